What follows belongs to an exercise in optimizing a design on an open flow for small area; a production flow would make more cautious choices.
The RTL was checked by simulation tests, not by an equivalence proof against the original design.
The runs stand in the order in which they began. Some may have run side by side, so a run need not build on the results above it, and the first need not be the original design.
The series may have gaps, and a smaller design here may also do less where the tests do not look.
Power figures rest on the tool's default switching activity, not on a simulated workload.

**flow/config.mk**
```make
export PLATFORM = sky130hd
export DESIGN_NAME = Array_44
export DESIGN_NICKNAME = Array_44
export VERILOG_FILES = /design/flow/design.v
export SDC_FILE = /design/flow/constraint.sdc
export NUM_CORES = 8
export LEC_CHECK = 0
export CAP_MARGIN = 30
export CORE_MARGIN = 2
export CORE_UTILIZATION = 40
export SLEW_MARGIN = 20
```
**flow/constraint.sdc**
```tcl
create_clock -name core_clock -period 9.5 [get_ports {Clk}]
set_input_delay 1.9000 -clock core_clock [delete_from_list [all_inputs] [get_ports {Clk}]]
set_output_delay 1.9000 -clock core_clock [all_outputs]
set_load 0.01 [all_outputs]
```
**flow/design.v**
```verilog
`timescale 1ns/1ps
module ACT_PRE_PROCESS_UNIT(Input_act_data,mask,Output_act_data);
	parameter DATA_WIDTH = 8;
	parameter BLOCK_NUMBER = 16;
	input [BLOCK_NUMBER*DATA_WIDTH-1:0]Input_act_data;
	input [3:0]mask;
	output reg [DATA_WIDTH-1:0]Output_act_data;
	always @(Input_act_data,mask)
	begin
		case(mask)
		4'b0000:Output_act_data = Input_act_data[DATA_WIDTH*1-1:DATA_WIDTH*0];
		4'b0001:Output_act_data = Input_act_data[DATA_WIDTH*2-1:DATA_WIDTH*1];
		4'b0010:Output_act_data = Input_act_data[DATA_WIDTH*3-1:DATA_WIDTH*2];
		4'b0011:Output_act_data = Input_act_data[DATA_WIDTH*4-1:DATA_WIDTH*3];
		4'b0100:Output_act_data = Input_act_data[DATA_WIDTH*5-1:DATA_WIDTH*4];
		4'b0101:Output_act_data = Input_act_data[DATA_WIDTH*6-1:DATA_WIDTH*5];
		4'b0110:Output_act_data = Input_act_data[DATA_WIDTH*7-1:DATA_WIDTH*6];
		4'b0111:Output_act_data = Input_act_data[DATA_WIDTH*8-1:DATA_WIDTH*7];
		4'b1000:Output_act_data = Input_act_data[DATA_WIDTH*9-1:DATA_WIDTH*8];
		4'b1001:Output_act_data = Input_act_data[DATA_WIDTH*10-1:DATA_WIDTH*9];
		4'b1010:Output_act_data = Input_act_data[DATA_WIDTH*11-1:DATA_WIDTH*10];
		4'b1011:Output_act_data = Input_act_data[DATA_WIDTH*12-1:DATA_WIDTH*11];
		4'b1100:Output_act_data = Input_act_data[DATA_WIDTH*13-1:DATA_WIDTH*12];
		4'b1101:Output_act_data = Input_act_data[DATA_WIDTH*14-1:DATA_WIDTH*13];
		4'b1110:Output_act_data = Input_act_data[DATA_WIDTH*15-1:DATA_WIDTH*14];
		4'b1111:Output_act_data = Input_act_data[DATA_WIDTH*16-1:DATA_WIDTH*15];	
		endcase
	end
endmodule 
`timescale 1ns/1ps
module CONTROL_UNIT(Mask,Direction,Select_signal);
	input [3:0]Mask;
	input Direction;
	output reg [1:0]Select_signal;
	always @(Direction,Mask)
	begin
		if(Direction == 0)
			Select_signal = Mask[3:2];
		else 
		begin
			Select_signal = Mask[1:0];
		end
	end
endmodule 
`timescale 1ns/100ps
module MAC_UNIT(Input_act,Input_weight,Block_control,Select,Clk,Output_0,Output_1,Output_2,Output_3,rst);
	parameter DATA_WIDTH = 8;
	parameter BLOCK_WIDTH = 4;
	parameter SELECT_WIDTH = 2;
	input [DATA_WIDTH-1:0]Input_act;
	input [DATA_WIDTH-1:0]Input_weight;
	input Block_control;
	input [SELECT_WIDTH-1:0] Select;
	input Clk;
	input rst;
	output reg [4*DATA_WIDTH-1:0] Output_0;
	output reg [4*DATA_WIDTH-1:0] Output_1;
	output reg [4*DATA_WIDTH-1:0] Output_2;
	output reg [4*DATA_WIDTH-1:0] Output_3;
	wire Block_control_out;
	wire [4*DATA_WIDTH-1:0]multi_result;
	wire [4*DATA_WIDTH-1:0]add_result;
	reg [4*DATA_WIDTH-1:0]output_mux;
    reg [4*DATA_WIDTH-1:0] Input_mux_0;
	reg [4*DATA_WIDTH-1:0] Input_mux_1;
	reg [4*DATA_WIDTH-1:0] Input_mux_2;
	reg [4*DATA_WIDTH-1:0] Input_mux_3;
	assign multi_result = Input_act*Input_weight;
	assign add_result = multi_result+output_mux;
	always@(posedge Clk)
	begin
		if(!rst)
		begin
			Input_mux_0 <= 0;
			Input_mux_1 <= 0;
			Input_mux_2 <= 0;
			Input_mux_3 <= 0;
		end
		else if(rst == 1)
	    begin
			if(Block_control == 1)
			begin
				if(Select == 0)
				begin
					Input_mux_0 <= add_result;
				end
				else if(Select == 1) 
				begin
					Input_mux_1 <= add_result;
				end
				else if(Select == 2)
				begin
					Input_mux_2 <= add_result;
				end
				else if(Select == 3)
				begin
					Input_mux_3 <= add_result;
				end
			end
			else if(Block_control == 0)
			begin
				Input_mux_0 <= 0;
				Input_mux_1 <= 0;
				Input_mux_2 <= 0;
				Input_mux_3 <= 0;
			end
		end
	end
	always @(*)
	begin
		case(Select)
			2'b00: begin
				   output_mux = Input_mux_0;
				   end
			2'b01: begin
				   output_mux = Input_mux_1;
				   end
			2'b10: begin
				   output_mux = Input_mux_2;
				   end
			2'b11: begin
				   output_mux = Input_mux_3;
				   end
		endcase
	end
	assign Block_control_out = ~Block_control;
	always @(*)
	begin
		if(Block_control_out == 1)
			Output_0 = Input_mux_0;
		else
			Output_0 = 0;
	end
	always @(*)
	begin
		if(Block_control_out == 1)
			Output_1 = Input_mux_1;
		else
			Output_1 = 0;
	end
	always @(*)
	begin
		if(Block_control_out == 1)
			Output_2 = Input_mux_2;
		else
			Output_2 = 0;
	end
	always @(*)
	begin
		if(Block_control_out == 1)
			Output_3= Input_mux_3;
		else
			Output_3 = 0;
	end
endmodule
`timescale 1ns/100ps
module RESULT_PROCESS(Input_data_0,Input_data_1,Input_data_2,Input_data_3,Control,Clk,rst,
				      Output_data_0,Output_data_1,Output_data_2,Output_data_3);
	parameter DATA_WIDTH = 8;
	input [4*DATA_WIDTH-1:0]Input_data_0;
	input [4*DATA_WIDTH-1:0]Input_data_1;
	input [4*DATA_WIDTH-1:0]Input_data_2;
	input [4*DATA_WIDTH-1:0]Input_data_3;
	input Control;
	input Clk;
	input rst;
	output [4*DATA_WIDTH-1:0]Output_data_0;
	output [4*DATA_WIDTH-1:0]Output_data_1;
	output [4*DATA_WIDTH-1:0]Output_data_2;
	output [4*DATA_WIDTH-1:0]Output_data_3;
	RESULT_ACC result_acc_0(.Input_data(Input_data_0),.Control(Control),.Clk(Clk),.rst(rst),.Output_data(Output_data_0));
	RESULT_ACC result_acc_1(.Input_data(Input_data_1),.Control(Control),.Clk(Clk),.rst(rst),.Output_data(Output_data_1));
	RESULT_ACC result_acc_2(.Input_data(Input_data_2),.Control(Control),.Clk(Clk),.rst(rst),.Output_data(Output_data_2));
	RESULT_ACC result_acc_3(.Input_data(Input_data_3),.Control(Control),.Clk(Clk),.rst(rst),.Output_data(Output_data_3));
endmodule
module RESULT_ACC(Input_data,Control,Clk,rst,Output_data);
	parameter DATA_WIDTH = 8;
	input [4*DATA_WIDTH-1:0] Input_data;
	input Control;
	input Clk;
	input rst;
	output reg [4*DATA_WIDTH-1:0]Output_data;
	reg [4*DATA_WIDTH-1:0]ACC_data;	
	wire [4*DATA_WIDTH-1:0]ACC_partial_data;
	reg [4*DATA_WIDTH-1:0]ACC_partial_OutputMUX_data;
	reg [4*DATA_WIDTH-1:0]ACC_partial_InputMUX_data;
	assign ACC_partial_data = ACC_data + Input_data;
	always@(posedge Clk)
	begin
		if(!rst)begin
			ACC_partial_InputMUX_data <= 0;
		end
		else begin
			ACC_partial_InputMUX_data <= ACC_partial_data;
		end
	end
	always @(*)
	begin
		Output_data = ACC_partial_InputMUX_data;
		ACC_partial_OutputMUX_data = ACC_partial_InputMUX_data;
	end
	always @(ACC_partial_OutputMUX_data,Control)
	begin
	   if(Control == 1)
	       ACC_data = ACC_partial_OutputMUX_data;
	   else
	       ACC_data = 0;
	end
endmodule
`timescale 1ns/1ps
module RESULT_SELECT(Result_local_0,Result_local_1,Result_local_2,Result_local_3,
					 ResultIn_0,ResultIn_1,ResultIn_2,ResultIn_3,Clk,ResultCapture,rst,
					 ResultOut_0,ResultOut_1,ResultOut_2,ResultOut_3);
	parameter DATA_WIDTH = 8;
	input [4*DATA_WIDTH-1:0] Result_local_0;
	input [4*DATA_WIDTH-1:0] Result_local_1;
	input [4*DATA_WIDTH-1:0] Result_local_2;
	input [4*DATA_WIDTH-1:0] Result_local_3;
	input [4*DATA_WIDTH-1:0] ResultIn_0;
	input [4*DATA_WIDTH-1:0] ResultIn_1;
	input [4*DATA_WIDTH-1:0] ResultIn_2;
	input [4*DATA_WIDTH-1:0] ResultIn_3;
	input Clk;
	input rst;
	input ResultCapture;
	output reg [4*DATA_WIDTH-1:0] ResultOut_0;
	output reg [4*DATA_WIDTH-1:0] ResultOut_1;
	output reg [4*DATA_WIDTH-1:0] ResultOut_2;
	output reg [4*DATA_WIDTH-1:0] ResultOut_3;
	reg [4*DATA_WIDTH-1:0]ResultOut_mux_0;
	reg [4*DATA_WIDTH-1:0]ResultOut_mux_1;
	reg [4*DATA_WIDTH-1:0]ResultOut_mux_2;
	reg [4*DATA_WIDTH-1:0]ResultOut_mux_3;
	always @(ResultCapture,Result_local_0,ResultIn_0)
	begin
		if(ResultCapture == 0)
			ResultOut_mux_0 = Result_local_0;
		else
			ResultOut_mux_0 = ResultIn_0;
	end
	always @(ResultCapture,Result_local_1,ResultIn_1)
	begin
		if(ResultCapture == 0)
			ResultOut_mux_1 = Result_local_1;
		else
			ResultOut_mux_1 = ResultIn_1;
	end
	always @(ResultCapture,Result_local_2,ResultIn_2)
	begin
		if(ResultCapture == 0)
			ResultOut_mux_2 = Result_local_2;
		else
			ResultOut_mux_2 = ResultIn_2;
	end
	always @(ResultCapture,Result_local_3,ResultIn_3)
	begin
		if(ResultCapture == 0)
			ResultOut_mux_3 = Result_local_3;
		else
			ResultOut_mux_3 = ResultIn_3;
	end
	always @(posedge Clk)
	begin
		if(!rst)begin
			ResultOut_0 <= 0;
			ResultOut_1 <= 0;
			ResultOut_2 <= 0;
			ResultOut_3 <= 0;
		end
		else begin
			ResultOut_0 <= ResultOut_mux_0;
			ResultOut_1 <= ResultOut_mux_1;
			ResultOut_2 <= ResultOut_mux_2;
			ResultOut_3 <= ResultOut_mux_3;	
		end
	end
endmodule
`timescale 1ns/100ps
module CELL_UNIT (Input_act_data,Input_weight,mask,Block_control,Direction,Control,ResultCapture,Clk,rst,
            Cell_Output_data_0,Cell_Output_data_1,Cell_Output_data_2,Cell_Output_data_3,
            ResultIn_0,ResultIn_1,ResultIn_2,ResultIn_3);
	parameter DATA_WIDTH = 8;
	parameter BLOCK_WIDTH = 4;
	parameter SELECT_WIDTH = 2;
    input [BLOCK_WIDTH*BLOCK_WIDTH*DATA_WIDTH-1:0]Input_act_data;
	input [DATA_WIDTH-1:0]Input_weight;
    input [4*DATA_WIDTH-1:0]ResultIn_0;
    input [4*DATA_WIDTH-1:0]ResultIn_1;
    input [4*DATA_WIDTH-1:0]ResultIn_2;
    input [4*DATA_WIDTH-1:0]ResultIn_3;
    input [BLOCK_WIDTH-1:0]mask;
    input Block_control;
    input Direction;
    input Control;
    input ResultCapture;
    input Clk;
	input rst;
    output wire [4*DATA_WIDTH-1:0]Cell_Output_data_0;
    output wire [4*DATA_WIDTH-1:0]Cell_Output_data_1;
    output wire [4*DATA_WIDTH-1:0]Cell_Output_data_2;
    output wire [4*DATA_WIDTH-1:0]Cell_Output_data_3;
    wire [DATA_WIDTH-1:0]Input_act;
    wire [1:0]Select;
    wire [4*DATA_WIDTH-1:0] MAC_Output_0;
    wire [4*DATA_WIDTH-1:0] MAC_Output_1;
    wire [4*DATA_WIDTH-1:0] MAC_Output_2;
    wire [4*DATA_WIDTH-1:0] MAC_Output_3;
    wire [4*DATA_WIDTH-1:0]Result_Process_Output_0;
    wire [4*DATA_WIDTH-1:0]Result_Process_Output_1;
    wire [4*DATA_WIDTH-1:0]Result_Process_Output_2;
    wire [4*DATA_WIDTH-1:0]Result_Process_Output_3;
    ACT_PRE_PROCESS_UNIT act_pre_process_unit(
        .Input_act_data(Input_act_data),
        .mask(mask),
        .Output_act_data(Input_act)
    );
    CONTROL_UNIT control_unit(
        .Mask(mask),
        .Direction(Direction),
        .Select_signal(Select)
    );
    MAC_UNIT mac_unit(
        .Input_act(Input_act),
        .Input_weight(Input_weight),
        .Block_control(Block_control),
        .Select(Select),
        .Clk(Clk),
		.rst(rst),
        .Output_0(MAC_Output_0),
        .Output_1(MAC_Output_1),
        .Output_2(MAC_Output_2),
        .Output_3(MAC_Output_3)
    );
    RESULT_PROCESS result_process(
        .Input_data_0(MAC_Output_0),
        .Input_data_1(MAC_Output_1),
        .Input_data_2(MAC_Output_2),
        .Input_data_3(MAC_Output_3),
        .Control(Control),
        .Clk(Clk),
		.rst(rst),
        .Output_data_0(Result_Process_Output_0),
        .Output_data_1(Result_Process_Output_1),
        .Output_data_2(Result_Process_Output_2),
        .Output_data_3(Result_Process_Output_3)
    );
    RESULT_SELECT result_select(
        .Result_local_0(Result_Process_Output_0),
        .Result_local_1(Result_Process_Output_1),
        .Result_local_2(Result_Process_Output_2),
        .Result_local_3(Result_Process_Output_3),
        .ResultIn_0(ResultIn_0),
        .ResultIn_1(ResultIn_1),
        .ResultIn_2(ResultIn_2),
        .ResultIn_3(ResultIn_3),
        .Clk(Clk),
		.rst(rst),
        .ResultCapture(ResultCapture),
        .ResultOut_0(Cell_Output_data_0),
        .ResultOut_1(Cell_Output_data_1),
        .ResultOut_2(Cell_Output_data_2),
        .ResultOut_3(Cell_Output_data_3)
    );
endmodule
`timescale 1ns/100ps
module Array_44 #(
	parameter DATA_WIDTH = 8,
	parameter BLOCK_SIZE = 4,
	parameter SELECT_WIDTH = 2,
	parameter ARRAY_SIZE = 4
	)(
	input [BLOCK_SIZE*BLOCK_SIZE*DATA_WIDTH-1:0]Input_act0,
	input [BLOCK_SIZE*BLOCK_SIZE*DATA_WIDTH-1:0]Input_act1,
	input [BLOCK_SIZE*BLOCK_SIZE*DATA_WIDTH-1:0]Input_act2,
	input [BLOCK_SIZE*BLOCK_SIZE*DATA_WIDTH-1:0]Input_act3,
	input [DATA_WIDTH-1:0]Input_weight0,
	input [DATA_WIDTH-1:0]Input_weight1,
	input [DATA_WIDTH-1:0]Input_weight2,
	input [DATA_WIDTH-1:0]Input_weight3,
	input [4*DATA_WIDTH-1:0]Resultln0,
	input [4*DATA_WIDTH-1:0]Resultln1,
	input [4*DATA_WIDTH-1:0]Resultln2,
	input [4*DATA_WIDTH-1:0]Resultln3,
	input [4*DATA_WIDTH-1:0]Resultln4,
	input [4*DATA_WIDTH-1:0]Resultln5,
	input [4*DATA_WIDTH-1:0]Resultln6,
	input [4*DATA_WIDTH-1:0]Resultln7,
	input [4*DATA_WIDTH-1:0]Resultln8,
	input [4*DATA_WIDTH-1:0]Resultln9,
	input [4*DATA_WIDTH-1:0]Resultln10,
	input [4*DATA_WIDTH-1:0]Resultln11,
	input [4*DATA_WIDTH-1:0]Resultln12,
	input [4*DATA_WIDTH-1:0]Resultln13,
	input [4*DATA_WIDTH-1:0]Resultln14,
	input [4*DATA_WIDTH-1:0]Resultln15,
	input [3:0]mask0,
	input [3:0]mask1,
	input [3:0]mask2,
	input [3:0]mask3,
	input [3:0]mask4,
	input [3:0]mask5,
	input [3:0]mask6,
	input [3:0]mask7,
	input [3:0]mask8,
	input [3:0]mask9,
	input [3:0]mask10,
	input [3:0]mask11,
	input [3:0]mask12,
	input [3:0]mask13,
	input [3:0]mask14,
	input [3:0]mask15,
	input Block_control,
	input Direction,
	input Control,
	input ResultCapture,
	input Clk,
	input rst,
	output [4*DATA_WIDTH-1:0]Array_Output0,
	output [4*DATA_WIDTH-1:0]Array_Output1,
	output [4*DATA_WIDTH-1:0]Array_Output2,
	output [4*DATA_WIDTH-1:0]Array_Output3,
	output [4*DATA_WIDTH-1:0]Array_Output4,
	output [4*DATA_WIDTH-1:0]Array_Output5,
	output [4*DATA_WIDTH-1:0]Array_Output6,
	output [4*DATA_WIDTH-1:0]Array_Output7,
	output [4*DATA_WIDTH-1:0]Array_Output8,
	output [4*DATA_WIDTH-1:0]Array_Output9,
	output [4*DATA_WIDTH-1:0]Array_Output10,
	output [4*DATA_WIDTH-1:0]Array_Output11,
	output [4*DATA_WIDTH-1:0]Array_Output12,
	output [4*DATA_WIDTH-1:0]Array_Output13,
	output [4*DATA_WIDTH-1:0]Array_Output14,
	output [4*DATA_WIDTH-1:0]Array_Output15	
	);
	wire [4*DATA_WIDTH-1:0]Array_process[4*(BLOCK_SIZE-1)*BLOCK_SIZE-1:0];
	CELL_UNIT
	#(
		.DATA_WIDTH(DATA_WIDTH),
		.BLOCK_WIDTH(BLOCK_SIZE),
		.SELECT_WIDTH(SELECT_WIDTH)
	)
	Cell_unit_00
	(
		.Input_act_data(Input_act0),
		.Input_weight(Input_weight0),
		.mask(mask0),
		.Block_control(Block_control),
		.Direction(Direction),
		.Control(Control),
		.ResultCapture(ResultCapture),
		.Clk(Clk),
		.rst(rst),
		.ResultIn_0(Resultln0),
		.ResultIn_1(Resultln1),
		.ResultIn_2(Resultln2),
		.ResultIn_3(Resultln3),
		.Cell_Output_data_0(Array_process[0]),
		.Cell_Output_data_1(Array_process[1]),
		.Cell_Output_data_2(Array_process[2]),
		.Cell_Output_data_3(Array_process[3])
	);
	CELL_UNIT
	#(
		.DATA_WIDTH(DATA_WIDTH),
		.BLOCK_WIDTH(BLOCK_SIZE),
		.SELECT_WIDTH(SELECT_WIDTH)
	)
	Cell_unit_10
	(
		.Input_act_data(Input_act1),
		.Input_weight(Input_weight0),
		.mask(mask4),
		.Block_control(Block_control),
		.Direction(Direction),
		.Control(Control),
		.ResultCapture(ResultCapture),
		.Clk(Clk),
		.rst(rst),
		.ResultIn_0(Array_process[0]),
		.ResultIn_1(Array_process[1]),
		.ResultIn_2(Array_process[2]),
		.ResultIn_3(Array_process[3]),
		.Cell_Output_data_0(Array_process[16]),
		.Cell_Output_data_1(Array_process[17]),
		.Cell_Output_data_2(Array_process[18]),
		.Cell_Output_data_3(Array_process[19])
	);
	CELL_UNIT
	#(
		.DATA_WIDTH(DATA_WIDTH),
		.BLOCK_WIDTH(BLOCK_SIZE),
		.SELECT_WIDTH(SELECT_WIDTH)
	)
	Cell_unit_20
	(
		.Input_act_data(Input_act2),
		.Input_weight(Input_weight0),
		.mask(mask8),
		.Block_control(Block_control),
		.Direction(Direction),
		.Control(Control),
		.ResultCapture(ResultCapture),
		.Clk(Clk),
		.rst(rst),
		.ResultIn_0(Array_process[16]),
		.ResultIn_1(Array_process[17]),
		.ResultIn_2(Array_process[18]),
		.ResultIn_3(Array_process[19]),
		.Cell_Output_data_0(Array_process[32]),
		.Cell_Output_data_1(Array_process[33]),
		.Cell_Output_data_2(Array_process[34]),
		.Cell_Output_data_3(Array_process[35])
	);
	CELL_UNIT
	#(
		.DATA_WIDTH(DATA_WIDTH),
		.BLOCK_WIDTH(BLOCK_SIZE),
		.SELECT_WIDTH(SELECT_WIDTH)
	)
	Cell_unit_30
	(
		.Input_act_data(Input_act3),
		.Input_weight(Input_weight0),
		.mask(mask12),
		.Block_control(Block_control),
		.Direction(Direction),
		.Control(Control),
		.ResultCapture(ResultCapture),
		.Clk(Clk),
		.rst(rst),
		.ResultIn_0(Array_process[32]),
		.ResultIn_1(Array_process[33]),
		.ResultIn_2(Array_process[34]),
		.ResultIn_3(Array_process[35]),
		.Cell_Output_data_0(Array_Output0),
		.Cell_Output_data_1(Array_Output1),
		.Cell_Output_data_2(Array_Output2),
		.Cell_Output_data_3(Array_Output3)
	);
	CELL_UNIT
	#(
		.DATA_WIDTH(DATA_WIDTH),
		.BLOCK_WIDTH(BLOCK_SIZE),
		.SELECT_WIDTH(SELECT_WIDTH)
	)
	Cell_unit_01
	(
		.Input_act_data(Input_act0),
		.Input_weight(Input_weight1),
		.mask(mask1),
		.Block_control(Block_control),
		.Direction(Direction),
		.Control(Control),
		.ResultCapture(ResultCapture),
		.Clk(Clk),
		.rst(rst),
		.ResultIn_0(Resultln4),
		.ResultIn_1(Resultln5),
		.ResultIn_2(Resultln6),
		.ResultIn_3(Resultln7),
		.Cell_Output_data_0(Array_process[4]),
		.Cell_Output_data_1(Array_process[5]),
		.Cell_Output_data_2(Array_process[6]),
		.Cell_Output_data_3(Array_process[7])
	);
	CELL_UNIT
	#(
		.DATA_WIDTH(DATA_WIDTH),
		.BLOCK_WIDTH(BLOCK_SIZE),
		.SELECT_WIDTH(SELECT_WIDTH)
	)
	Cell_unit_11
	(
		.Input_act_data(Input_act1),
		.Input_weight(Input_weight1),
		.mask(mask5),
		.Block_control(Block_control),
		.Direction(Direction),
		.Control(Control),
		.ResultCapture(ResultCapture),
		.Clk(Clk),
		.rst(rst),
		.ResultIn_0(Array_process[4]),
		.ResultIn_1(Array_process[5]),
		.ResultIn_2(Array_process[6]),
		.ResultIn_3(Array_process[7]),
		.Cell_Output_data_0(Array_process[20]),
		.Cell_Output_data_1(Array_process[21]),
		.Cell_Output_data_2(Array_process[22]),
		.Cell_Output_data_3(Array_process[23])
	);
	CELL_UNIT
	#(
		.DATA_WIDTH(DATA_WIDTH),
		.BLOCK_WIDTH(BLOCK_SIZE),
		.SELECT_WIDTH(SELECT_WIDTH)
	)
	Cell_unit_21
	(
		.Input_act_data(Input_act2),
		.Input_weight(Input_weight1),
		.mask(mask9),
		.Block_control(Block_control),
		.Direction(Direction),
		.Control(Control),
		.ResultCapture(ResultCapture),
		.Clk(Clk),
		.rst(rst),
		.ResultIn_0(Array_process[20]),
		.ResultIn_1(Array_process[21]),
		.ResultIn_2(Array_process[22]),
		.ResultIn_3(Array_process[23]),
		.Cell_Output_data_0(Array_process[36]),
		.Cell_Output_data_1(Array_process[37]),
		.Cell_Output_data_2(Array_process[38]),
		.Cell_Output_data_3(Array_process[39])
	);
	CELL_UNIT
	#(
		.DATA_WIDTH(DATA_WIDTH),
		.BLOCK_WIDTH(BLOCK_SIZE),
		.SELECT_WIDTH(SELECT_WIDTH)
	)
	Cell_unit_31
	(
		.Input_act_data(Input_act3),
		.Input_weight(Input_weight1),
		.mask(mask13),
		.Block_control(Block_control),
		.Direction(Direction),
		.Control(Control),
		.ResultCapture(ResultCapture),
		.Clk(Clk),
		.rst(rst),
		.ResultIn_0(Array_process[36]),
		.ResultIn_1(Array_process[37]),
		.ResultIn_2(Array_process[38]),
		.ResultIn_3(Array_process[39]),
		.Cell_Output_data_0(Array_Output4),
		.Cell_Output_data_1(Array_Output5),
		.Cell_Output_data_2(Array_Output6),
		.Cell_Output_data_3(Array_Output7)
	);
	CELL_UNIT
	#(
		.DATA_WIDTH(DATA_WIDTH),
		.BLOCK_WIDTH(BLOCK_SIZE),
		.SELECT_WIDTH(SELECT_WIDTH)
	)
	Cell_unit_02
	(
		.Input_act_data(Input_act0),
		.Input_weight(Input_weight2),
		.mask(mask2),
		.Block_control(Block_control),
		.Direction(Direction),
		.Control(Control),
		.ResultCapture(ResultCapture),
		.Clk(Clk),
		.rst(rst),
		.ResultIn_0(Resultln8),
		.ResultIn_1(Resultln9),
		.ResultIn_2(Resultln10),
		.ResultIn_3(Resultln11),
		.Cell_Output_data_0(Array_process[8]),
		.Cell_Output_data_1(Array_process[9]),
		.Cell_Output_data_2(Array_process[10]),
		.Cell_Output_data_3(Array_process[11])
	);
	CELL_UNIT
	#(
		.DATA_WIDTH(DATA_WIDTH),
		.BLOCK_WIDTH(BLOCK_SIZE),
		.SELECT_WIDTH(SELECT_WIDTH)
	)
	Cell_unit_12
	(
		.Input_act_data(Input_act1),
		.Input_weight(Input_weight2),
		.mask(mask6),
		.Block_control(Block_control),
		.Direction(Direction),
		.Control(Control),
		.ResultCapture(ResultCapture),
		.Clk(Clk),
		.rst(rst),
		.ResultIn_0(Array_process[8]),
		.ResultIn_1(Array_process[9]),
		.ResultIn_2(Array_process[10]),
		.ResultIn_3(Array_process[11]),
		.Cell_Output_data_0(Array_process[24]),
		.Cell_Output_data_1(Array_process[25]),
		.Cell_Output_data_2(Array_process[26]),
		.Cell_Output_data_3(Array_process[27])
	);
	CELL_UNIT
	#(
		.DATA_WIDTH(DATA_WIDTH),
		.BLOCK_WIDTH(BLOCK_SIZE),
		.SELECT_WIDTH(SELECT_WIDTH)
	)
	Cell_unit_22
	(
		.Input_act_data(Input_act2),
		.Input_weight(Input_weight2),
		.mask(mask10),
		.Block_control(Block_control),
		.Direction(Direction),
		.Control(Control),
		.ResultCapture(ResultCapture),
		.Clk(Clk),
		.rst(rst),
		.ResultIn_0(Array_process[24]),
		.ResultIn_1(Array_process[25]),
		.ResultIn_2(Array_process[26]),
		.ResultIn_3(Array_process[27]),
		.Cell_Output_data_0(Array_process[40]),
		.Cell_Output_data_1(Array_process[41]),
		.Cell_Output_data_2(Array_process[42]),
		.Cell_Output_data_3(Array_process[43])
	);
	CELL_UNIT
	#(
		.DATA_WIDTH(DATA_WIDTH),
		.BLOCK_WIDTH(BLOCK_SIZE),
		.SELECT_WIDTH(SELECT_WIDTH)
	)
	Cell_unit_32
	(
		.Input_act_data(Input_act3),
		.Input_weight(Input_weight2),
		.mask(mask14),
		.Block_control(Block_control),
		.Direction(Direction),
		.Control(Control),
		.ResultCapture(ResultCapture),
		.Clk(Clk),
		.rst(rst),
		.ResultIn_0(Array_process[40]),
		.ResultIn_1(Array_process[41]),
		.ResultIn_2(Array_process[42]),
		.ResultIn_3(Array_process[43]),
		.Cell_Output_data_0(Array_Output8),
		.Cell_Output_data_1(Array_Output9),
		.Cell_Output_data_2(Array_Output10),
		.Cell_Output_data_3(Array_Output11)
	);
	CELL_UNIT
	#(
		.DATA_WIDTH(DATA_WIDTH),
		.BLOCK_WIDTH(BLOCK_SIZE),
		.SELECT_WIDTH(SELECT_WIDTH)
	)
	Cell_unit_03
	(
		.Input_act_data(Input_act0),
		.Input_weight(Input_weight3),
		.mask(mask3),
		.Block_control(Block_control),
		.Direction(Direction),
		.Control(Control),
		.ResultCapture(ResultCapture),
		.Clk(Clk),
		.rst(rst),
		.ResultIn_0(Resultln12),
		.ResultIn_1(Resultln13),
		.ResultIn_2(Resultln14),
		.ResultIn_3(Resultln15),
		.Cell_Output_data_0(Array_process[12]),
		.Cell_Output_data_1(Array_process[13]),
		.Cell_Output_data_2(Array_process[14]),
		.Cell_Output_data_3(Array_process[15])
	);
	CELL_UNIT
	#(
		.DATA_WIDTH(DATA_WIDTH),
		.BLOCK_WIDTH(BLOCK_SIZE),
		.SELECT_WIDTH(SELECT_WIDTH)
	)
	Cell_unit_13
	(
		.Input_act_data(Input_act1),
		.Input_weight(Input_weight3),
		.mask(mask7),
		.Block_control(Block_control),
		.Direction(Direction),
		.Control(Control),
		.ResultCapture(ResultCapture),
		.Clk(Clk),
		.rst(rst),
		.ResultIn_0(Array_process[12]),
		.ResultIn_1(Array_process[13]),
		.ResultIn_2(Array_process[14]),
		.ResultIn_3(Array_process[15]),
		.Cell_Output_data_0(Array_process[28]),
		.Cell_Output_data_1(Array_process[29]),
		.Cell_Output_data_2(Array_process[30]),
		.Cell_Output_data_3(Array_process[31])
	);
	CELL_UNIT
	#(
		.DATA_WIDTH(DATA_WIDTH),
		.BLOCK_WIDTH(BLOCK_SIZE),
		.SELECT_WIDTH(SELECT_WIDTH)
	)
	Cell_unit_23
	(
		.Input_act_data(Input_act2),
		.Input_weight(Input_weight3),
		.mask(mask11),
		.Block_control(Block_control),
		.Direction(Direction),
		.Control(Control),
		.ResultCapture(ResultCapture),
		.Clk(Clk),
		.rst(rst),
		.ResultIn_0(Array_process[28]),
		.ResultIn_1(Array_process[29]),
		.ResultIn_2(Array_process[30]),
		.ResultIn_3(Array_process[31]),
		.Cell_Output_data_0(Array_process[44]),
		.Cell_Output_data_1(Array_process[45]),
		.Cell_Output_data_2(Array_process[46]),
		.Cell_Output_data_3(Array_process[47])
	);
	CELL_UNIT
	#(
		.DATA_WIDTH(DATA_WIDTH),
		.BLOCK_WIDTH(BLOCK_SIZE),
		.SELECT_WIDTH(SELECT_WIDTH)
	)
	Cell_unit_33
	(
		.Input_act_data(Input_act3),
		.Input_weight(Input_weight3),
		.mask(mask15),
		.Block_control(Block_control),
		.Direction(Direction),
		.Control(Control),
		.ResultCapture(ResultCapture),
		.Clk(Clk),
		.rst(rst),
		.ResultIn_0(Array_process[44]),
		.ResultIn_1(Array_process[45]),
		.ResultIn_2(Array_process[46]),
		.ResultIn_3(Array_process[47]),
		.Cell_Output_data_0(Array_Output12),
		.Cell_Output_data_1(Array_Output13),
		.Cell_Output_data_2(Array_Output14),
		.Cell_Output_data_3(Array_Output15)
	);
endmodule 
```
**flow/run.sh**
```bash
#!/bin/bash
# synth_recipe.tcl (not shown) runs the flow's synth.tcl, then flattens the netlist and writes it again
# the make line also repeats each setting of config.mk as NAME=value (left out here)
make -C /OpenROAD-flow-scripts/flow DESIGN_CONFIG=/design/flow/config.mk WORK_HOME=/design/flow/orfs CLKGATE_MAP_FILE= SYNTH_SCRIPT=/design/flow/synth_recipe.tcl finish
```
==> results of run 1 <==
cell usage after synthesis, types with 68 or more instances:
cell / number / area [sq um]
a221oi_1: 142 / 1244
ha_1: 2816 / 35230
dfxtp_1: 6144 / 123000
nand3_1: 719 / 3598
mux2_2: 156 / 1757
a22oi_1: 154 / 1156
buf_1: 336 / 1261
o211ai_1: 113 / 848.3
o21ai_0: 1783 / 8924
xor2_1: 1021 / 8942
nor2b_1: 2436 / 15240
a211oi_1: 496 / 3724
o21bai_1: 260 / 1952
fa_1: 656 / 13130
a2111oi_0: 75 / 656.9
clkbuf_1: 1965 / 7376
o21a_1: 325 / 2440
and3_1: 237 / 1483
a311oi_1: 68 / 595.6
nand2b_1: 463 / 2897
or3_1: 287 / 1795
nor3_1: 735 / 3679
a21oi_1: 3296 / 16500
inv_1: 1696 / 6366
a21o_1: 1099 / 8250
nand2_1: 3098 / 11630
and2_1: 2840 / 17770
mux4_2: 488 / 10990
nand4_1: 196 / 1226
o31ai_1: 170 / 1276
nor2_1: 6535 / 24530
a211o_1: 72 / 630.6
or2_2: 79 / 494.2
xnor2_1: 1270 / 11120
mux2i_1: 2311 / 23130
a22o_1: 85 / 744.5
o22ai_1: 82 / 513.0
nor3b_1: 118 / 885.9
a21boi_0: 102 / 765.7
a31oi_1: 328 / 2052
a32oi_1: 72 / 630.6
power breakdown:
part	leakage [nW]	total [mW]	internal, mW	switching [mW]
sequential	49.7	28.4	27.1	1.26
combinational	147	47.5	20.5	27.0
clock	12.2	29.6	17.4	12.2
worst paths after layout:
| check | start | to | slack (ps) | cells after the start |
|---|---|---|---|---|
| max | mask10[3] | Cell_unit_22.mac_unit.Input_mux_0[24] | 230 | 43 |
| min | Cell_unit_02.result_select.ResultOut_0[15] | Cell_unit_12.result_select.ResultOut_0[15] | 430 | 2 |
| max reg2reg | Cell_unit_10.mac_unit.Input_mux_2[0] | flop | 4350 | 15 |
| min reg2reg | Cell_unit_02.result_select.ResultOut_0[15] | Cell_unit_12.result_select.ResultOut_0[15] | 430 | 2 |
placed cells by master, fill, tap and decap left out, types with 310 or more instances in the layout:
cell,n
and2_1,2839
dfxtp_1,6144
fa_1,656
nor3_1,730
inv_1,1695
o21ai_0,1763
a21o_1,1099
xnor2_1,1239
ha_1,2812
clkbuf_16,730
buf_12,369
xor2_1,1007
nor2_1,6478
nand2_1,3093
a211oi_1,493
buf_4,3113
mux2i_1,2300
a21oi_1,3255
nor2b_1,2433
a31oi_1,310
mux4_2,488
nand2b_1,463
o21a_1,320
clkdlybuf4s50_1,1564
nand3_1,715
kinds of logic after synthesis:
| logic type | share of synthesized area |
|---|---|
| flip-flops | 0.3160 |
| AND/OR/NAND/NOR | 0.2250 |
| XOR/XNOR | 0.05156 |
| adder cells (fa/ha/maj) | 0.1243 |
| AO/OA/AOI/OAI | 0.1506 |
| buffers and inverters | 0.03978 |
| multiplexers | 0.09281 |
metrics by stage:
stage / hold slack, ps / area, sq um / std cells
floorplan: 437.1 / 389200 / 46330
global placement: 448.9 / 444000 / 61970
detailed placement: 454.2 / 444500 / 62010
CTS: 426.5 / 469500 / 63300
global route: 463.7 / 470800 / 63440
finish: 430.6 / 471100 / 63560
cell type report:
cell class | instances | area (sq um)
fill | 93090 | 499600
clock buffer | 998 | 20750
multi-input combinational | 36110 | 252400
timing repair buffer | 5165 | 47720
sequential | 6144 | 123000
tap | 12920 | 16170
antenna | 215 | 538.0
inverter | 1708 | 6422
clock inverter | 299 | 4090
metal layers:
metal,track usage,up-vias,share of wire
li1,-,166900,-
met1,0.4887,177600,0.42
met2,0.5509,16530,0.42
met3,0.07551,3354,0.085
met4,0.2408,112,0.079
met5,0,-,0.00040
worst reg2reg max path, delay by kind of cell (launching register included):
| family | cells | cell delay [ps] |
|---|---|---|
| DFF | 1 | 370 |
| adders and majority gates | 2 | 650 |
| and+or+nand+nor | 3 | 420 |
| buffers and inverters | 1 | 70 |
| xor gates and xnor gates | 1 | 140 |
| AOI/OAI and AO/OA | 8 | 3390 |
timing repair:
action	4_1_cts	5_1_grt
gates resized for setup	28	126
hold buffers	0	0
buffers inserted	1	17
pin swaps	11	34
setup endpoints to repair	78	458
==> out/qor.yml, run 1 <==
outcome:
  status: "complete, no violations"
power_and_ir_drop:
  ir_drop_uv: 417.0
  p_per_area_nw_per_um2: 224.0
  power_mw: 105.5
  p_leak_nw: 209.2
synthesis:
  yosysWarnings: 6
  synth_edf_count: 0
  seq_area_frac_synth: 0.3160
  ys_types: 113
  synth_seq_cells: 6144
  postSynthAreaPerCell_sq_um: 8.401
  async_reset_ff_frac: 0
  syn_inst: 46330
  netlist_area_sq_um: 389200
  synth_top_flop_cell: "dfxtp_1"
  syn_nets: 50930
sta:
  max_freq_mhz: 107.9
  tns_ps: 0
  min_period_over_period: 0.9758
  finalClockSkew_ps: 90.54
  finalHoldViolations: 0
  tightest_slew_ps: 1197
  setup_viol: 0
  slew_headroom: 0.2020
  min_period_ps: 9270
  slew_violations: 0
  setup_ws_ps: 229.7
global_routing:
  track_usage: 0.3707
  antenna_found_initial: 318
  grt_start_max_net_pins: 195
  grt_pass1_wl_microns: 2625000
  grt_overflow_total: 0
  first_global_vias: 348500
clock_tree:
  numClockSinks: 6144
  numCtsBuffers: 722
  clockBufferDepth: 5
  cts-root-buf: "clkbuf_16"
  cts_tree: "built"
  clk_pin_slew_ps: 60
  clock_latency_ps: 1130
  htreeDepth: 6
floorplan:
  io-pin-count: 1638
  dieHeight_microns: 990.4
  die_x_microns: 990.4
  rows: 362
  coreArea_sq_um: 970600
  die_area_sq_um: 980900
  start_util: 0.4010
detailed_routing:
  dr.pass1.iters: 10
  antenna_left: 0
  drc: 0
  wl_microns: 1898000
  vias: 364400
  routedWlPerCell_microns: 29.86
  drt_iter0_drc: 39680
  via_per_inst: 5.734
run:
  maxCapViolCount: 0
setup_path:
  cp.required_ps: 10450
  endpoint_kind: "flop"
  critical_path_class: "input pin to flop"
  startpoint_type: "input pin"
  critPathArrivalTime_ps: 10220
  critPathMaxFanout: 11
  slowest_stage: "fa_1"
  crit_family: "compound AO/OA/AOI/OAI gates"
  max_stage_delay_ps: 530
  crit_buf_inv: 12
place:
  gp_congestion: 1.090
  pre_cts_ws_ps: -2185
  post-dp-hpwl_microns: 1541000
  port-buffer-count: 1637
worst_hold_path:
  min_path_type: "flop to flop"
layout:
  area_delta_synth_final_pct: 21.03
  final_util: 0.4853
  nets: 54440
  layout-drive-gt1-share: 0.1163
==> run 2: changes to the inputs <==
==> flow/design.v (replaced) <==
`timescale 1ns/1ps
module ACT_PRE_PROCESS_UNIT(Input_act_data, mask, Output_act_data);
	input  [127:0] Input_act_data;
	input  [3:0]   mask;
	output [7:0]   Output_act_data;
	wire [15:0] dec = 16'b1 << mask;
	wire [7:0] term [0:15];
	genvar i;
	generate for (i = 0; i < 16; i = i + 1) begin : g_t
		assign term[i] = Input_act_data[8*i +: 8] & {8{dec[i]}};
	end endgenerate
	assign Output_act_data = ((term[0] | term[1]) | (term[2] | term[3])) |
	                         ((term[4] | term[5]) | (term[6] | term[7])) |
	                         ((term[8] | term[9]) | (term[10] | term[11])) |
	                         ((term[12] | term[13]) | (term[14] | term[15]));
endmodule
`timescale 1ns/1ps
module CONTROL_UNIT(Mask, Direction, Select_onehot);
	input  [3:0] Mask;
	input        Direction;
	output [3:0] Select_onehot;
	wire [1:0] s = Direction ? Mask[1:0] : Mask[3:2];
	assign Select_onehot = 4'b0001 << s;
endmodule
`timescale 1ns/100ps
module MAC_UNIT(Input_act, Input_weight, Input_weight3, Select, P, Sum);
	input  [7:0]   Input_act;
	input  [7:0]   Input_weight;
	input  [9:0]   Input_weight3;   
	input  [3:0]   Select;          
	input  [127:0] P;
	output [31:0]  Sum;
	wire [31:0] psel = ({32{Select[0]}} & P[31:0])  | ({32{Select[1]}} & P[63:32]) |
	                   ({32{Select[2]}} & P[95:64]) | ({32{Select[3]}} & P[127:96]);
	wire [15:0] p = psel[15:0];
	wire [9:0] w1 = {2'b00, Input_weight};
	wire [9:0] w2 = {1'b0, Input_weight, 1'b0};
	wire [9:0] w3 = Input_weight3;
	wire d0_1 = Input_act[0] & ~Input_act[1];
	wire d0_2 = ~Input_act[0] & Input_act[1];
	wire d0_3 = Input_act[0] & Input_act[1];
	wire [9:0] pp0 = ({10{d0_1}} & w1) | ({10{d0_2}} & w2) | ({10{d0_3}} & w3);
	wire d1_1 = Input_act[2] & ~Input_act[3];
	wire d1_2 = ~Input_act[2] & Input_act[3];
	wire d1_3 = Input_act[2] & Input_act[3];
	wire [9:0] pp1 = ({10{d1_1}} & w1) | ({10{d1_2}} & w2) | ({10{d1_3}} & w3);
	wire d2_1 = Input_act[4] & ~Input_act[5];
	wire d2_2 = ~Input_act[4] & Input_act[5];
	wire d2_3 = Input_act[4] & Input_act[5];
	wire [9:0] pp2 = ({10{d2_1}} & w1) | ({10{d2_2}} & w2) | ({10{d2_3}} & w3);
	wire d3_1 = Input_act[6] & ~Input_act[7];
	wire d3_2 = ~Input_act[6] & Input_act[7];
	wire d3_3 = Input_act[6] & Input_act[7];
	wire [9:0] pp3 = ({10{d3_1}} & w1) | ({10{d3_2}} & w2) | ({10{d3_3}} & w3);
	wire ts1 = p[6] ^ pp0[6];
	wire tc2 = p[6] & pp0[6];
	wire ts3 = p[7] ^ pp0[7] ^ pp1[5];
	wire tc4 = (p[7] & pp0[7]) | (p[7] & pp1[5]) | (pp0[7] & pp1[5]);
	wire ts5 = p[8] ^ pp0[8] ^ pp1[6];
	wire tc6 = (p[8] & pp0[8]) | (p[8] & pp1[6]) | (pp0[8] & pp1[6]);
	wire ts7 = p[9] ^ pp0[9] ^ pp1[7];
	wire tc8 = (p[9] & pp0[9]) | (p[9] & pp1[7]) | (pp0[9] & pp1[7]);
	wire ts9 = p[10] ^ pp1[8];
	wire tc10 = p[10] & pp1[8];
	wire ts11 = p[11] ^ pp1[9];
	wire tc12 = p[11] & pp1[9];
	wire ts13 = p[4] ^ pp0[4];
	wire tc14 = p[4] & pp0[4];
	wire ts15 = p[5] ^ pp0[5] ^ pp1[3];
	wire tc16 = (p[5] & pp0[5]) | (p[5] & pp1[3]) | (pp0[5] & pp1[3]);
	wire ts17 = pp1[4] ^ pp2[2] ^ pp3[0];
	wire tc18 = (pp1[4] & pp2[2]) | (pp1[4] & pp3[0]) | (pp2[2] & pp3[0]);
	wire ts19 = pp2[3] ^ pp3[1] ^ tc2;
	wire tc20 = (pp2[3] & pp3[1]) | (pp2[3] & tc2) | (pp3[1] & tc2);
	wire ts21 = pp2[4] ^ pp3[2] ^ tc4;
	wire tc22 = (pp2[4] & pp3[2]) | (pp2[4] & tc4) | (pp3[2] & tc4);
	wire ts23 = pp2[5] ^ pp3[3] ^ tc6;
	wire tc24 = (pp2[5] & pp3[3]) | (pp2[5] & tc6) | (pp3[3] & tc6);
	wire ts25 = pp2[6] ^ pp3[4] ^ ts9;
	wire tc26 = (pp2[6] & pp3[4]) | (pp2[6] & ts9) | (pp3[4] & ts9);
	wire ts27 = pp2[7] ^ pp3[5] ^ tc10;
	wire tc28 = (pp2[7] & pp3[5]) | (pp2[7] & tc10) | (pp3[5] & tc10);
	wire ts29 = p[12] ^ pp2[8] ^ pp3[6];
	wire tc30 = (p[12] & pp2[8]) | (p[12] & pp3[6]) | (pp2[8] & pp3[6]);
	wire ts31 = p[13] ^ pp2[9];
	wire tc32 = p[13] & pp2[9];
	wire ts33 = p[2] ^ pp0[2];
	wire tc34 = p[2] & pp0[2];
	wire ts35 = p[3] ^ pp0[3] ^ pp1[1];
	wire tc36 = (p[3] & pp0[3]) | (p[3] & pp1[1]) | (pp0[3] & pp1[1]);
	wire ts37 = pp1[2] ^ pp2[0] ^ ts13;
	wire tc38 = (pp1[2] & pp2[0]) | (pp1[2] & ts13) | (pp2[0] & ts13);
	wire ts39 = pp2[1] ^ tc14 ^ ts15;
	wire tc40 = (pp2[1] & tc14) | (pp2[1] & ts15) | (tc14 & ts15);
	wire ts41 = ts1 ^ tc16 ^ ts17;
	wire tc42 = (ts1 & tc16) | (ts1 & ts17) | (tc16 & ts17);
	wire ts43 = tc18 ^ ts3 ^ ts19;
	wire tc44 = (tc18 & ts3) | (tc18 & ts19) | (ts3 & ts19);
	wire ts45 = ts5 ^ tc20 ^ ts21;
	wire tc46 = (ts5 & tc20) | (ts5 & ts21) | (tc20 & ts21);
	wire ts47 = ts7 ^ tc22 ^ ts23;
	wire tc48 = (ts7 & tc22) | (ts7 & ts23) | (tc22 & ts23);
	wire ts49 = tc8 ^ ts25 ^ tc24;
	wire tc50 = (tc8 & ts25) | (tc8 & tc24) | (ts25 & tc24);
	wire ts51 = ts11 ^ ts27 ^ tc26;
	wire tc52 = (ts11 & ts27) | (ts11 & tc26) | (ts27 & tc26);
	wire ts53 = tc12 ^ ts29 ^ tc28;
	wire tc54 = (tc12 & ts29) | (tc12 & tc28) | (ts29 & tc28);
	wire ts55 = pp3[7] ^ ts31 ^ tc30;
	wire tc56 = (pp3[7] & ts31) | (pp3[7] & tc30) | (ts31 & tc30);
	wire ts57 = p[14] ^ pp3[8] ^ tc32;
	wire tc58 = (p[14] & pp3[8]) | (p[14] & tc32) | (pp3[8] & tc32);
	wire ts59 = p[15] ^ pp3[9];
	wire tc60 = p[15] & pp3[9];
	wire [15:0] ra = {ts59, ts57, ts55, ts53, ts51, ts49, ts47, ts45, ts43, ts41, ts39, ts37, ts35, pp1[0], p[1], p[0]};
	wire [15:0] rb = {tc58, tc56, tc54, tc52, tc50, tc48, tc46, tc44, tc42, tc40, tc38, tc36, tc34, ts33, pp0[1], pp0[0]};
	wire [15:0] g0 = ra & rb;
	wire [15:0] p0 = ra ^ rb;
	wire bg61 = g0[1] | (p0[1] & g0[0]);
	wire bp62 = p0[1] & p0[0];
	wire bg63 = g0[3] | (p0[3] & g0[2]);
	wire bp64 = p0[3] & p0[2];
	wire bg65 = g0[5] | (p0[5] & g0[4]);
	wire bp66 = p0[5] & p0[4];
	wire bg67 = g0[7] | (p0[7] & g0[6]);
	wire bp68 = p0[7] & p0[6];
	wire bg69 = g0[9] | (p0[9] & g0[8]);
	wire bp70 = p0[9] & p0[8];
	wire bg71 = g0[11] | (p0[11] & g0[10]);
	wire bp72 = p0[11] & p0[10];
	wire bg73 = g0[13] | (p0[13] & g0[12]);
	wire bp74 = p0[13] & p0[12];
	wire bg75 = g0[15] | (p0[15] & g0[14]);
	wire bp76 = p0[15] & p0[14];
	wire bg77 = bg63 | (bp64 & bg61);
	wire bp78 = bp64 & bp62;
	wire bg79 = bg67 | (bp68 & bg65);
	wire bp80 = bp68 & bp66;
	wire bg81 = bg71 | (bp72 & bg69);
	wire bp82 = bp72 & bp70;
	wire bg83 = bg75 | (bp76 & bg73);
	wire bp84 = bp76 & bp74;
	wire bg85 = bg79 | (bp80 & bg77);
	wire bp86 = bp80 & bp78;
	wire bg87 = bg83 | (bp84 & bg81);
	wire bp88 = bp84 & bp82;
	wire bg89 = bg87 | (bp88 & bg85);
	wire bp90 = bp88 & bp86;
	wire bg91 = bg81 | (bp82 & bg85);
	wire bp92 = bp82 & bp86;
	wire bg93 = bg65 | (bp66 & bg77);
	wire bp94 = bp66 & bp78;
	wire bg95 = bg69 | (bp70 & bg85);
	wire bp96 = bp70 & bp86;
	wire bg97 = bg73 | (bp74 & bg91);
	wire bp98 = bp74 & bp92;
	wire bg99 = g0[2] | (p0[2] & bg61);
	wire bp100 = p0[2] & bp62;
	wire bg101 = g0[4] | (p0[4] & bg77);
	wire bp102 = p0[4] & bp78;
	wire bg103 = g0[6] | (p0[6] & bg93);
	wire bp104 = p0[6] & bp94;
	wire bg105 = g0[8] | (p0[8] & bg85);
	wire bp106 = p0[8] & bp86;
	wire bg107 = g0[10] | (p0[10] & bg95);
	wire bp108 = p0[10] & bp96;
	wire bg109 = g0[12] | (p0[12] & bg91);
	wire bp110 = p0[12] & bp92;
	wire bg111 = g0[14] | (p0[14] & bg97);
	wire bp112 = p0[14] & bp98;
	wire [15:0] lo;
	assign lo[0] = p0[0];
	assign lo[1] = p0[1] ^ g0[0];
	assign lo[2] = p0[2] ^ bg61;
	assign lo[3] = p0[3] ^ bg99;
	assign lo[4] = p0[4] ^ bg77;
	assign lo[5] = p0[5] ^ bg101;
	assign lo[6] = p0[6] ^ bg93;
	assign lo[7] = p0[7] ^ bg103;
	assign lo[8] = p0[8] ^ bg85;
	assign lo[9] = p0[9] ^ bg105;
	assign lo[10] = p0[10] ^ bg95;
	assign lo[11] = p0[11] ^ bg107;
	assign lo[12] = p0[12] ^ bg91;
	assign lo[13] = p0[13] ^ bg109;
	assign lo[14] = p0[14] ^ bg97;
	assign lo[15] = p0[15] ^ bg111;
	wire c16 = bg89 | tc60;
	wire [16:0] ones;
	assign ones[0] = 1'b1;
	genvar gi;
	generate for (gi = 0; gi < 16; gi = gi + 1) begin : g_inc
		assign ones[gi+1] = ones[gi] & psel[16+gi];
	end endgenerate
	wire [15:0] hi = psel[31:16] ^ ({16{c16}} & ones[15:0]);
	assign Sum = {hi, lo};
endmodule
`timescale 1ns/100ps
module RESULT_PROCESS(Clk, mac, g_mac, g_keep, g_hold, g_add, g_load, P, A, ca);
	input         Clk;
	input  [31:0] mac;
	input         g_mac, g_keep;           
	input         g_hold, g_add, g_load;   
	output reg [31:0] P;
	output reg [31:0] A;
	output reg        ca;
	wire [32:0] cy;
	wire [31:0] sum;
	assign cy[0] = 1'b0;
	genvar i;
	generate
		for (i = 0; i < 32; i = i + 1) begin : fa
			wire ci = (i == 16) ? ca : cy[i];
			assign sum[i]  = A[i] ^ P[i] ^ ci;
			assign cy[i+1] = (A[i] & P[i]) | (A[i] & ci) | (P[i] & ci);
		end
	endgenerate
	always @(posedge Clk) begin
		P  <= ({32{g_mac}} & mac) | ({32{g_keep}} & P);
		A  <= ({32{g_hold}} & A) | ({32{g_add}} & sum) | ({32{g_load}} & P);
		ca <= (g_hold & ca) | (g_add & cy[16]);
	end
endmodule
`timescale 1ns/1ps
module RESULT_SELECT #(parameter ROW = 0) (Clk, g_in, g_loc, A, ca, S_in, cs_in, S, cs);
	input          Clk;
	input          g_in, g_loc;
	input  [127:0] A;
	input  [3:0]   ca;
	input  [127:0] S_in;
	input  [3:0]   cs_in;     
	output [127:0] S;
	output [3:0]   cs;
	wire [127:0] x  = ({128{g_in}} & S_in)  | ({128{g_loc}} & A);
	wire [3:0]   cx = ({4{g_in}} & ((ROW == 0) ? 4'b0 : cs_in)) | ({4{g_loc}} & ca);
	generate
		if (ROW == 3) begin : resolve
			wire [127:0] y;
			genvar k, i;
			for (k = 0; k < 4; k = k + 1) begin : lane
				wire [16:0] cy;
				assign cy[0] = cx[k];
				for (i = 0; i < 16; i = i + 1) begin : ha
					assign y[32*k+16+i] = x[32*k+16+i] ^ cy[i];
					assign cy[i+1]      = x[32*k+16+i] & cy[i];
				end
				assign y[32*k +: 16] = x[32*k +: 16];
			end
			reg [127:0] Sr;
			always @(posedge Clk) Sr <= y;
			assign S = Sr;
			assign cs = 4'b0;
		end else begin : pass
			reg [127:0] Sr;
			reg [3:0]   csr;
			always @(posedge Clk) begin
				Sr  <= x;
				csr <= cx;
			end
			assign S = Sr;
			assign cs = csr;
		end
	endgenerate
endmodule
`timescale 1ns/100ps
module CELL_UNIT #(parameter ROW = 0) (
	input          Clk,
	input  [127:0] Input_act_data,
	input  [7:0]   Input_weight,
	input  [9:0]   Input_weight3,
	input  [3:0]   mask,
	input          Direction,
	input          g_acc, g_hold, g_add, g_load, g_in, g_loc,
	input  [127:0] S_in,
	input  [3:0]   cs_in,
	output [127:0] S_out,
	output [3:0]   cs_out
);
	wire [7:0]  act;
	wire [3:0]  sel;
	wire [31:0] mac;
	wire [127:0] P, A;
	wire [3:0]  ca;
	ACT_PRE_PROCESS_UNIT act_pre_process_unit (.Input_act_data(Input_act_data), .mask(mask), .Output_act_data(act));
	CONTROL_UNIT control_unit (.Mask(mask), .Direction(Direction), .Select_onehot(sel));
	MAC_UNIT mac_unit (.Input_act(act), .Input_weight(Input_weight), .Input_weight3(Input_weight3), .Select(sel), .P(P), .Sum(mac));
	genvar k;
	generate
		for (k = 0; k < 4; k = k + 1) begin : lane
			RESULT_PROCESS result_process (
				.Clk(Clk), .mac(mac),
				.g_mac(g_acc & sel[k]), .g_keep(g_acc & ~sel[k]),
				.g_hold(g_hold), .g_add(g_add), .g_load(g_load),
				.P(P[32*k +: 32]), .A(A[32*k +: 32]), .ca(ca[k])
			);
		end
	endgenerate
	RESULT_SELECT #(.ROW(ROW)) result_select (
		.Clk(Clk), .g_in(g_in), .g_loc(g_loc),
		.A(A), .ca(ca), .S_in(S_in), .cs_in(cs_in),
		.S(S_out), .cs(cs_out)
	);
endmodule
`timescale 1ns/100ps
module Array_44 #(
	parameter DATA_WIDTH = 8,
	parameter BLOCK_SIZE = 4,
	parameter SELECT_WIDTH = 2,
	parameter ARRAY_SIZE = 4
	)(
	input [BLOCK_SIZE*BLOCK_SIZE*DATA_WIDTH-1:0]Input_act0,
	input [BLOCK_SIZE*BLOCK_SIZE*DATA_WIDTH-1:0]Input_act1,
	input [BLOCK_SIZE*BLOCK_SIZE*DATA_WIDTH-1:0]Input_act2,
	input [BLOCK_SIZE*BLOCK_SIZE*DATA_WIDTH-1:0]Input_act3,
	input [DATA_WIDTH-1:0]Input_weight0,
	input [DATA_WIDTH-1:0]Input_weight1,
	input [DATA_WIDTH-1:0]Input_weight2,
	input [DATA_WIDTH-1:0]Input_weight3,
	input [4*DATA_WIDTH-1:0]Resultln0,
	input [4*DATA_WIDTH-1:0]Resultln1,
	input [4*DATA_WIDTH-1:0]Resultln2,
	input [4*DATA_WIDTH-1:0]Resultln3,
	input [4*DATA_WIDTH-1:0]Resultln4,
	input [4*DATA_WIDTH-1:0]Resultln5,
	input [4*DATA_WIDTH-1:0]Resultln6,
	input [4*DATA_WIDTH-1:0]Resultln7,
	input [4*DATA_WIDTH-1:0]Resultln8,
	input [4*DATA_WIDTH-1:0]Resultln9,
	input [4*DATA_WIDTH-1:0]Resultln10,
	input [4*DATA_WIDTH-1:0]Resultln11,
	input [4*DATA_WIDTH-1:0]Resultln12,
	input [4*DATA_WIDTH-1:0]Resultln13,
	input [4*DATA_WIDTH-1:0]Resultln14,
	input [4*DATA_WIDTH-1:0]Resultln15,
	input [3:0]mask0,
	input [3:0]mask1,
	input [3:0]mask2,
	input [3:0]mask3,
	input [3:0]mask4,
	input [3:0]mask5,
	input [3:0]mask6,
	input [3:0]mask7,
	input [3:0]mask8,
	input [3:0]mask9,
	input [3:0]mask10,
	input [3:0]mask11,
	input [3:0]mask12,
	input [3:0]mask13,
	input [3:0]mask14,
	input [3:0]mask15,
	input Block_control,
	input Direction,
	input Control,
	input ResultCapture,
	input Clk,
	input rst,
	output [4*DATA_WIDTH-1:0]Array_Output0,
	output [4*DATA_WIDTH-1:0]Array_Output1,
	output [4*DATA_WIDTH-1:0]Array_Output2,
	output [4*DATA_WIDTH-1:0]Array_Output3,
	output [4*DATA_WIDTH-1:0]Array_Output4,
	output [4*DATA_WIDTH-1:0]Array_Output5,
	output [4*DATA_WIDTH-1:0]Array_Output6,
	output [4*DATA_WIDTH-1:0]Array_Output7,
	output [4*DATA_WIDTH-1:0]Array_Output8,
	output [4*DATA_WIDTH-1:0]Array_Output9,
	output [4*DATA_WIDTH-1:0]Array_Output10,
	output [4*DATA_WIDTH-1:0]Array_Output11,
	output [4*DATA_WIDTH-1:0]Array_Output12,
	output [4*DATA_WIDTH-1:0]Array_Output13,
	output [4*DATA_WIDTH-1:0]Array_Output14,
	output [4*DATA_WIDTH-1:0]Array_Output15
	);
	wire [127:0] act [0:3];
	assign act[0] = Input_act0;
	assign act[1] = Input_act1;
	assign act[2] = Input_act2;
	assign act[3] = Input_act3;
	wire [7:0] wt [0:3];
	wire [9:0] wt3 [0:3];    
	assign wt[0] = Input_weight0;
	assign wt[1] = Input_weight1;
	assign wt[2] = Input_weight2;
	assign wt[3] = Input_weight3;
	assign wt3[0] = Input_weight0 + {Input_weight0, 1'b0};
	assign wt3[1] = Input_weight1 + {Input_weight1, 1'b0};
	assign wt3[2] = Input_weight2 + {Input_weight2, 1'b0};
	assign wt3[3] = Input_weight3 + {Input_weight3, 1'b0};
	wire [3:0] msk [0:15];
	assign msk[0] = mask0;   assign msk[1] = mask1;   assign msk[2] = mask2;   assign msk[3] = mask3;
	assign msk[4] = mask4;   assign msk[5] = mask5;   assign msk[6] = mask6;   assign msk[7] = mask7;
	assign msk[8] = mask8;   assign msk[9] = mask9;   assign msk[10] = mask10; assign msk[11] = mask11;
	assign msk[12] = mask12; assign msk[13] = mask13; assign msk[14] = mask14; assign msk[15] = mask15;
	wire [127:0] rin [0:3];
	assign rin[0] = {Resultln3,  Resultln2,  Resultln1,  Resultln0};
	assign rin[1] = {Resultln7,  Resultln6,  Resultln5,  Resultln4};
	assign rin[2] = {Resultln11, Resultln10, Resultln9,  Resultln8};
	assign rin[3] = {Resultln15, Resultln14, Resultln13, Resultln12};
	wire g_acc  = rst &  Block_control;                  
	wire g_hold = rst &  Block_control &  Control;       
	wire g_add  = rst & ~Block_control &  Control;       
	wire g_load = rst & ~Block_control & ~Control;       
	wire g_in   = rst &  ResultCapture;                  
	wire g_loc  = rst & ~ResultCapture;                  
	wire [127:0] s_chain [0:4][0:3];
	wire [3:0]   c_chain [0:4][0:3];
	genvar r, c;
	generate
		for (c = 0; c < 4; c = c + 1) begin : col
			assign s_chain[0][c] = rin[c];
			assign c_chain[0][c] = 4'b0;
			for (r = 0; r < 4; r = r + 1) begin : row
				CELL_UNIT #(.ROW(r)) u_cell (
					.Clk(Clk),
					.Input_act_data(act[r]),
					.Input_weight(wt[c]),
					.Input_weight3(wt3[c]),
					.mask(msk[4*r+c]),
					.Direction(Direction),
					.g_acc(g_acc), .g_hold(g_hold), .g_add(g_add), .g_load(g_load),
					.g_in(g_in), .g_loc(g_loc),
					.S_in(s_chain[r][c]), .cs_in(c_chain[r][c]),
					.S_out(s_chain[r+1][c]), .cs_out(c_chain[r+1][c])
				);
			end
		end
	endgenerate
	assign {Array_Output3,  Array_Output2,  Array_Output1,  Array_Output0}  = s_chain[4][0];
	assign {Array_Output7,  Array_Output6,  Array_Output5,  Array_Output4}  = s_chain[4][1];
	assign {Array_Output11, Array_Output10, Array_Output9,  Array_Output8}  = s_chain[4][2];
	assign {Array_Output15, Array_Output14, Array_Output13, Array_Output12} = s_chain[4][3];
endmodule
--- a/flow/config.mk
+++ b/flow/config.mk
@@ -7,2 +7,3 @@
 export LEC_CHECK = 0
+export ABC_AREA = 1
 export CAP_MARGIN = 30
==> run 2 against run 1 <==
  * Worst hold slack worse by 11 ps
  * Core utilization is 1.2 points lower
  * Clock skew is 31 ps higher
  * Die area is 19% lower
  * Synthesized cell count is 20% lower
  * Design area is 21% lower
==> out/qor.yml, run 2 <==
outcome:
  status: "complete, no violations"
power_and_ir_drop:
  ir_drop_uv: 225.7
  seqPwrFrac: 0.364
  p_per_area_nw_per_um2: 204.0
  power_frac_comb: 0.260
  p_leak_nw: 127.2
  power_frac_clock: 0.376
  intPower_mw: 49.40
  switching_share: 0.3505
  p_sw_mw: 26.66
  power_mw: 76.06
setup_path:
  critical_path_class: "input pin to flop"
  r2r_start: "col[3].row[0].u_cell.lane[0].result_process.A[0]"
  critPathLaunch: "mask10[2]"
  critPathMaxFanout: 11
  max_stage_delay_ps: 690
  endpoint_kind: "flop"
  startpoint_type: "input pin"
  crit_top_cell: "nand2_1"
  critPathArrivalTime_ps: 9750
  cp.required_ps: 10530
  slowest_stage: "nor2_1"
worst_hold_path:
  min_path_type: "flop to flop"
  min_from: "col[0].row[2].u_cell.lane[0].result_process.P[22]"
synthesis:
  synth_top_flop_cell: "dfxtp_1"
  yosysWarnings: 7
  synth_commonest_cells: "6256 x dfxtp_1, 5833 x inv_1, 4982 x o21ai_0, 3599 x nand3_1, 3286 x nand2_1"
  async_reset_ff_frac: 0
  seq_area_frac_synth: 0.3955
  ys_types: 57
  postSynthAreaPerCell_sq_um: 8.573
  syn_inst: 36940
  syn_nets: 41190
  synth_seq_cells: 6256
  yosys.cell_count.top_type: "dfxtp_1"
  synth_area_leaders: "dfxtp_1 40%, fa_1 15%, o21ai_0 7.9%, inv_1 6.9%, nand3_1 5.7%"
  yosysTopAreaCell: "dfxtp_1"
  netlist_area_sq_um: 316700
  synth_edf_count: 0
  synthDominantCellAreaShare: 0.3955
floorplan:
  rows: 326
  start_util: 0.4017
  dieHeight_microns: 893.8
  die_area_sq_um: 798900
  die_x_microns: 893.8
  io-pin-count: 1638
  coreArea_sq_um: 788500
sta:
  rsz0062_at_grt: "false"
  setup_viol: 0
  max_freq_mhz: 114.7
  finalHoldViolations: 0
  slew_violations: 0
  min_period_ps: 8719
  tns_ps: 0
  min_period_over_period: 0.9178
  slew_headroom: 0.1477
  tightest_slew_ps: 1265
  finalClockSkew_ps: 121.6
place:
  post-dp-hpwl_microns: 1432000
  port-buffer-count: 1637
  dpl-instance-area_sq_um: 347800
  placed_cells: 48130
  gp_congestion: 1.103
clock_tree:
  cts_setup_buffers: 0
  clk_pin_slew_ps: 60
  cts_tree: "built"
  numClockSinks: 6256
  holdBufCountCts: 0
  numCtsBuffers: 687
  cts_resized: 0
  htreeDepth: 6
  clockBufferDepth: 4
  clock_latency_ps: 1240
  cts-root-buf: "clkbuf_16"
global_routing:
  grt_overflow_total: 0
  antenna_found_initial: 413
  track_usage: 0.4348
  grt_pass1_wl_microns: 2418000
  grt_start_max_net_pins: 214
  first_global_vias: 286900
detailed_routing:
  routedWlPerCell_microns: 36.25
  wl_microns: 1804000
  antenna_left: 0
  via_per_inst: 6.047
  drt_iter0_drc: 43630
  dr.pass1.iters: 9
  drc: 0
  vias: 301000
layout:
  area_delta_synth_final_pct: 17.76
  nets: 42590
  layout_commonest_cell: "dfxtp_1"
  reg_top3: "col.row.u_cell.lane.result_process.A: 2048 flops, col.row.u_cell.lane.result_process.P: 2048 flops, col.row.u_cell.result_select.pass.Sr: 1536 flops"
  fillers: 75980
  layout.cells.non_filler: 49780
  final_cell_mix: "6256 x dfxtp_1, 5828 x inv_1, 4940 x o21ai_0"
  layout-drive-gt1-share: 0.06553
  final_cell_area_sq_um: 372900
run:
  maxCapViolCount: 0
run 2: cell types whose count changed in the layout (fill, tap and decap cells not counted), sizes merged, moves of 2319 or more:
| cell | previous run | this run |
|---|---|---|
| inv | 1720 | 5876 |
| and2 | 2846 | 20 |
| o22ai | 82 | 2567 |
| nand3 | 723 | 3612 |
| o21ai | 1798 | 5078 |
| a21oi | 3298 | 418 |
| mux2i | 2319 | 0 |
| buf | 3585 | 1164 |
| nor2b | 2437 | 0 |
| nor2 | 6535 | 1316 |
run 2: path summary, 6_finish.rpt:
| kind | endpoint | slack, ps | cells past startpoint |
|---|---|---|---|
| hold / removal | col[0].row[2].u_cell.lane[0].result_process.A[22] | 420 | 2 |
| hold reg to reg | col[0].row[2].u_cell.lane[0].result_process.A[22] | 420 | 2 |
| setup / recovery | col[2].row[2].u_cell.lane[1].result_process.P[17] | 780 | 25 |
| setup reg to reg | col[3].row[0].u_cell.lane[0].result_process.A[15] | 2140 | 18 |
run 2: worst max-delay path, delay by kind of cell:
| kind | cells | cell delay (ps) |
|---|---|---|
| fa+ha+maj | 5 | 1750 |
| xor+xnor | 1 | 340 |
| compound gates | 3 | 830 |
| simple gates | 11 | 2950 |
| buf+inv | 5 | 1920 |
run 2: logic make-up after synthesis:
group,synth area share
XOR/XNOR,0.008269
AO/OA/AOI/OAI,0.1981
buffers and inverters,0.09636
flip-flops,0.3955
adder cells (fa/ha/maj),0.1808
AND/OR/NAND/NOR,0.1211
run 2: power by group through the flow:
stage / clock (mW) / sequential (mW) / combinational [mW]
floorplan: 0 / 28.1 / 10.0
global placement: 0 / 28.2 / 19.0
detailed placement: 0 / 28.3 / 19.1
CTS: 28.6 / 27.7 / 19.2
global route: 29.7 / 27.8 / 20.8
finish: 28.6 / 27.7 / 19.8
run 2: per-stage QoR:
stage | worst slack [ps] | util | hold slack [ps]
floorplan | 2337 | - | 420.8
global placement | -409.4 | 0.4405 | 436.6
detailed placement | -325.1 | 0.4412 | 433.9
CTS | 893.7 | 0.4714 | 411.1
global route | 374.6 | 0.4725 | 457.9
finish | 780.9 | 0.4730 | 419.2
run 2: cell type report:
class	count	area, sq um	share of cell area
inverters	5979	22470	0.06024
repair buffers	2788	25950	0.06959
well taps	10500	13130	0.03521
diodes	379	948.4	0.002543
multi-input cells	22630	161300	0.4326
clock inverters	292	4114	0.01103
flip-flops and latches	6256	125200	0.3358
clock buffers	958	19770	0.05300
run 2: routing by layer:
layer	GRT usage	part of all wire
met3	0.1227	0.11
met5	0.001431	0.00061
met1	0.5281	0.36
met4	0.3840	0.11
met2	0.6292	0.42
==> run 3: changes to the inputs <==
--- a/flow/config.mk
+++ b/flow/config.mk
@@ -11,2 +11,3 @@
 export CORE_UTILIZATION = 40
+export CTS_BUF_LIST = sky130_fd_sc_hd__clkbuf_4 sky130_fd_sc_hd__clkbuf_8
 export SLEW_MARGIN = 20
==> run 3 against run 2 <==
  * Worst setup slack gained 440 ps
  * Clock skew is 31 ps higher
  * Worst hold slack got worse by 34 ps
  * Combinational power about the same
  * Synthesized cell count is the same
  * Design area is essentially flat
  * Clock-buffer cell count increased by 835
==> out/qor.yml, run 3 <==
place:
  post-dp-hpwl_microns: 1432000
  placed_cells: 48130
  port-buffer-count: 1637
  gp_congestion: 1.103
  pre_cts_ws_ps: -325.1
  dpl-instance-area_sq_um: 347800
setup_path:
  cp.required_ps: 10860
  r2r_slack_ps: 2130
  critPathMaxFanout: 11
  startpoint_type: "input pin"
  critical_path_class: "input pin to flop"
  reg2reg_depth: 18
  r2r_start: "col[3].row[0].u_cell.lane[0].result_process.A[0]"
  r2r-end: "col[3].row[0].u_cell.lane[0].result_process.A[15]"
  endpoint_kind: "flop"
  critPathArrivalTime_ps: 9650
clock_tree:
  cts_resized: 0
  numCtsBuffers: 1177
  cts-root-buf: "clkbuf_8"
  holdBufCountCts: 0
  numClockSinks: 6256
  cts_tree: "built"
  clockBufferDepth: 5
  clock_latency_ps: 1560
  cts_setup_buffers: 0
  clk_pin_slew_ps: 60
  htreeDepth: 7
detailed_routing:
  drt_iter0_drc: 43270
  vias: 304600
  antenna_left: 0
  routedWlPerCell_microns: 35.93
  via_per_inst: 6.033
  drc: 0
  wl_microns: 1815000
  dr.pass1.iters: 9
layout:
  layout.cells.non_filler: 50500
  final_cell_mix: "6256 x dfxtp_1, 5828 x inv_1, 4940 x o21ai_0"
  nets: 43080
  fillers: 76400
  area_delta_synth_final_pct: 17.84
  reg_top3: "col.row.u_cell.lane.result_process.A: 2048 flops, col.row.u_cell.lane.result_process.P: 2048 flops, col.row.u_cell.result_select.pass.Sr: 1536 flops"
  final_cell_area_sq_um: 373200
  layout-drive-gt1-share: 0.08531
  layout_commonest_cell: "dfxtp_1"
global_routing:
  track_usage: 0.4392
  antenna_found_initial: 428
  grt_start_max_net_pins: 214
  grt_overflow_total: 0
  first_global_vias: 291300
  grt_pass1_wl_microns: 2432000
synthesis:
  synth_edf_count: 0
  async_reset_ff_frac: 0
  netlist_area_sq_um: 316700
  synth_top_flop_cell: "dfxtp_1"
  synth_commonest_cells: "6256 x dfxtp_1, 5833 x inv_1, 4982 x o21ai_0, 3599 x nand3_1, 3286 x nand2_1"
  synth_area_leaders: "dfxtp_1 40%, fa_1 15%, o21ai_0 7.9%, inv_1 6.9%, nand3_1 5.7%"
  yosysTopAreaCell: "dfxtp_1"
  yosys.cell_count.top_type: "dfxtp_1"
  yosysWarnings: 7
  synthDominantCellAreaShare: 0.3955
  synth_seq_cells: 6256
  seq_area_frac_synth: 0.3955
  ys_types: 57
  syn_inst: 36940
  postSynthAreaPerCell_sq_um: 8.573
  syn_nets: 41190
sta:
  setup_ws_ps: 1216
  slew_violations: 0
  min_period_over_period: 0.8720
  min_period_ps: 8284
  slew_headroom: 0.1356
  tightest_slew_ps: 1297
  max_freq_mhz: 120.7
  rsz0062_at_grt: "false"
  finalHoldViolations: 0
  setup_viol: 0
  finalClockSkew_ps: 153.0
power_and_ir_drop:
  ir_drop_uv: 194.9
  p_per_area_nw_per_um2: 202.1
  power_mw: 75.41
  p_leak_nw: 128.3
floorplan:
  coreArea_sq_um: 788500
  rows: 326
  start_util: 0.4017
  io-pin-count: 1638
  dieHeight_microns: 893.8
  die_area_sq_um: 798900
  die_x_microns: 893.8
run:
  maxCapViolCount: 0
worst_hold_path:
  min_from: "col[0].row[2].u_cell.lane[3].result_process.P[20]"
  whs_endpoint: "col[0].row[2].u_cell.lane[3].result_process.A[20]"
  min_path_type: "flop to flop"
  hold_depth: 2
outcome:
  status: "complete, no violations"
==> run 3: cell counts after synthesis <==
Identical to the previous run, type by type.
==> run 3: power by group <==
group          internal (mW)  switching [mW]
registers               27.2           0.549
clock network           15.7            12.2
logic                   5.91            13.9
==> run 3: layer usage <==
layer | up-vias | track usage | wire [microns]
li1 | 129200 | - | -
met1 | 149900 | 0.5251 | 659500
met2 | 20570 | 0.6304 | 758100
met3 | 4793 | 0.1410 | 203500
met4 | 140 | 0.3928 | 192500
met5 | - | 0.001014 | 959
==> run 3: logic make-up (layout without fill, tap and decap cells) <==
group | after synthesis | after routing | synth area share
compound gates | 10570 | 10570 | 0.1981
xor+xnor | 299 | 299 | 0.008269
fa+ha+maj | 3124 | 3124 | 0.1808
buf+inv | 8058 | 10730 | 0.09636
flops | 6256 | 6256 | 0.3955
other cells | 0 | 391 | 0
simple gates | 8631 | 8631 | 0.1211
==> run 3: how the worst max path moves through the flow <==
stage | start | to | slack, ps | cells after the start
6_report | mask10[2] | col[2].row[2].u_cell.lane[2].result_process.P[17] | 1220 | 25
5_1_grt | mask10[2] | col[2].row[2].u_cell.lane[2].result_process.P[17] | 710 | 25
4_1_cts | mask10[2] | col[2].row[2].u_cell.lane[2].result_process.P[17] | 1230 | 25
3_5_place_dp | mask10[2] | col[2].row[2].u_cell.lane[1].result_process.P[17] | -330 | 25
3_3_place_gp | mask10[2] | col[2].row[2].u_cell.lane[1].result_process.P[17] | -410 | 25
2_1_floorplan | Input_weight1[1] | col[1].row[1].u_cell.lane[1].result_process.P[13] | 2340 | 21
==> run 3: per-stage QoR <==
step,hold WS [ps],util,setup TNS [ps]
2_1_floorplan,420.8,-,0
3_3_place_gp,436.6,0.4405,-7218
3_5_place_dp,433.9,0.4412,-3595
4_1_cts,372.6,0.4718,0
5_1_grt,430.5,0.4728,0
6_report,385.6,0.4733,0
==> run 3: worst max-delay path, cell delays in order <==
cell and delay, ps:
clkdlybuf4s50_1 670, inv_1 460, nand3_1 550, o22ai_1 570
nor2_1 100, nand4_1 470, clkinv_1 470, nor2_1 480
nand2_1 90, o211ai_1 110, ha_1 210, fa_1 420
fa_1 510, ha_1 340, nand2_1 70, inv_1 50
nand3_1 70, nand3_1 210, nand2_1 120, nand2_1 50
nor2_1 680, inv_1 270, ha_1 280, xor2_1 350
o22ai_1 110
==> run 3: area by class of cell <==
class / count / area, sq um / area share
repair buffers: 2787 / 25940 / 0.06951
clock buffers: 1793 / 22680 / 0.06077
well taps: 10500 / 13130 / 0.03519
inverters: 5979 / 22470 / 0.06019
flip-flops and latches: 6256 / 125200 / 0.3356
multi-input cells: 22630 / 161300 / 0.4323
clock inverters: 168 / 1450 / 0.003886
diodes: 391 / 978.4 / 0.002622

-- afterwards: timing with drivers on the ports --
The results above use ideal ports. As a check the final layouts listed here were re-extracted and re-timed, cells and wires unchanged. Step 1, drivers: a clkbuf_16 drives Clk and a buf_2 each remaining input, both assumed. Step 2 times the ports against the registers' clock, not the clock port: input delays grow and output delays shrink by t, the midpoint of the rising clock arrivals with the driver on. Slacks: ideal / step 1 / step 2; pairs: ideal / step 1.
run | t, ns | setup slack, ns | hold WS [ns] | worst setup path at the end | slew at the worst register clock pin (ns)
run 1 | 1.252 | 0.230 / -0.087 / -1.339 | 0.431 / 0.431 / 0.431 | input to register | 0.07 / 0.07
run 2 | 1.342 | 0.781 / 0.704 / -0.638 | 0.419 / 0.419 / 0.419 | input to register | 0.08 / 0.08
run 3 | 1.655 | 1.216 / 1.134 / -0.521 | 0.386 / 0.386 / 0.386 | input to register | 0.08 / 0.08
With both steps, setup timing fails in every run listed, where it was met with ideal ports. The setup slack of run 3, which loses most, moves by -0.082 ns with the drivers and by -1.737 ns with both steps.
